This is an optimization exercise on Yosys and OpenROAD, whose aim is small area, not a production implementation. Where RTL was checked, it was by simulation tests only, not by an equivalence proof against the original. Runs are listed by start time; runs that overlapped did not see each other's results, and the first one shown may already differ from the original design. Some runs may be left out. An edit can pass the tests and still lose a function that they never use. The RTL of runs 5 to 8 was laid out without a check of its function. In runs 10 to 14 the design's own scripts or RTL, not TritonCTS, make the clock network. The clock port is modelled as an ideal driver, which makes a skipped or thinned clock tree look cheaper than it is; a real chip needs a root buffer or a tree. Power and IR drop assume default switching activity.

==> design/flow/design.v <==
`timescale 1 ns / 1 ps
module  MT9V_REG
   (
   pclk,
   data_in,   
   fm_in,
   ln_in,  
   data_out, 
   fm_out,
   ln_out  
   );
	input pclk;
	input [7:0] data_in;	
	input fm_in;
	input ln_in;	
	output [7:0] data_out;	
	output fm_out;
	output ln_out;	
	reg [7:0] data;
	reg fm;
	reg ln;	
	always @(posedge pclk)
	data <= data_in;
	always @(posedge pclk)
	fm	 <= fm_in;
	always @(posedge pclk)
	ln	 <= ln_in;
	assign data_out = data;
	assign fm_out 	= fm;
	assign ln_out 	= ln;
endmodule
`timescale 1 ns / 1 ps
module MT9V_to_AXIS(
	pclk,
	rst,
    data,
    fm,
    ln,
	m_axis_video_tdata,
	m_axis_video_tlast,
	m_axis_video_tuser,
	m_axis_video_tvalid,
	av,
	hs,
	vs
	);
  localparam P1_delay = 71;
  input pclk;
  input rst;
  input [7:0]data;
  input fm;
  input ln;
  output [7:0] m_axis_video_tdata;
  output m_axis_video_tlast;
  output m_axis_video_tuser;
  output m_axis_video_tvalid;
  output av;
  output hs;
  output vs;
  reg fm_reg1;
  reg fm_reg2;
  reg ln_reg1;
  reg ln_reg2;
  reg ln_reg3;
  reg ln_reg4;
  reg [7:0] data_reg1;
  reg [7:0] data_reg2;
  reg flag;
  reg start;
  reg [P1_delay + 1:0] fm_with_P1_delay_reg;
  reg [15:0] pixcnt1;	 
  reg [15:0] pixcnt2;	 
  reg [15:0] pixcnt3;	 
  reg [15:0] pixcnt_max;
  reg [15:0] linecnt;
  reg hs_reg1;	 
  reg hs_reg2;	 
  reg vs_reg;
  always @(posedge pclk)
  data_reg1 <= data;
  always @(posedge pclk)
  data_reg2 <= data_reg1;
  always @(posedge pclk)
  if(rst)
	ln_reg1 <= 1'b0;
  else
	ln_reg1 <= ln;
  always @(posedge pclk)
  if(rst)
	ln_reg2 <= 1'b0;
  else
	ln_reg2 <= ln_reg1 & (!ln);
  always @(posedge pclk)
  if(rst)
	ln_reg3 <= 1'b0;
  else
	ln_reg3 <= (!ln_reg1) & ln;  
  always @(posedge pclk)
	  if(rst)
		ln_reg4 <= 1'b0;
	  else
	  if(ln_reg3)
		ln_reg4 <= 1'b0;
	  else
		if(ln_reg1 & (!ln))
		ln_reg4 <= 1'b1;
		else
		ln_reg4 <= ln_reg4;
  always @(posedge pclk)
	  if(rst)
		flag <= 1'b0;
	  else
	  if(ln_reg3)
		flag <= 1;
	  else
		if(!fm)
			flag <= 0;
		else
			flag <= flag;
  always @(posedge pclk)
  if(rst)
	start <= 1'b0;
  else
	start <= ln_reg3 & (!flag);
  always @(posedge pclk)
  if(rst)
	fm_reg1 <= 1'b0;
  else
	fm_reg1 <= fm;
  always @(posedge pclk)
  if(rst)
	fm_reg2 <= 1'b0;
  else
	fm_reg2 <= fm_reg1 & ln_reg1;
  always @(posedge pclk)
  if(rst)
	fm_with_P1_delay_reg <= 0;
  else
	fm_with_P1_delay_reg <= {fm,fm_with_P1_delay_reg[P1_delay + 1:1]};
  assign m_axis_video_tdata = data_reg2;
  assign m_axis_video_tlast = ln_reg4; 
  assign m_axis_video_tuser = start;
  assign m_axis_video_tvalid = fm_reg2;
  always @(posedge pclk)
	  if(rst)
		  pixcnt1 <= 0;
	  else
	  if((fm_reg2)|(!fm_with_P1_delay_reg[0]))
		  pixcnt1 <= 0;
	  else
		  pixcnt1 <= pixcnt1 + 1;
  always @(posedge pclk)
	  if(rst)
		  hs_reg1 <= 1'b0;
	  else
	  if(pixcnt1 >= 15 & pixcnt1 < 15 + 48)
		  hs_reg1 <= 1'b1;
	  else
		  hs_reg1 <= 1'b0;
  always @(posedge pclk)
	  if(rst)
		  pixcnt2 <= 0;
	  else
	  if(!fm_reg2)
		  pixcnt2 <= 0;
	  else
		  pixcnt2 <= pixcnt2 + 1;
  always @(posedge pclk)
	  if(rst)
		  pixcnt_max <= 0;
	  else
	  if(start) 
		  pixcnt_max <= 0;
	  else
		  if(pixcnt_max <= pixcnt2)
			pixcnt_max <= pixcnt2;
		  else
			pixcnt_max <= pixcnt_max;
  always @(posedge pclk)
	  if(rst)
		  pixcnt3 <= 0;
	  else
	  if(fm_with_P1_delay_reg[0])
		  pixcnt3 <= 0;
	  else
		  if(pixcnt3 == pixcnt_max + 93)
			pixcnt3 <= 0;
		  else
			pixcnt3 <= pixcnt3 + 1;
  always @(posedge pclk)
	  if(rst)
		  hs_reg2 <= 1'b0;
	  else
	  if(pixcnt3 >= pixcnt_max + 15 & pixcnt3 < pixcnt_max + 15 + 48)
		  hs_reg2 <= 1'b1;
	  else
		  hs_reg2 <= 1'b0;			
	always @(posedge pclk)
	  if(rst)
		  linecnt <= 0;
	  else
	  if(fm_with_P1_delay_reg[0]) 
		  linecnt <= 0;
	  else  
		  if(pixcnt3 == pixcnt_max + 92) 
			linecnt <= linecnt + 1;
		  else
			linecnt <= linecnt;  
  always @(posedge pclk)
	  if(rst)
		  vs_reg <= 1'b0;
	  else
	  if(linecnt == 16'h000a | linecnt == 16'h000b)
		  vs_reg <= 1'b1;
	  else
		  vs_reg <= 1'b0;			
  assign hs = hs_reg1 | hs_reg2;
  assign vs = vs_reg;
  assign av = fm_reg2;
endmodule
`timescale 1 ns / 1 ps
module mt9v_frontend (
	input        pclk,
	input        rst,
	input  [7:0] data,
	input        fm,
	input        ln,
	output [7:0] m_axis_video_tdata,
	output       m_axis_video_tlast,
	output       m_axis_video_tuser,
	output       m_axis_video_tvalid,
	output       av,
	output       hs,
	output       vs
);
  wire [7:0] data_r;
  wire       fm_r;
  wire       ln_r;
  MT9V_REG u_reg (
	.pclk(pclk),
	.data_in(data),
	.fm_in(fm),
	.ln_in(ln),
	.data_out(data_r),
	.fm_out(fm_r),
	.ln_out(ln_r)
  );
  MT9V_to_AXIS u_axis (
	.pclk(pclk),
	.rst(rst),
	.data(data_r),
	.fm(fm_r),
	.ln(ln_r),
	.m_axis_video_tdata(m_axis_video_tdata),
	.m_axis_video_tlast(m_axis_video_tlast),
	.m_axis_video_tuser(m_axis_video_tuser),
	.m_axis_video_tvalid(m_axis_video_tvalid),
	.av(av),
	.hs(hs),
	.vs(vs)
  );
endmodule
==> design/flow/run.sh <==
#!/bin/bash
# synth_recipe.tcl (not shown) runs the flow's synth.tcl, then flattens the netlist and writes it again
# the make line also repeats each setting of config.mk as NAME=value (left out here)
make -C /OpenROAD-flow-scripts/flow DESIGN_CONFIG=/design/flow/config.mk WORK_HOME=/design/flow/orfs CLKGATE_MAP_FILE= SYNTH_SCRIPT=/design/flow/synth_recipe.tcl finish
==> design/flow/config.mk <==
export PLATFORM = sky130hd
export DESIGN_NAME = mt9v_frontend
export DESIGN_NICKNAME = mt9v_frontend
export VERILOG_FILES = /design/flow/design.v
export SDC_FILE = /design/flow/constraint.sdc
export NUM_CORES = 4
export LEC_CHECK = 0
export CAP_MARGIN = 20
export CORE_MARGIN = 2
export CORE_UTILIZATION = 40
export PLACE_DENSITY = 0.6
export SLEW_MARGIN = 20
==> design/flow/constraint.sdc <==
create_clock -name core_clock -period 5.0 [get_ports {pclk}]
set_input_delay 1.0000 -clock core_clock [delete_from_list [all_inputs] [get_ports {pclk}]]
set_output_delay 1.0000 -clock core_clock [all_outputs]
set_load 0.01 [all_outputs]
==> flow_summary_export.csv, run 1 <==
group,metric,value,unit
run_status,status,"complete, no violations",
timing,fin_crit_sh,0.769,
global_route,grt_max_degree,76,
worst_hold_path,whs_endpoint,"u_axis.data_reg2[3]",
global_route,antenna_found_initial,0,
synth,syn-cell-area,8600,sq um
place,port_buffers,25,
pwr,p_leak,3.58,nW
place,dpl.hpwl,11300,microns
die,rows,53,
final_layout,area_growth,12.2,%
critical_path,timing.rr.start,"u_axis.pixcnt_max[2]",
critical_path,max_stage_delay,0.58,ns
critical_path,r2r_slack,1.16,ns
critical_path,cp-start-kind,"register",
critical_path,cpLargestDelayFamily,"compound AO/OA/AOI/OAI gates",
final_layout,drive_above_1_share,0.0472,
clocking,post-cts-setup-buffer-count,0,
drt,detail-route-antenna-nets,0,
synth,avgSynthCellArea,9.13,sq um
critical_path,crit_chain,"inv_1 > ha_1 > a21oi_1 > nor4bb_1 > o21ai_0 > a21boi_1 > nand2_1 > xnor2_1 > ha_1 > a21oi_1 > nor2b_1 > o211ai_1 > a31oi_1 > a211o_1 > a221oi_1",
synth,netlist.area_leader.share,0.437,
critical_path,cp_slowest_cell,"dfxtp_1",
clocking,cts_resized,0,
place,place_ws,1.19,ns
synth,yosysWarnings,2,
synth,synthCells,942,
pwr,vdd.ir_drop.worst,280,uV
final_layout,n_antenna_cell,0,
critical_path,r2r_end,"u_axis.hs_reg2",
worst_hold_path,hold_depth,0,
worst_hold_path,min_from,"u_axis.data_reg1[3]",
clocking,clk_pin_slew,0.09,ns
clocking,cts_tree,"done",
drt,drc,0,
drt,routed_via_density,5.01,
drt,dr.pass1.iters,4,
clocking,cts_num_sinks,188,
global_route,grt_usage,0.152,
timing,slew_headroom,0.344,
global_route,grt_pass1_wl,27800,microns
timing,hold_violations,0,
clocking,htreeDepth,4,
die,coreArea,21100,sq um
pwr,powerDensity,315,nW/um^2
critical_path,cp.required,5.35,ns
critical_path,cp_data_arrival_time,4.19,ns
synth,synth_edf_count,0,
final_layout,multi_input_area,4500,sq um
clocking,holdBufCountCts,0,
final_layout,n_fill_cell,2053,
drt,drtIter0Drc,246,
final_layout,final_cell_mix,"188 x dfxtp_1, 83 x nor2b_1, 81 x nand2_1, 73 x nor2_1, 59 x xnor2_1",
synth,syn-num-nets,1008,
clocking,numCtsBuffers,17,
timing,period_minus_slack,3.84,ns
synth,netlist-cell-type-count,64,
die,io-pin-count,26,
clocking,clkLatencyLatePin,0.44,ns
synth,synthTopCellsByArea,"dfxtp_1 44%, ha_1 7.9%, nor2b_1 6.0%",
pwr,power,3.04,mW
final_layout,layout.cells.most_common,"dfxtp_1",
timing,fmax,260,MHz
global_route,gr-total-overflow,0,
final_layout,final_area,9650,sq um
clocking,cts.path.max_buffers,2,
run,cap_violations,0,
final_layout,final_util,0.458,
synth,synthFlopType,"dfxtp_1",
die,start_util,0.408,
timing,skew,0.0190,ns
final_layout,largest_reg_flops,72,
critical_path,crit_path_end_kind,"register",
synth,synth_largest_area_cell,"dfxtp_1",
timing,rsz0062_at_grt,"no",
critical_path,cp_num_buf_inv,1,
place,place.gp.congestion,0.832,
critical_path,reg2reg_depth,15,
die,fp.dieH,151,microns
timing,fin_ws,1.16,ns
synth,ys_ff_latch,188,
timing,setup_violations,0,
place,dpl_cell_area,9000,sq um
critical_path,crit_fanout,12,
clocking,clockRootBuffer,"clkbuf_16",
die,dieArea,22700,sq um
synth,seq_area_frac_synth,0.437,
synth,async_flop_share,0,
timing,tightestPinTransition,0.984,ns
drt,drt_wl_total,16400,microns
global_route,grt_pass1_vias,5650,
worst_hold_path,min_path_type,"register to register",
final_layout,final_nets,1007,
drt,wl_per_cell,13.4,microns
final_layout,register_area,3760,sq um
die,die_w,151,microns
drt,vias,6157,
critical_path,worstSetupPathType,"register to register",
timing,fin_setup_tns,0,ns
timing,report.final.slew_viol_count,0,
-- stage by stage --
step                      std cells  hold slack (ns)
after floorplan                 942            0.310
after global placement         1197            0.309
after detailed placement       1197            0.312
after CTS                      1229            0.326
after global routing           1229            0.331
final                          1229            0.321
-- cell type report --
class | count | share of cell area
Clock buffer | 17 | 0.0441
Sequential cell | 188 | 0.390
Tap cell | 275 | 0.0356
Clock inverter | 15 | 0.0236
Timing Repair Buffer | 28 | 0.0277
Inverter | 33 | 0.0128
Multi-Input combinational cell | 673 | 0.466
-- logic make-up after synthesis --
logic type      share of synthesized area
buf+inv                            0.0397
simple gates                        0.239
flops                               0.437
compound gates                     0.0916
xor+xnor                           0.0906
fa+ha+maj                          0.0797
mux                                0.0224
-- worst max path at each step --
stage / end / cells past startpoint / startpoint
after floorplan: u_axis.hs_reg2 / 17 / u_axis.pixcnt_max[2]
final: u_axis.hs_reg2 / 15 / u_axis.pixcnt_max[2]
after global placement: u_axis.hs_reg2 / 15 / u_axis.pixcnt_max[2]
after CTS: u_axis.hs_reg2 / 15 / u_axis.pixcnt_max[2]
after detailed placement: u_axis.hs_reg2 / 15 / u_axis.pixcnt_max[2]
after global routing: u_axis.hs_reg2 / 15 / u_axis.pixcnt_max[2]
-- cell usage after synthesis, types with 9 or more instances --
| cell | n |
|---|---|
| ha_1 | 54 |
| xnor2_1 | 59 |
| a21oi_1 | 38 |
| and2_1 | 11 |
| buf_2 | 12 |
| nor4_1 | 9 |
| nand3_1 | 30 |
| o21ai_0 | 23 |
| clkbuf_1 | 30 |
| dfxtp_1 | 188 |
| nand2_1 | 81 |
| nor2b_1 | 83 |
| nor3_1 | 14 |
| nor2_1 | 74 |
| o31ai_1 | 11 |
| or4_1 | 12 |
| and3_1 | 17 |
| xor2_1 | 30 |
| mux2i_1 | 17 |
| nand4_1 | 19 |
| inv_1 | 33 |
-- power by group --
group          leakage [nW]  switching [mW]  internal [mW]
clock                 0.316           0.711          0.746
combinational          1.74          0.0336         0.0256
sequential             1.53         0.00856           1.51
-- routing by layer --
metal  vias to the layer above  part of all wire  GRT usage
met5                         -                 0          0
met4                         0             0.015     0.0570
met3                        16             0.028     0.0221
met2                        75              0.43      0.232
met1                      2832              0.52      0.218
li1                       3234                 -          -
==> run 2: changes to the inputs <==
==> design/flow/design.v (replaced) <==
`timescale 1 ns / 1 ps
module MT9V_REG (
	input        pclk,
	input  [7:0] data_in,
	input        fm_in,
	input        ln_in,
	output [7:0] data_out,
	output       fm_out,
	output       ln_out
);
	reg [7:0] data;
	reg       fm;
	reg       ln;
	always @(posedge pclk) begin
		data <= data_in;
		fm   <= fm_in;
		ln   <= ln_in;
	end
	assign data_out = data;
	assign fm_out   = fm;
	assign ln_out   = ln;
endmodule
`timescale 1 ns / 1 ps
module MT9V_to_AXIS (
	input        pclk,
	input        rst,
	input  [7:0] data,
	input        fm,
	input        ln,
	output [7:0] m_axis_video_tdata,
	output       m_axis_video_tlast,
	output       m_axis_video_tuser,
	output       m_axis_video_tvalid,
	output       av,
	output       hs,
	output       vs
);
	reg [7:0]  data_reg1, data_reg2;
	reg        ln_reg1, ln_reg3, ln_reg4;
	reg        flag, start, fm_reg2;
	reg [72:0] fm_dly;
	reg        fmd_ok;
	reg [15:0] pixcnt1, pixcnt2, pixcnt3, pixcnt_max, linecnt;
	reg        hs_reg, vs_reg;
	wire fm_reg1 = fm_dly[72];
	wire fmd     = fm_dly[0] & fmd_ok;
	wire [16:0] diff = {1'b0, pixcnt3} - {1'b0, pixcnt_max};
	wire diff_hi0 = ~|diff[16:7];
	wire d93  = diff_hi0 & (diff[6:0] == 7'd93);
	wire d92  = diff_hi0 & (diff[6:0] == 7'd92);
	wire dhs  = diff_hi0 & (diff[6:0] >= 7'd15) & (diff[6:0] < 7'd63);
	wire p1hs = (pixcnt1[15:6] == 10'd0) & (pixcnt1[5:0] >= 6'd15) & (pixcnt1[5:0] != 6'd63);
	always @(posedge pclk) begin
		data_reg1 <= data;
		data_reg2 <= data_reg1;
		fm_dly    <= {fm, fm_dly[72:1]};
	end
	always @(posedge pclk)
		if (rst) begin
			ln_reg1    <= 1'b0;
			ln_reg3    <= 1'b0;
			ln_reg4    <= 1'b0;
			flag       <= 1'b0;
			start      <= 1'b0;
			fm_reg2    <= 1'b0;
			fmd_ok     <= 1'b0;
			pixcnt1    <= 16'd0;
			pixcnt2    <= 16'd0;
			pixcnt3    <= 16'd0;
			pixcnt_max <= 16'd0;
			linecnt    <= 16'd0;
			hs_reg     <= 1'b0;
			vs_reg     <= 1'b0;
		end else begin
			ln_reg1 <= ln;
			ln_reg3 <= ~ln_reg1 & ln;
			if (ln_reg3)
				ln_reg4 <= 1'b0;
			else if (ln_reg1 & ~ln)
				ln_reg4 <= 1'b1;
			if (ln_reg3)
				flag <= 1'b1;
			else if (~fm)
				flag <= 1'b0;
			start   <= ln_reg3 & ~flag;
			fm_reg2 <= fm_reg1 & ln_reg1;
			if (pixcnt3[6] & pixcnt3[3])
				fmd_ok <= 1'b1;
			pixcnt1 <= (fm_reg2 | ~fmd) ? 16'd0 : pixcnt1 + 16'd1;
			pixcnt2 <= fm_reg2 ? pixcnt2 + 16'd1 : 16'd0;
			if (start)
				pixcnt_max <= 16'd0;
			else if (pixcnt_max <= pixcnt2)
				pixcnt_max <= pixcnt2;
			pixcnt3 <= (fmd | d93) ? 16'd0 : pixcnt3 + 16'd1;
			if (fmd)
				linecnt <= 16'd0;
			else if (d92)
				linecnt <= linecnt + 16'd1;
			hs_reg <= p1hs | dhs;
			vs_reg <= (linecnt[15:1] == 15'd5);
		end
	assign m_axis_video_tdata  = data_reg2;
	assign m_axis_video_tlast  = ln_reg4;
	assign m_axis_video_tuser  = start;
	assign m_axis_video_tvalid = fm_reg2;
	assign av = fm_reg2;
	assign hs = hs_reg;
	assign vs = vs_reg;
endmodule
`timescale 1 ns / 1 ps
module mt9v_frontend (
	input        pclk,
	input        rst,
	input  [7:0] data,
	input        fm,
	input        ln,
	output [7:0] m_axis_video_tdata,
	output       m_axis_video_tlast,
	output       m_axis_video_tuser,
	output       m_axis_video_tvalid,
	output       av,
	output       hs,
	output       vs
);
  wire [7:0] data_r;
  wire       fm_r;
  wire       ln_r;
  MT9V_REG u_reg (
	.pclk(pclk),
	.data_in(data),
	.fm_in(fm),
	.ln_in(ln),
	.data_out(data_r),
	.fm_out(fm_r),
	.ln_out(ln_r)
  );
  MT9V_to_AXIS u_axis (
	.pclk(pclk),
	.rst(rst),
	.data(data_r),
	.fm(fm_r),
	.ln(ln_r),
	.m_axis_video_tdata(m_axis_video_tdata),
	.m_axis_video_tlast(m_axis_video_tlast),
	.m_axis_video_tuser(m_axis_video_tuser),
	.m_axis_video_tvalid(m_axis_video_tvalid),
	.av(av),
	.hs(hs),
	.vs(vs)
  );
endmodule
--- a/design/flow/config.mk
+++ b/design/flow/config.mk
@@ -5,6 +5,7 @@
 export SDC_FILE = /design/flow/constraint.sdc
 export NUM_CORES = 4
 export LEC_CHECK = 0
+export ABC_AREA = 1
 export CAP_MARGIN = 20
 export CORE_MARGIN = 2
 export CORE_UTILIZATION = 40
==> run 2 against run 1 <==
Net effect: clock-buffer cell count unchanged; routed wire length decreased by 16%; clock skew decreased by 0.0023 ns; via count shrank 10%; final cell count is 2.7% lower; global-route usage down 0.11 points; clock power down 5%; sequential power is essentially flat; first-iteration DRC count increased by 20%; utilization grew 1.7 points; worst hold slack improved by 0.0033 ns; synthesized cell count decreased by 2.5%; largest cell class is now registers.
==> flow_summary_export.csv, run 2 <==
group,metric,value,unit
run_status,status,"complete, no violations",
pwr,p_leak,3.66,nW
critical_path,cpLargestDelayFamily,"simple AND/OR/NAND/NOR gates",
timing,period_minus_slack,2.99,ns
timing,rsz0062_at_grt,"no",
drt,routed_via_density,4.63,
run,cap_violations,0,
clocking,cts_tree,"done",
synth,async_flop_share,0,
pwr,p_seq_frac,0.495,
critical_path,cp_data_arrival_time,3.31,ns
pwr,p_comb_frac,0.058,
final_layout,final_cell_mix,"204 x nand2_1, 188 x dfxtp_1, 134 x inv_1, 80 x nor2_1, 67 x a21oi_1",
critical_path,cpMostUsedCell,"nand2_1",
die,coreArea,18100,sq um
die,rows,49,
critical_path,cp-start-kind,"register",
synth,seq_area_frac_synth,0.506,
critical_path,worstSetupPathType,"register to register",
drt,drtIter0Drc,295,
final_layout,layout.cells.most_common,"nand2_1",
clocking,clkLatencyLatePin,0.43,ns
synth,yosysMostFrequentCell,"nand2_1",
timing,tightestPinTransition,0.884,ns
die,start_util,0.412,
critical_path,max_stage_delay,0.70,ns
clocking,post-cts-setup-buffer-count,0,
global_route,grt_pass1_vias,5419,
final_layout,final_util,0.474,
pwr,switching_share,0.253,
synth,ys_ff_latch,188,
timing,fin_crit_sh,0.598,
worst_hold_path,min_from,"u_axis.fm_dly[3]",
synth,yosysWarnings,2,
timing,skew,0.0167,ns
pwr,vdd.ir_drop.worst,385,uV
synth,synth_common_cells,"204 x nand2_1, 188 x dfxtp_1, 134 x inv_1",
final_layout,n_antenna_cell,0,
critical_path,cp-startpoint,"u_axis.pixcnt3[0]",
synth,avgSynthCellArea,8.11,sq um
clocking,holdBufCountCts,0,
clocking,cts_resized,0,
critical_path,crit_fanout,23,
pwr,powerDensity,364,nW/um^2
final_layout,drive_above_1_share,0.0889,
critical_path,cp_num_buf_inv,2,
die,dieArea,19700,sq um
drt,drt_wl_total,13800,microns
pwr,clkPwrFrac,0.447,
synth,syn-cell-area,7440,sq um
clocking,cts_num_sinks,188,
synth,syn-num-nets,967,
final_layout,largest_reg_flops,73,
timing,setup_violations,0,
timing,fin_setup_tns,0,ns
place,port_buffers,25,
drt,dr.pass1.iters,5,
clocking,htreeDepth,4,
synth,synthTopCellsByArea,"dfxtp_1 51%, nand2_1 10%, inv_1 6.8%",
synth,synthCells,918,
timing,report.final.slew_viol_count,0,
die,die_w,140,microns
place,dpl.hpwl,10200,microns
worst_hold_path,min_path_type,"register to register",
place,dpl_cell_area,7930,sq um
critical_path,crit_chain,"inv_1 > ha_1 > fa_1 > inv_1 > nand2_1 > nand2_1 > nand3_1 > nand2_1 > nand2_1 > nand3_2 > nand2_1 > nor2_2 > nand3b_1 > nor2_2 > nand3_1 > nand2_1 > nor2_1",
synth,netlist.area_leader.share,0.506,
final_layout,area_growth,15.2,%
timing,hold_violations,0,
synth,synth_largest_area_cell,"dfxtp_1",
synth,netlist-cell-type-count,38,
drt,detail-route-antenna-nets,0,
final_layout,final_area,8580,sq um
global_route,gr-total-overflow,0,
critical_path,crit_path_end_kind,"register",
timing,fmax,335,MHz
synth,synth_edf_count,0,
pwr,internal_power,2.33,mW
clocking,clk_pin_slew,0.08,ns
drt,wl_per_cell,11.6,microns
drt,drc,0,
timing,slew_headroom,0.410,
final_layout,final_nets,1003,
critical_path,cp.required,5.32,ns
global_route,grt_usage,0.151,
die,io-pin-count,26,
global_route,antenna_found_initial,0,
synth,synthFlopType,"dfxtp_1",
critical_path,cp_slowest_cell,"nor2_2",
clocking,cts.path.max_buffers,2,
drt,vias,5543,
critical_path,timing.rr.start,"u_axis.pixcnt3[0]",
place,place.gp.congestion,0.840,
clocking,clockRootBuffer,"clkbuf_16",
clocking,numCtsBuffers,17,
pwr,p_sw,791,uW
die,fp.dieH,140,microns
global_route,grt_pass1_wl,24400,microns
global_route,grt_max_degree,24,
==> run 2: worst reg2reg max path, stage by stage (launching register included) <==
cell and delay (ns):
dfxtp_1 0.37, inv_1 0.08, ha_1 0.20, fa_1 0.36, inv_1 0.11, nand2_1 0.08
nand2_1 0.06, nand3_1 0.08, nand2_1 0.09, nand2_1 0.10, nand3_2 0.09, nand2_1 0.06
nor2_2 0.09, nand3b_1 0.10, nor2_2 0.70, nand3_1 0.15, nand2_1 0.10, nor2_1 0.04
==> run 2: per-stage QoR <==
stage	cells	power [mW]	hold WS (ns)	setup WS, ns
detailed placement	1164	1.76	0.312	2.02
CTS	1196	3.17	0.327	2.01
global route	1196	3.25	0.324	1.62
floorplan	918	1.72	0.310	2.65
global placement	1164	1.76	0.310	2.10
finish	1196	3.12	0.325	2.01
==> run 2: worst paths after layout <==
kind         depth (start not counted)  slack (ns)                end
min reg2reg                          0        0.32   u_axis.fm_dly[2]
max reg2reg                         17        2.01  u_axis.linecnt[6]
max                                 17        2.01  u_axis.linecnt[6]
min                                  0        0.32   u_axis.fm_dly[2]
==> run 2: logic make-up after synthesis <==
group / synth area share
flops: 0.506
fa+ha+maj: 0.0632
simple gates: 0.266
compound gates: 0.0694
xor+xnor: 0.0176
buf+inv: 0.0780
==> run 2: layer usage <==
metal  vias up  share of wire  routed length (microns)  track usage
met5         -              0                        0            0
met4         0         0.0082                      114       0.0425
met3         8          0.029                      395       0.0427
met2        58           0.47                     6540        0.257
met1      2472           0.49                     6780        0.188
li1       3005              -                        -            -
==> run 2: final cells by class <==
cell class	count	area, sq um
clock buffers	17	425
clock inverters	15	220
fillers	1736	9510
inverters	136	510
multi-input cells	583	3100
flip-flops and latches	188	3760
well taps	229	287
repair buffers	28	273
==> run 2: power groups by stage <==
| stage | Sequential (mW) | Combinational (mW) | Clock [mW] |
|---|---|---|---|
| 6_report | 1.54 | 0.182 | 1.39 |
| 2_1_floorplan | 1.58 | 0.139 | 0 |
| 4_1_cts | 1.55 | 0.185 | 1.44 |
| 3_3_place_gp | 1.58 | 0.182 | 0 |
| 5_1_grt | 1.55 | 0.208 | 1.50 |
| 3_5_place_dp | 1.58 | 0.184 | 0 |
==> run 3: changes to the inputs <==
--- a/design/flow/config.mk
+++ b/design/flow/config.mk
@@ -5,7 +5,6 @@
 export SDC_FILE = /design/flow/constraint.sdc
 export NUM_CORES = 4
 export LEC_CHECK = 0
-export ABC_AREA = 1
 export CAP_MARGIN = 20
 export CORE_MARGIN = 2
 export CORE_UTILIZATION = 40
==> run 3 against run 2 <==
Net effect: clock-buffer cell count stayed put; utilization is 0.44 points lower; clock power hardly changed; still clean on timing, DRC and antenna; first-iteration DRC count is 5.4% higher; fmax is 21% lower; largest power group unchanged.
==> flow_summary_export.csv, run 3 <==
group,metric,value,unit
timing,slew_headroom,0.527,
synth,ys_ff_latch,188,
drt,detail-route-antenna-nets,0,
critical_path,crit_fanout,16,
place,dpl.hpwl,10700,microns
clocking,holdBufCountCts,0,
synth,synth_common_cells,"188 x dfxtp_1, 67 x nor2_1, 50 x nand3_1",
clocking,htreeDepth,4,
run_status,status,"complete, no violations",
place,dpl.cell_count,988,
drt,wl_per_cell,14.9,microns
final_layout,drive_above_1_share,0.0645,
pwr,internal_power,2.29,mW
timing,fin_setup_tns,0,ns
pwr,switching_share,0.256,
synth,synthCells,755,
final_layout,n_fill_cell,1680,
final_layout,final_area,8440,sq um
clocking,cts_resized,0,
drt,routed_via_density,5.38,
final_layout,final_cell_mix,"188 x dfxtp_1, 67 x nor2_1, 50 x nand3_1, 48 x inv_1, 47 x nand2_1",
clocking,cts_tree,"done",
pwr,clkPwrFrac,0.459,
die,fp.dieH,139,microns
global_route,use_met3,0.0392,
global_route,gr-total-overflow,0,
global_route,grt_use_met1,0.197,
pwr,powerDensity,365,nW/um^2
worst_hold_path,min_path_type,"register to register",
pwr,p_sw,788,uW
critical_path,cp-startpoint,"u_axis.pixcnt_max[3]",
synth,netlist-cell-type-count,59,
die,die_w,139,microns
synth,syn-cell-area,7330,sq um
pwr,vdd.ir_drop.worst,301,uV
global_route,grt_pass1_vias,5181,
final_layout,largest_reg_flops,73,
global_route,grt_pass1_wl,25000,microns
critical_path,crit_path_end_kind,"register",
drt,drtIter0Drc,311,
worst_hold_path,min_from,"u_axis.fm_dly[35]",
synth,synthFlopType,"dfxtp_1",
final_layout,area_growth,15.3,%
critical_path,timing.rr.start,"u_axis.pixcnt_max[3]",
global_route,grt_busiest_layer,"met2",
timing,fmax,264,MHz
synth,syn-num-nets,804,
die,coreArea,18000,sq um
final_layout,layout.cells.most_common,"dfxtp_1",
place,dpl_cell_area,7790,sq um
final_layout,n_antenna_cell,0,
synth,synth_edf_count,0,
pwr,p_comb_frac,0.039,
clocking,cts.path.max_buffers,2,
clocking,numCtsBuffers,17,
timing,fin_crit_sh,0.758,
place,place.gp.congestion,0.885,
pwr,p_seq_frac,0.501,
synth,seq_area_frac_synth,0.514,
die,start_util,0.408,
final_layout,final_nets,827,
timing,setup_violations,0,
clocking,post-cts-setup-buffer-count,0,
pwr,p_leak,3.17,nW
timing,skew,0.0137,ns
timing,rsz0062_at_grt,"no",
clocking,clockRootBuffer,"clkbuf_16",
synth,yosysWarnings,2,
run,cap_violations,0,
synth,avgSynthCellArea,9.70,sq um
synth,netlist.area_leader.share,0.514,
synth,synthTopCellsByArea,"dfxtp_1 51%, ha_1 6.1%, nor2_1 3.4%",
die,dieArea,19400,sq um
timing,report.final.slew_viol_count,0,
timing,period_minus_slack,3.79,ns
drt,drt_wl_total,15200,microns
global_route,antenna_found_initial,0,
global_route,grt_max_degree,24,
die,io-pin-count,26,
clocking,cts_num_sinks,188,
synth,async_flop_share,0,
place,port_buffers,25,
drt,drc,0,
drt,vias,5491,
timing,hold_violations,0,
clocking,clk_pin_slew,0.08,ns
critical_path,cp.required,5.30,ns
synth,yosysMostFrequentCell,"dfxtp_1",
critical_path,cp_data_arrival_time,4.09,ns
clocking,clkLatencyLatePin,0.44,ns
die,rows,49,
synth,synth_largest_area_cell,"dfxtp_1",
final_layout,instances_no_fill,1020,
critical_path,cp-start-kind,"register",
timing,tightestPinTransition,0.710,ns
critical_path,worstSetupPathType,"register to register",
global_route,grtUsageMet2,0.261,
global_route,grt_usage,0.160,
drt,dr.pass1.iters,5,
timing,hold_ws,0.330,ns
## run 3: power groups by stage
stage	combinational (mW)	sequential [mW]	clock, mW
after floorplan	0.0792	1.58	0
after global placement	0.119	1.58	0
after detailed placement	0.121	1.58	0
after CTS	0.122	1.55	1.45
after global routing	0.134	1.55	1.51
final	0.122	1.54	1.41
## run 3: kinds of logic (layout without fill, tap and decap cells)
kind of cell	Yosys count	count (layout)	share of synthesized area
AOI/OAI and AO/OA	136	136	0.132
xor gates and xnor gates	46	46	0.0550
adders and majority gates	37	37	0.0642
buffers and inverters	75	111	0.0406
DFF	188	188	0.514
muxes	4	4	0.00547
and+or+nand+nor	269	269	0.189
## run 3: per-stage QoR
| step | power, mW | setup slack [ns] | utilization |
|---|---|---|---|
| detailed placement | 1.70 | 1.21 | 0.434 |
| CTS | 3.12 | 1.21 | 0.470 |
| global placement | 1.70 | 1.35 | 0.434 |
| global route | 3.20 | 0.872 | 0.470 |
| finish | 3.08 | 1.21 | 0.470 |
| floorplan | 1.66 | 1.63 | - |
## run 3: area by class of cell
| type | count | area [sq um] | share of cell area |
|---|---|---|---|
| tap | 229 | 287 | 0.0339 |
| clock buffer | 17 | 425 | 0.0504 |
| clock inverter | 15 | 223 | 0.0264 |
| sequential | 188 | 3760 | 0.446 |
| multi-input combinational | 492 | 3270 | 0.387 |
| inverter | 48 | 180 | 0.0213 |
| timing repair buffer | 31 | 295 | 0.0350 |
## run 3: final timing paths
| check | endpoint | slack, ns | cells after the start |
|---|---|---|---|
| worst max-delay path | u_axis.pixcnt3[5] | 1.21 | 11 |
| worst min-delay path | u_axis.fm_dly[34] | 0.33 | 0 |
| worst max register to register | u_axis.pixcnt3[5] | 1.21 | 11 |
| worst min register to register | u_axis.fm_dly[34] | 0.33 | 0 |
## run 3: per-layer routing
metal | routed length, microns | up-vias
li1 | - | 2732
met1 | 7030 | 2624
met2 | 7240 | 107
met3 | 535 | 28
met4 | 404 | 0
met5 | 0 | -
## run 3: critical path, stage by stage (launching register included)
cell	delay [ns]
dfxtp_1	0.40
inv_1	0.07
ha_1	0.42
a21o_1	0.24
and2_4	0.17
or4_4	0.53
a2111o_1	0.37
and3_1	0.17
nor4_4	0.34
o21ai_1	0.20
o31ai_4	0.62
nor2_1	0.11
==> run 4: changes to the inputs <==
--- a/design/flow/config.mk
+++ b/design/flow/config.mk
@@ -8,5 +8,6 @@
 export CAP_MARGIN = 20
 export CORE_MARGIN = 2
 export CORE_UTILIZATION = 40
+export CTS_BUF_LIST = sky130_fd_sc_hd__clkbuf_2 sky130_fd_sc_hd__clkbuf_4 sky130_fd_sc_hd__clkbuf_8
 export PLACE_DENSITY = 0.6
 export SLEW_MARGIN = 20
==> run 4 against run 3 <==
Net effect: utilization shrank 1.1 points; worst hold slack is essentially flat; sequential share of layout area grew 1.0 points; combinational power is essentially flat; synthesized area is the same; critical path type unchanged; fmax is essentially flat; total power shrank 11%; clock skew grew 0.0017 ns; highest routed layer unchanged; worst setup slack lost 0.0030 ns; still clean; global-route usage shrank 0.16 points.
==> flow_summary_export.csv, run 4 <==
group,metric,value,unit
worst_hold_path,min_path_type,"register to register",
drt,routed_via_density,5.36,
synth,synthFlopType,"dfxtp_1",
pwr,p_sw,742,uW
critical_path,crit_path_end_kind,"register",
timing,tightestPinTransition,0.708,ns
critical_path,cp-start-kind,"register",
worst_hold_path,min_from,"u_axis.fm_dly[13]",
global_route,grt_usage,0.158,
timing,fin_setup_tns,0,ns
timing,fin_crit_sh,0.759,
clocking,cts_resized,0,
die,fp.dieH,139,microns
pwr,internal_power,2.00,mW
final_layout,n_antenna_cell,0,
synth,async_flop_share,0,
critical_path,cp_data_arrival_time,4.13,ns
timing,slew_headroom,0.528,
synth,ys_ff_latch,188,
run,cap_violations,0,
critical_path,crit_chain,"inv_1 > ha_1 > fa_1 > nor2b_1 > o211ai_1 > a211oi_1 > o21ai_0 > a2111o_1 > nor4_4 > o21ai_1 > o31ai_4 > nor2_1",
pwr,p_comb_frac,0.044,
synth,syn-cell-area,7330,sq um
clocking,cts_tree,"done",
drt,wl_per_cell,14.8,microns
clocking,cts.path.max_buffers,2,
pwr,switching_share,0.271,
synth,netlist.area_leader.share,0.514,
clocking,clkLatencyLatePin,0.48,ns
final_layout,final_util,0.459,
place,place.gp.congestion,0.885,
pwr,powerDensity,332,nW/um^2
timing,report.final.slew_viol_count,0,
die,start_util,0.408,
final_layout,n_fill_cell,1700,
pwr,vdd.ir_drop.worst,304,uV
timing,skew,0.0154,ns
drt,dr.pass1.iters,6,
die,dieArea,19400,sq um
final_layout,final_cell_mix,"188 x dfxtp_1, 67 x nor2_1, 50 x nand3_1, 48 x inv_1, 47 x nand2_1",
drt,drt_wl_total,15100,microns
clocking,clockRootBuffer,"clkbuf_8",
synth,seq_area_frac_synth,0.514,
critical_path,cp.required,5.34,ns
synth,synth_largest_area_cell,"dfxtp_1",
synth,synth_common_cells,"188 x dfxtp_1, 67 x nor2_1, 50 x nand3_1",
die,io-pin-count,26,
critical_path,max_stage_delay,0.62,ns
timing,fmax,264,MHz
synth,yosysMostFrequentCell,"dfxtp_1",
final_layout,final_nets,827,
synth,yosysWarnings,2,
global_route,grt_pass1_wl,24700,microns
global_route,grt_pass1_vias,5141,
synth,synth_edf_count,0,
synth,synthCells,755,
synth,netlist-cell-type-count,59,
synth,avgSynthCellArea,9.70,sq um
critical_path,cp_num_buf_inv,1,
worst_hold_path,hold_depth,0,
critical_path,r2r_end,"u_axis.pixcnt3[2]",
timing,hold_violations,0,
global_route,gr-total-overflow,0,
final_layout,final_area,8250,sq um
synth,syn-num-nets,804,
die,die_w,139,microns
pwr,clkPwrFrac,0.392,
place,dpl_cell_area,7790,sq um
final_layout,layout.cells.most_common,"dfxtp_1",
critical_path,reg2reg_depth,12,
clocking,post-cts-setup-buffer-count,0,
critical_path,timing.rr.start,"u_axis.pixcnt3[0]",
final_layout,largest_reg_flops,73,
clocking,cts_num_sinks,188,
global_route,grt_max_degree,24,
clocking,numCtsBuffers,17,
critical_path,crit_fanout,16,
drt,drc,0,
die,coreArea,18000,sq um
worst_hold_path,whs_endpoint,"u_axis.fm_dly[12]",
clocking,htreeDepth,4,
critical_path,cpLargestDelayFamily,"compound AO/OA/AOI/OAI gates",
timing,period_minus_slack,3.79,ns
timing,setup_violations,0,
place,dpl.hpwl,10700,microns
final_layout,drive_above_1_share,0.0645,
drt,detail-route-antenna-nets,0,
pwr,p_leak,3.09,nW
critical_path,r2r_slack,1.21,ns
pwr,p_seq_frac,0.564,
clocking,clk_pin_slew,0.12,ns
critical_path,worstSetupPathType,"register to register",
run_status,status,"complete, no violations",
final_layout,area_growth,12.6,%
die,rows,49,
drt,vias,5466,
critical_path,cp_slowest_cell,"o31ai_4",
synth,synthTopCellsByArea,"dfxtp_1 51%, ha_1 6.1%, nor2_1 3.4%",
timing,rsz0062_at_grt,"no",
drt,drtIter0Drc,302,
clocking,holdBufCountCts,0,
global_route,antenna_found_initial,0,
place,port_buffers,25,
## run 4: cell counts after synthesis
Identical to the previous run, type by type.
## run 4: final cells by class
| cell class | count | area [sq um] | area share |
|---|---|---|---|
| Clock buffer | 17 | 234 | 0.0284 |
| Clock inverter | 15 | 223 | 0.0270 |
| Inverter | 48 | 180 | 0.0218 |
| Multi-Input combinational cell | 492 | 3270 | 0.396 |
| Sequential cell | 188 | 3760 | 0.456 |
| Tap cell | 229 | 287 | 0.0347 |
| Timing Repair Buffer | 31 | 295 | 0.0358 |
## run 4: worst max-delay path by stage
stage          cells after the start            endpoint  slack [ns]                  from
3_5_place_dp                      12   u_axis.pixcnt3[2]        1.21     u_axis.pixcnt3[0]
4_1_cts                           11   u_axis.pixcnt3[2]        1.20  u_axis.pixcnt_max[3]
3_3_place_gp                      11   u_axis.pixcnt3[2]        1.35  u_axis.pixcnt_max[3]
5_1_grt                           12   u_axis.pixcnt3[3]        0.86     u_axis.pixcnt3[0]
2_1_floorplan                     13  u_axis.pixcnt3[12]        1.63  u_axis.pixcnt_max[3]
6_report                          12   u_axis.pixcnt3[2]        1.21     u_axis.pixcnt3[0]
## run 4: layer usage
metal / GRT usage / routed length, microns / up-vias
met2: 0.255 / 7050 / 135
met1: 0.195 / 6930 / 2566
met5: 0 / 0 / -
met3: 0.0403 / 645 / 31
met4: 0.0824 / 430 / 0
li1: - / - / 2734
## run 4: cell families (layout without fill, tap and decap cells)
group / count (synthesis) / in the layout / synth area share
muxes: 4 / 4 / 0.00547
DFF: 188 / 188 / 0.514
adders and majority gates: 37 / 37 / 0.0642
AOI/OAI and AO/OA: 136 / 136 / 0.132
buffers and inverters: 75 / 111 / 0.0406
xor gates and xnor gates: 46 / 46 / 0.0550
and+or+nand+nor: 269 / 269 / 0.189
## run 4: metrics by stage
stage | power, mW | worst slack, ns | cells | hold WS [ns]
2_1_floorplan | 1.66 | 1.63 | 755 | 0.310
3_3_place_gp | 1.70 | 1.35 | 988 | 0.310
3_5_place_dp | 1.70 | 1.21 | 988 | 0.312
4_1_cts | 2.78 | 1.20 | 1020 | 0.334
5_1_grt | 2.86 | 0.858 | 1020 | 0.333
6_report | 2.74 | 1.21 | 1020 | 0.330
## run 4: worst register-to-register path, cell delays in order, from the launching register on
cell and delay [ns]:
dfxtp_1 0.40, inv_1 0.06, ha_1 0.20, fa_1 0.42, nor2b_1 0.19, o211ai_1 0.10, a211oi_1 0.45, o21ai_0 0.17
a2111o_1 0.42, nor4_4 0.31, o21ai_1 0.20, o31ai_4 0.62, nor2_1 0.11
## run 4: power by group through the flow
stage | Clock (mW) | Combinational, mW | Sequential, mW
after detailed placement | 0 | 0.121 | 1.58
after CTS | 1.11 | 0.122 | 1.55
final | 1.07 | 0.121 | 1.55
after global placement | 0 | 0.119 | 1.58
after floorplan | 0 | 0.0792 | 1.58
after global routing | 1.18 | 0.134 | 1.55
==> run 5: changes to the inputs <==
--- a/design/flow/design.v
+++ b/design/flow/design.v
@@ -41,7 +41,7 @@
 	reg [72:0] fm_dly;
 	reg        fmd_ok;
 	reg [15:0] pixcnt1, pixcnt2, pixcnt3, pixcnt_max, linecnt;
-	reg        hs_reg, vs_reg;
+	reg        hs_reg, hs1_reg, vs_reg;
 	wire fm_reg1 = fm_dly[72];
 	wire fmd     = fm_dly[0] & fmd_ok;
 	wire [16:0] diff = {1'b0, pixcnt3} - {1'b0, pixcnt_max};
@@ -49,7 +49,14 @@
 	wire d93  = diff_hi0 & (diff[6:0] == 7'd93);
 	wire d92  = diff_hi0 & (diff[6:0] == 7'd92);
 	wire dhs  = diff_hi0 & (diff[6:0] >= 7'd15) & (diff[6:0] < 7'd63);
-	wire p1hs = (pixcnt1[15:6] == 10'd0) & (pixcnt1[5:0] >= 6'd15) & (pixcnt1[5:0] != 6'd63);
+	localparam [15:0] P1_15 = 16'h400b;
+	localparam [15:0] P1_63 = 16'h44f4;
+	wire p1_low0 = ~|pixcnt1[14:0];
+	wire p1_fb   = pixcnt1[15] ^ pixcnt1[13] ^ pixcnt1[12] ^ pixcnt1[10] ^ p1_low0;
+	wire p1_zero = p1_low0 & ~pixcnt1[15];
+	wire lc_low0 = ~|linecnt[14:0];
+	wire lc_fb   = linecnt[15] ^ linecnt[13] ^ linecnt[12] ^ linecnt[10] ^ lc_low0;
+	wire hs1_next = (pixcnt1 == P1_15) | (hs1_reg & ~p1_zero & (pixcnt1 != P1_63));
 	always @(posedge pclk) begin
 		data_reg1 <= data;
 		data_reg2 <= data_reg1;
@@ -70,6 +77,7 @@
 			pixcnt_max <= 16'd0;
 			linecnt    <= 16'd0;
 			hs_reg     <= 1'b0;
+			hs1_reg    <= 1'b0;
 			vs_reg     <= 1'b0;
 		end else begin
 			ln_reg1 <= ln;
@@ -86,7 +94,7 @@
 			fm_reg2 <= fm_reg1 & ln_reg1;
 			if (pixcnt3[6] & pixcnt3[3])
 				fmd_ok <= 1'b1;
-			pixcnt1 <= (fm_reg2 | ~fmd) ? 16'd0 : pixcnt1 + 16'd1;
+			pixcnt1 <= (fm_reg2 | ~fmd) ? 16'd0 : {pixcnt1[14:0], p1_fb};
 			pixcnt2 <= fm_reg2 ? pixcnt2 + 16'd1 : 16'd0;
 			if (start)
 				pixcnt_max <= 16'd0;
@@ -96,16 +104,17 @@
 			if (fmd)
 				linecnt <= 16'd0;
 			else if (d92)
-				linecnt <= linecnt + 16'd1;
-			hs_reg <= p1hs | dhs;
-			vs_reg <= (linecnt[15:1] == 15'd5);
+				linecnt <= {linecnt[14:0], lc_fb};
+			hs1_reg <= hs1_next;
+			hs_reg  <= dhs;
+			vs_reg <= (linecnt[15:11] == 5'd0) & (linecnt[8:0] == 9'd0) & (linecnt[10] ^ linecnt[9]);
 		end
 	assign m_axis_video_tdata  = data_reg2;
 	assign m_axis_video_tlast  = ln_reg4;
 	assign m_axis_video_tuser  = start;
 	assign m_axis_video_tvalid = fm_reg2;
 	assign av = fm_reg2;
-	assign hs = hs_reg;
+	assign hs = hs_reg | hs1_reg;
 	assign vs = vs_reg;
 endmodule
 `timescale 1 ns / 1 ps
==> design/flow/flow/run.sh (new file) <==
#!/bin/bash
export CTS_ARGS="-sink_clustering_enable -repair_clock_nets -dont_use_dummy_load"
bash standard.sh > standard.log 2>&1
==> design/flow/standard.sh (new file) <==
#!/bin/bash
# synth_recipe.tcl (not shown) runs the flow's synth.tcl, then flattens the netlist and writes it again
# the make line also repeats each setting of config.mk as NAME=value (left out here)
make -C /OpenROAD-flow-scripts/flow DESIGN_CONFIG=/design/flow/config.mk WORK_HOME=/design/flow/orfs CLKGATE_MAP_FILE= SYNTH_SCRIPT=/design/flow/synth_recipe.tcl "${@:-finish}"
--- a/design/flow/config.mk
+++ b/design/flow/config.mk
@@ -8,6 +8,5 @@
 export CAP_MARGIN = 20
 export CORE_MARGIN = 2
 export CORE_UTILIZATION = 40
-export CTS_BUF_LIST = sky130_fd_sc_hd__clkbuf_2 sky130_fd_sc_hd__clkbuf_4 sky130_fd_sc_hd__clkbuf_8
 export PLACE_DENSITY = 0.6
 export SLEW_MARGIN = 20
removed: design/flow/run.sh
==> run 5 against run 4 <==
Net effect: via count shrank 17%; worst hold slack lost 0.0094 ns; still clean; fmax grew 11%.
==> flow_summary_export.csv, run 5 <==
group,metric,value,unit
drt,wl_per_cell,13.4,microns
die,io-pin-count,26,
final_layout,area_growth,13.0,%
place,dpl.cell_count,897,
clocking,holdBufCountCts,0,
drt,vias,4521,
timing,fin_setup_tns,0,ns
timing,skew,0.0164,ns
timing,setup_violations,0,
timing,fin_crit_sh,0.685,
critical_path,worstSetupPathType,"register to register",
drt,dr.pass1.iters,4,
synth,synth_largest_area_cell,"dfxtp_1",
drt,wl_met1,5920,microns
synth,synthTopCellsByArea,"dfxtp_1 55%, ha_1 6.2%, mux2i_1 4.8%",
timing,hold_ws,0.320,ns
critical_path,reg2reg_depth,12,
die,fp.dieH,135,microns
die,die_w,135,microns
drt,met3_length,505,microns
critical_path,cp_data_arrival_time,3.75,ns
global_route,gr-total-overflow,0,
drt,drt_wl_total,12300,microns
clocking,clockRootBuffer,"clkbuf_16",
drt,detail-route-antenna-nets,0,
die,dieArea,18200,sq um
worst_hold_path,min_path_type,"register to register",
final_layout,largest_reg_flops,73,
synth,synth_edf_count,0,
critical_path,crit_path_end_kind,"register",
final_layout,final_cell_mix,"189 x dfxtp_1, 70 x nor2_1, 57 x nand2_1, 40 x inv_1, 34 x ha_1",
global_route,antenna_found_initial,0,
clocking,cts.path.max_buffers,2,
timing,period_minus_slack,3.42,ns
critical_path,crit_fanout,16,
critical_path,cp-startpoint,"u_axis.pixcnt3[0]",
final_layout,drive_above_1_share,0.0548,
die,coreArea,16600,sq um
final_layout,n_fill_cell,1515,
synth,syn-num-nets,715,
synth,synth_common_cells,"189 x dfxtp_1, 70 x nor2_1, 57 x nand2_1",
timing,tightestPinTransition,0.719,ns
synth,avgSynthCellArea,10.3,sq um
global_route,grt_pass1_wl,21300,microns
critical_path,r2r_slack,1.58,ns
place,port_buffers,25,
synth,netlist.area_leader.share,0.552,
critical_path,timing.rr.start,"u_axis.pixcnt3[0]",
synth,yosysMostFrequentCell,"dfxtp_1",
synth,synthCells,668,
drt,routed_via_density,4.95,
timing,report.final.slew_viol_count,0,
drt,dr_wl_met2,5460,microns
global_route,grt_max_degree,34,
synth,synthFlopType,"dfxtp_1",
synth,syn-cell-area,6860,sq um
worst_hold_path,min_from,"u_axis.fm_dly[55]",
clocking,post-cts-setup-buffer-count,0,
global_route,grt_usage,0.147,
place,dpl.hpwl,8660,microns
worst_hold_path,hold_depth,0,
synth,netlist-cell-type-count,61,
final_layout,instances_no_fill,914,
synth,seq_area_frac_synth,0.552,
pwr,p_leak,3.02,nW
clocking,cts_resized,0,
final_layout,layout.cells.most_common,"dfxtp_1",
worst_hold_path,whs_endpoint,"u_axis.fm_dly[54]",
die,start_util,0.412,
pwr,powerDensity,353,nW/um^2
timing,hold_violations,0,
critical_path,cp-start-kind,"register",
timing,fmax,292,MHz
clocking,cts_tree,"done",
timing,rsz0062_at_grt,"no",
pwr,vdd.ir_drop.worst,237,uV
clocking,clkLatencyLatePin,0.43,ns
place,place.gp.congestion,0.878,
synth,ys_ff_latch,189,
synth,async_flop_share,0,
clocking,clk_pin_slew,0.08,ns
drt,top_layer,"met4",
drt,drtIter0Drc,183,
timing,slew_headroom,0.521,
synth,yosysWarnings,2,
run,cap_violations,0,
global_route,grt_pass1_vias,4591,
critical_path,cp.required,5.32,ns
clocking,cts_num_sinks,189,
drt,drc,0,
die,rows,47,
final_layout,final_nets,743,
run_status,status,"complete, no violations",
final_layout,n_antenna_cell,0,
clocking,numCtsBuffers,17,
clocking,htreeDepth,4,
critical_path,r2r_end,"u_axis.linecnt[2]",
run 5: kinds of logic after synthesis:
group                      share of synthesized area
and+or+nand+nor                                0.172
DFF                                            0.552
AOI/OAI and AO/OA                             0.0743
buffers and inverters                         0.0371
xor gates and xnor gates                      0.0511
adders and majority gates                     0.0650
muxes                                         0.0482
run 5: critical path, cell delays in order, from the launching register on:
cell and delay [ns]:
dfxtp_1 0.39, inv_1 0.06, ha_1 0.20, fa_1 0.41, nand2b_1 0.18, a21oi_1 0.31, o21a_2 0.24, o21ai_1 0.06
nor3b_1 0.14, or4_4 0.58, nor4_4 0.22, buf_4 0.31, mux2i_1 0.25
run 5: power by group:
| group | internal (mW) | leakage [nW] | switching [mW] |
|---|---|---|---|
| Combinational | 0.0507 | 1.26 | 0.0579 |
| Clock | 0.591 | 0.209 | 0.477 |
| Sequential | 1.54 | 1.55 | 0.0124 |
| Total | 2.18 | 3.02 | 0.548 |
run 5: layout make-up:
cell class / instances / area (sq um) / share of cell area
well taps: 220 / 275 / 0.0355
inverters: 40 / 150 / 0.0194
clock buffers: 17 / 425 / 0.0549
flip-flops and latches: 189 / 3780 / 0.489
repair buffers: 29 / 280 / 0.0362
multi-input cells: 419 / 2830 / 0.365
run 5: through the flow:
| stage | total power [mW] | setup slack [ns] | util | area (sq um) |
|---|---|---|---|---|
| floorplan | 1.66 | 1.72 | - | 6860 |
| global placement | 1.69 | 1.72 | 0.440 | 7310 |
| detailed placement | 1.70 | 1.60 | 0.440 | 7310 |
| CTS | 2.77 | 1.58 | 0.465 | 7740 |
| global route | 2.84 | 1.35 | 0.465 | 7740 |
| finish | 2.73 | 1.58 | 0.465 | 7740 |
run 5: worst max-delay path by stage:
stage,to,slack (ns),cells past startpoint
after floorplan,u_axis.linecnt[10],1.72,12
after global placement,u_axis.linecnt[10],1.72,12
after detailed placement,u_axis.linecnt[2],1.60,12
after CTS,u_axis.linecnt[2],1.58,12
after global routing,u_axis.linecnt[2],1.35,12
final,u_axis.linecnt[2],1.58,12
run 5: metal layers:
layer / vias to the layer above / GRT usage
met5: - / 0
met4: 0 / 0.0760
met3: 31 / 0.0383
met2: 80 / 0.234
met1: 2100 / 0.185
li1: 2310 / -
==> run 6: changes to the inputs <==
==> design/flow/flow/run.sh (replaced) <==
#!/bin/bash
export CTS_ARGS="-sink_clustering_enable -repair_clock_nets -dont_use_dummy_load -buf_list sky130_fd_sc_hd__clkbuf_8"
export BUFFER_PORTS_ARGS="-buffer_cell sky130_fd_sc_hd__buf_1"
bash standard.sh > standard.log 2>&1
==> run 6 against run 5 <==
Net effect: final cell count is 0.11% lower; worst setup slack improved by 0.026 ns; via count down 0.49%; clock-buffer cell count is the same; sequential power is essentially flat; fmax up 0.75%; clock skew up 0.013 ns.
==> flow_summary_export.csv, run 6 <==
group,metric,value,unit
synth,synthTopCellsByArea,"dfxtp_1 55%, ha_1 6.2%, mux2i_1 4.8%",
synth,muxShareOfSynthArea,0.0482,
drt,detail-route-antenna-nets,0,
clocking,cts_tree,"done",
pwr,vdd.ir_drop.worst,292,uV
place,port_buffers,25,
drt,drtIter0Drc,182,
synth,synth_xor_area_frac,0.0511,
synth,ys_ff_latch,189,
die,coreArea,16600,sq um
critical_path,crit_path_end_kind,"register",
clocking,clk_pin_slew,0.10,ns
timing,fin_setup_tns,0,ns
pwr,power,2.38,mW
synth,yosysMostFrequentCell,"dfxtp_1",
worst_hold_path,min_path_type,"register to register",
drt,routed_via_density,4.93,
synth,synthAdderAreaFrac,0.0650,
synth,syn-num-nets,715,
final_layout,multi_input_area,2840,sq um
timing,hold_violations,0,
timing,period_minus_slack,3.40,ns
synth,netlist.area_leader.share,0.552,
clocking,cts.path.max_buffers,2,
critical_path,worstSetupPathType,"register to register",
drt,wl_per_cell,13.3,microns
pwr,p_sw,498,uW
global_route,grt_pass1_vias,4414,
global_route,grt_usage,0.144,
final_layout,n_fill_cell,1570,
synth,synth_compound_area_frac,0.0743,
pwr,clkPwrFrac,0.306,
timing,fin_crit_sh,0.679,
final_layout,final_cell_mix,"189 x dfxtp_1, 70 x nor2_1, 57 x nand2_1, 40 x inv_1, 34 x ha_1",
synth,synth_common_cells,"189 x dfxtp_1, 70 x nor2_1, 57 x nand2_1",
place,place_ws,1.62,ns
drt,drc,0,
die,start_util,0.412,
synth,yosysWarnings,2,
place,place.gp.congestion,0.850,
synth,synthCells,668,
critical_path,cp_slowest_cell,"or4_4",
pwr,powerDensity,322,nW/um^2
final_layout,area_growth,7.90,%
critical_path,cp-start-kind,"register",
die,io-pin-count,26,
clocking,clockRootBuffer,"clkbuf_8",
drt,drt_wl_total,12200,microns
critical_path,cp_data_arrival_time,3.74,ns
clocking,numCtsBuffers,17,
place,dpl.hpwl,8660,microns
synth,seq_area_frac_synth,0.552,
pwr,switching_share,0.209,
final_layout,largest_reg_flops,73,
global_route,gr-total-overflow,0,
synth,syn-cell-area,6860,sq um
timing,setup_violations,0,
final_layout,layout.cells.most_common,"dfxtp_1",
critical_path,max_stage_delay,0.58,ns
critical_path,cpLargestDelayFamily,"simple AND/OR/NAND/NOR gates",
clocking,holdBufCountCts,0,
synth,synth_top_family_by_area,"simple AND/OR/NAND/NOR gates",
pwr,p_leak,2.86,nW
pwr,internal_power,1.88,mW
pwr,p_seq_frac,0.653,
synth,avgSynthCellArea,10.3,sq um
timing,fmax,294,MHz
clocking,clkLatencyLatePin,0.45,ns
final_layout,drive_above_1_share,0.0534,
final_layout,register_area,3780,sq um
timing,fin_ws,1.60,ns
critical_path,cp_num_buf_inv,2,
run,cap_violations,0,
timing,slew_headroom,0.509,
final_layout,final_nets,742,
timing,tightestPinTransition,0.734,ns
critical_path,crit_fanout,16,
die,fp.dieH,135,microns
run_status,status,"complete, no violations",
drt,dr.pass1.iters,4,
global_route,grt_pass1_wl,20900,microns
clocking,cts_num_sinks,189,
synth,synth_edf_count,0,
die,die_w,135,microns
pwr,p_comb_frac,0.041,
synth,async_flop_share,0,
timing,hold_ws,0.311,ns
timing,report.final.slew_viol_count,0,
drt,vias,4499,
clocking,post-cts-setup-buffer-count,0,
clocking,htreeDepth,4,
clocking,cts_resized,0,
synth,synth_largest_area_cell,"dfxtp_1",
synth,synthFlopType,"dfxtp_1",
global_route,antenna_found_initial,0,
timing,rsz0062_at_grt,"no",
die,dieArea,18200,sq um
critical_path,crit_chain,"inv_1 > ha_1 > fa_1 > nand2b_1 > a21oi_1 > o21a_2 > o21ai_1 > nor3b_1 > or4_4 > nor4_4 > buf_4 > mux2i_1",
critical_path,cp.required,5.34,ns
synth,netlist-cell-type-count,61,
timing,skew,0.0297,ns
synth,synth-simple-area-share,0.172,
die,rows,47,
final_layout,n_antenna_cell,0,
global_route,grt_max_degree,34,
==> run 6: cell types whose count changed in the layout (fill, tap and decap cells not counted), sizes merged <==
cell           change
buf               +24
clkdlybuf4s50     -25
==> run 6: final timing paths <==
path	to	startpoint	cells past startpoint	slack, ns
worst min-delay path	u_axis.fm_dly[13]	u_axis.fm_dly[14]	0	0.31
worst max-delay path	u_axis.linecnt[2]	u_axis.pixcnt3[0]	12	1.60
worst min register to register	u_axis.fm_dly[13]	u_axis.fm_dly[14]	0	0.31
worst max register to register	u_axis.linecnt[2]	u_axis.pixcnt3[0]	12	1.60
==> run 6: logic make-up (layout without fill, tap and decap cells) <==
kind of cell               after synthesis  in the layout
AOI/OAI and AO/OA                       74             74
xor gates and xnor gates                40             40
muxes                                   33             33
DFF                                    189            189
adders and majority gates               35             35
buffers and inverters                   60             85
and+or+nand+nor                        237            237
==> run 6: per-stage QoR <==
stage | area (sq um) | util | cells
global route | 7400 | 0.444 | 913
detailed placement | 7160 | 0.430 | 896
global placement | 7150 | 0.430 | 896
CTS | 7390 | 0.444 | 913
finish | 7400 | 0.444 | 913
floorplan | 6860 | - | 668
==> run 6: power by group through the flow <==
| stage | Sequential (mW) | Clock, mW | Combinational, mW |
|---|---|---|---|
| final | 1.55 | 0.729 | 0.0975 |
| after global routing | 1.56 | 0.823 | 0.108 |
| after CTS | 1.55 | 0.764 | 0.0973 |
| after detailed placement | 1.59 | 0 | 0.0966 |
| after global placement | 1.59 | 0 | 0.0944 |
| after floorplan | 1.59 | 0 | 0.0706 |
==> run 6: routing by layer <==
| metal | up-vias | wire (microns) | GRT usage |
|---|---|---|---|
| met3 | 22 | 470 | 0.0345 |
| met5 | - | 0 | 0 |
| met2 | 85 | 5560 | 0.229 |
| met1 | 2099 | 5850 | 0.188 |
| li1 | 2293 | - | - |
| met4 | 0 | 289 | 0.0579 |
==> run 6: final cells by class <==
class	instances	area share
inverters	40	0.0203
clock buffers	17	0.0316
well taps	220	0.0372
multi-input cells	419	0.384
repair buffers	28	0.0157
flip-flops and latches	189	0.512
==> run 7: changes to the inputs <==
--- a/design/flow/design.v
+++ b/design/flow/design.v
@@ -40,6 +40,7 @@
 	reg        flag, start, fm_reg2;
 	reg [72:0] fm_dly;
 	reg        fmd_ok;
+	reg        track;
 	reg [15:0] pixcnt1, pixcnt2, pixcnt3, pixcnt_max, linecnt;
 	reg        hs_reg, hs1_reg, vs_reg;
 	wire fm_reg1 = fm_dly[72];
@@ -71,6 +72,7 @@
 			start      <= 1'b0;
 			fm_reg2    <= 1'b0;
 			fmd_ok     <= 1'b0;
+			track      <= 1'b0;
 			pixcnt1    <= 16'd0;
 			pixcnt2    <= 16'd0;
 			pixcnt3    <= 16'd0;
@@ -98,8 +100,9 @@
 			pixcnt2 <= fm_reg2 ? pixcnt2 + 16'd1 : 16'd0;
 			if (start)
 				pixcnt_max <= 16'd0;
-			else if (pixcnt_max <= pixcnt2)
+			else if (track)
 				pixcnt_max <= pixcnt2;
+			track <= fm_reg2 & (start | (track ? ~&pixcnt2 : (pixcnt2 == pixcnt_max)));
 			pixcnt3 <= (fmd | d93) ? 16'd0 : pixcnt3 + 16'd1;
 			if (fmd)
 				linecnt <= 16'd0;
--- a/design/flow/config.mk
+++ b/design/flow/config.mk
@@ -7,6 +7,6 @@
 export LEC_CHECK = 0
 export CAP_MARGIN = 20
 export CORE_MARGIN = 2
-export CORE_UTILIZATION = 40
-export PLACE_DENSITY = 0.6
+export CORE_UTILIZATION = 70
+export PLACE_DENSITY = 0.75
 export SLEW_MARGIN = 20
==> run 7 against run 6 <==
Net effect: register-to-register slack got worse by 0.15 ns; design area shrank 5.5%; synthesized area is 3.9% lower; non-clock buffer count shrank 2; sequential power barely moved; via count down 6.3%; critical path type unchanged; critical path depth shrank 2; global-route usage increased by 9.2 points; largest cell class unchanged.
==> flow_summary_export.csv, run 7 <==
group,metric,value,unit
synth,synthFlopType,"dfxtp_1",
final_layout,layout.cells.most_common,"dfxtp_1",
place,place.gp.congestion,0.883,
critical_path,max_stage_delay,0.81,ns
pwr,p_comb_frac,0.038,
timing,report.final.slew_viol_count,0,
clocking,cts_resized,0,
timing,period_minus_slack,3.54,ns
global_route,grt_use_met1,0.297,
timing,slew_headroom,0.376,
clocking,clk_pin_slew,0.08,ns
timing,hold_ws,0.316,ns
final_layout,final_area,6990,sq um
final_layout,largest_reg_flops,73,
die,start_util,0.716,
timing,rsz0062_at_grt,"no",
final_layout,area_growth,6.10,%
timing,setup_violations,0,
synth,synthAdderAreaFrac,0.0372,
drt,dr.pass1.iters,4,
critical_path,reg2reg_depth,10,
synth,synth_largest_area_cell,"dfxtp_1",
critical_path,cp-start-kind,"register",
timing,fin_setup_tns,0,ns
synth,syn-num-nets,651,
pwr,vdd.ir_drop.worst,350,uV
worst_hold_path,whs_endpoint,"u_axis.fm_dly[21]",
timing,fmax,282,MHz
worst_hold_path,min_path_type,"register to register",
drt,drc,0,
pwr,powerDensity,342,nW/um^2
critical_path,cpLargestDelayFamily,"simple AND/OR/NAND/NOR gates",
synth,synthCells,620,
pwr,clkPwrFrac,0.307,
run_status,status,"complete, no violations",
critical_path,cp.required,5.35,ns
worst_hold_path,min_from,"u_axis.fm_dly[22]",
place,dpl_cell_area,6750,sq um
pwr,internal_power,1.89,mW
synth,synth_compound_area_frac,0.0718,
synth,syn-cell-area,6590,sq um
global_route,grt_pass1_wl,18500,microns
pwr,p_leak,2.78,nW
synth,async_flop_share,0,
clocking,cts.path.max_buffers,2,
synth,avgSynthCellArea,10.6,sq um
drt,detail-route-antenna-nets,0,
die,die_w,101,microns
drt,routed_via_density,5.55,
timing,hold_violations,0,
global_route,use_met3,0.0624,
die,dieArea,10200,sq um
pwr,p_seq_frac,0.655,
drt,drtIter0Drc,131,
global_route,grt_busiest_layer,"met2",
global_route,grt_pass1_vias,4059,
synth,ys_ff_latch,190,
synth,synth_common_cells,"190 x dfxtp_1, 71 x nor2_1, 45 x nand2_1",
clocking,cts_num_sinks,190,
critical_path,worstSetupPathType,"register to register",
synth,netlist-cell-type-count,52,
critical_path,r2r_end,"u_axis.linecnt[2]",
global_route,grtUsageMet2,0.391,
final_layout,final_nets,681,
critical_path,cp_slowest_cell,"nor3_4",
worst_hold_path,hold_depth,0,
run,cap_violations,0,
clocking,clkLatencyLatePin,0.45,ns
drt,drt_wl_total,11200,microns
die,rows,35,
clocking,post-cts-setup-buffer-count,0,
drt,wl_per_cell,14.7,microns
critical_path,r2r_slack,1.46,ns
critical_path,timing.rr.start,"u_axis.pixcnt_max[1]",
place,port_buffers,25,
synth,synthTopCellsByArea,"dfxtp_1 58%, mux2i_1 4.9%, xor2_1 4.3%",
timing,skew,0.0334,ns
clocking,cts_tree,"done",
synth,synth_xor_area_frac,0.0718,
die,coreArea,9200,sq um
global_route,gr-total-overflow,0,
global_route,grt_max_degree,22,
critical_path,crit_path_end_kind,"register",
critical_path,cp_data_arrival_time,3.89,ns
synth,synth-simple-area-share,0.167,
final_layout,n_antenna_cell,0,
synth,seq_area_frac_synth,0.577,
place,dpl.hpwl,7980,microns
die,io-pin-count,26,
synth,muxShareOfSynthArea,0.0503,
die,fp.dieH,101,microns
timing,fin_crit_sh,0.709,
synth,synth_edf_count,0,
clocking,holdBufCountCts,0,
final_layout,final_cell_mix,"190 x dfxtp_1, 71 x nor2_1, 45 x nand2_1, 32 x mux2i_1, 32 x xor2_1",
critical_path,cp_num_buf_inv,1,
drt,vias,4216,
global_route,antenna_found_initial,0,
pwr,switching_share,0.210,
synth,yosysMostFrequentCell,"dfxtp_1",
synth,yosysWarnings,2,
clocking,htreeDepth,4,
clocking,numCtsBuffers,17,
timing,tightestPinTransition,0.932,ns
final_layout,drive_above_1_share,0.0556,
synth,synth_top_family_by_area,"simple AND/OR/NAND/NOR gates",
pwr,p_sw,501,uW
synth,netlist.area_leader.share,0.577,
critical_path,crit_fanout,16,
critical_path,crit_chain,"inv_1 > ha_1 > nor2b_4 > o31ai_2 > a21oi_2 > or3_4 > a2111oi_4 > nand4_4 > nor3_4 > mux2i_1",
global_route,grt_usage,0.235,
clocking,clockRootBuffer,"clkbuf_8",
[run 7: cell types whose count changed in the layout (fill, tap and decap cells not counted), sizes merged, moves of 5 or more]
cell,change
xnor2,-11
nand2,-12
nor3,-6
ha,-16
xor2,+25
inv,-17
or3,+5
or4,-5
[run 7: per-stage QoR]
stage                     utilization  total power [mW]  setup slack [ns]  instances
after floorplan                     -              1.67              2.01        620
after global placement          0.734              1.68              1.66        742
after detailed placement        0.734              1.69              1.47        742
after CTS                       0.759              2.41              1.45        759
after global routing            0.760              2.48              1.25        759
final                           0.760              2.39              1.46        759
[run 7: worst max-delay path by stage]
| stage | start | to | slack [ns] | depth (start not counted) |
|---|---|---|---|---|
| final | u_axis.pixcnt_max[1] | u_axis.linecnt[2] | 1.46 | 10 |
| after global routing | u_axis.pixcnt3[0] | u_axis.linecnt[12] | 1.25 | 11 |
| after CTS | u_axis.pixcnt_max[1] | u_axis.linecnt[2] | 1.45 | 10 |
| after detailed placement | u_axis.pixcnt_max[1] | u_axis.linecnt[2] | 1.47 | 10 |
| after global placement | u_axis.pixcnt_max[1] | u_axis.linecnt[0] | 1.66 | 10 |
| after floorplan | u_axis.pixcnt_max[1] | u_axis.linecnt[6] | 2.01 | 11 |
[run 7: logic make-up after synthesis]
family	after synthesis
fa+ha+maj	19
buf+inv	38
compound gates	68
simple gates	218
xor+xnor	54
flops	190
mux	33
[run 7: power groups by stage]
stage	Clock [mW]	Combinational (mW)	Sequential, mW
CTS	0.752	0.0917	1.57
finish	0.734	0.0911	1.56
floorplan	0	0.0707	1.59
global placement	0	0.0873	1.60
global route	0.811	0.100	1.57
detailed placement	0	0.0908	1.60
[run 7: routing by layer]
layer / share of wire / wire [microns] / up-vias
li1: - / - / 2137
met1: 0.46 / 5120 / 1989
met2: 0.49 / 5490 / 68
met3: 0.033 / 366 / 22
met4: 0.016 / 184 / 0
met5: 0 / 0 / -
[run 7: cell type report]
cell class | count | area (sq um)
Sequential cell | 190 | 3800
Multi-Input combinational cell | 392 | 2630
Inverter | 23 | 86.3
Fill cell | 635 | 2210
Tap cell | 111 | 139
Timing Repair Buffer | 26 | 101
Clock buffer | 17 | 234
==> run 8: changes to the inputs <==
--- a/design/flow/design.v
+++ b/design/flow/design.v
@@ -51,13 +51,12 @@
 	wire d92  = diff_hi0 & (diff[6:0] == 7'd92);
 	wire dhs  = diff_hi0 & (diff[6:0] >= 7'd15) & (diff[6:0] < 7'd63);
 	localparam [15:0] P1_15 = 16'h400b;
-	localparam [15:0] P1_63 = 16'h44f4;
 	wire p1_low0 = ~|pixcnt1[14:0];
 	wire p1_fb   = pixcnt1[15] ^ pixcnt1[13] ^ pixcnt1[12] ^ pixcnt1[10] ^ p1_low0;
 	wire p1_zero = p1_low0 & ~pixcnt1[15];
 	wire lc_low0 = ~|linecnt[14:0];
 	wire lc_fb   = linecnt[15] ^ linecnt[13] ^ linecnt[12] ^ linecnt[10] ^ lc_low0;
-	wire hs1_next = (pixcnt1 == P1_15) | (hs1_reg & ~p1_zero & (pixcnt1 != P1_63));
+	wire hs1_next = (pixcnt1 == P1_15) | (hs1_reg & ~p1_zero & ~(~pixcnt1[0] & pixcnt1[4] & ~pixcnt1[9] & pixcnt1[10]));
 	always @(posedge pclk) begin
 		data_reg1 <= data;
 		data_reg2 <= data_reg1;
==> design/flow/flow/run.sh (replaced) <==
#!/bin/bash
# The standard layout (standard.sh), changed only in:
# - synthesis: ABC maps the logic for area (flow/abc_area.script, run in
#   place of ORFS's abc_speed.script), and adders are left to ABC instead of
#   being mapped to half/full-adder cells first (ADDER_MAP_FILE empty);
#   registers are untouched, so they keep the standard synthesis's names and
#   cell types;
# - CTS: no dummy clock loads, clkbuf_8 clock buffers;
# - port buffers: buf_1.
set -e
here=$(pwd)
rm -rf "$here/scripts_area"
cp -r "$FLOW_HOME/scripts" "$here/scripts_area"
cp "$here/flow/abc_area.script" "$here/scripts_area/abc_speed.script"
export CTS_ARGS="-sink_clustering_enable -repair_clock_nets -dont_use_dummy_load -buf_list sky130_fd_sc_hd__clkbuf_8"
export BUFFER_PORTS_ARGS="-buffer_cell sky130_fd_sc_hd__buf_1"
bash standard.sh SCRIPTS_DIR="$here/scripts_area" ADDER_MAP_FILE= synth > synth.log 2>&1
bash standard.sh > standard.log 2>&1
==> design/flow/flow/abc_area.script (new file) <==
strash
dch -f
amap
strash
dch -f
amap
strash
dch -f
amap
strash
dch -f
amap
==> run 8 against run 7 <==
Net effect: critical endpoint is now u_axis.linecnt[13]; utilization is 1.9 points higher; critical path depth grew 16; clock power decreased by 1%; largest power group unchanged; still clean on timing, DRC and antenna; synthesized cell count decreased by 11%; total power rose by 0.36%; die area shrank 12%.
==> flow_summary_export.csv, run 8 <==
group,metric,value,unit
run_status,status,"complete, no violations",
synth,syn-cell-area,5750,sq um
clocking,clockRootBuffer,"clkbuf_8",
final_layout,final_util,0.779,
clocking,clk_pin_slew,0.09,ns
clocking,cts.path.max_buffers,2,
timing,slew_headroom,0.358,
pwr,vdd.ir_drop.worst,297,uV
critical_path,cp.required,5.32,ns
place,port_buffers,25,
critical_path,reg2reg_depth,26,
pwr,clkPwrFrac,0.303,
clocking,cts_num_sinks,190,
critical_path,worstSetupPathType,"register to register",
drt,drtIter0Drc,200,
critical_path,max_stage_delay,0.36,ns
final_layout,n_antenna_cell,0,
drt,wl_per_cell,14.7,microns
pwr,p_sw,504,uW
timing,fin_setup_tns,0,ns
timing,fmax,224,MHz
clocking,clkLatencyLatePin,0.46,ns
synth,yosysWarnings,2,
drt,routed_via_density,5.75,
final_layout,layout.cells.most_common,"dfxtp_1",
place,place.gp.congestion,0.925,
global_route,grt_pass1_vias,3771,
synth,synthTopCellsByArea,"dfxtp_1 66%, nor2_1 5.4%, clkinv_1 3.7%",
global_route,gr-total-overflow,0,
final_layout,n_fill_cell,538,
die,fp.dieH,94.6,microns
drt,drt_wl_total,10500,microns
timing,period_minus_slack,4.47,ns
synth,async_flop_share,0,
synth,netlist-cell-type-count,38,
synth,synthCells,554,
final_layout,area_growth,9.65,%
pwr,p_seq_frac,0.653,
final_layout,multi_input_area,1750,sq um
final_layout,final_cell_mix,"189 x dfxtp_1, 83 x nor2_1, 55 x clkinv_1, 36 x nand2_1, 25 x buf_1",
synth,syn-num-nets,566,
place,dpl.hpwl,7120,microns
die,die_w,94.6,microns
global_route,grt_pass1_wl,16800,microns
final_layout,largest_reg_flops,73,
synth,seq_area_frac_synth,0.662,
synth,synth_edf_count,0,
die,dieArea,8950,sq um
run,cap_violations,0,
worst_hold_path,hold_depth,0,
die,start_util,0.710,
clocking,cts_tree,"done",
timing,setup_violations,0,
synth,synth_common_cells,"190 x dfxtp_1, 83 x nor2_1, 56 x clkinv_1",
critical_path,cp-start-kind,"register",
worst_hold_path,min_path_type,"register to register",
die,io-pin-count,26,
final_layout,final_nets,619,
pwr,powerDensity,381,nW/um^2
synth,avgSynthCellArea,10.4,sq um
worst_hold_path,min_from,"u_axis.data_reg1[7]",
die,coreArea,8090,sq um
timing,skew,0.0392,ns
critical_path,cp_data_arrival_time,4.79,ns
final_layout,drive_above_1_share,0.0562,
timing,report.final.slew_viol_count,0,
critical_path,timing.rr.start,"u_axis.pixcnt3[1]",
timing,hold_violations,0,
pwr,power,2.40,mW
clocking,holdBufCountCts,0,
synth,netlist.area_leader.share,0.662,
final_layout,register_area,3800,sq um
pwr,internal_power,1.89,mW
global_route,grt_max_degree,22,
pwr,p_comb_frac,0.044,
pwr,switching_share,0.210,
critical_path,cpMostUsedCell,"nand2_1",
clocking,numCtsBuffers,17,
critical_path,crit_path_end_kind,"register",
clocking,htreeDepth,4,
timing,rsz0062_at_grt,"no",
synth,ys_ff_latch,190,
pwr,p_leak,2.29,nW
drt,dr.pass1.iters,5,
timing,fin_crit_sh,0.894,
synth,synth_largest_area_cell,"dfxtp_1",
drt,drc,0,
die,rows,33,
synth,yosysMostFrequentCell,"dfxtp_1",
worst_hold_path,whs_endpoint,"u_axis.data_reg2[7]",
critical_path,crit_fanout,13,
drt,detail-route-antenna-nets,0,
global_route,grt_usage,0.246,
critical_path,r2r_slack,0.53,ns
synth,synthFlopType,"dfxtp_1",
critical_path,r2r_end,"u_axis.linecnt[13]",
timing,tightestPinTransition,0.963,ns
drt,vias,4079,
critical_path,cp_slowest_cell,"dfxtp_1",
global_route,antenna_found_initial,0,
-- run 8: cell count changes after synthesis, moves of 18 or more --
cell and delta:
clkinv_1 +56, mux2i_1 -32, xor2_1 -30, a211oi_1 +24
inv_1 -23, xnor2_1 -22, and2_1 -19, ha_1 -18
-- run 8: per-stage QoR --
step	cell area, sq um	setup WS [ns]	std cells	hold WS [ns]
after floorplan	5750	0.616	554	0.310
after global placement	5980	0.498	685	0.310
after detailed placement	5980	0.237	685	0.312
after CTS	6210	0.209	702	0.311
after global routing	6300	0.0435	710	0.315
final	6300	0.529	710	0.309
-- run 8: what timing repair did --
action                                  CTS  global route
setup buffers                             0             7
endpoints found under the setup margin    0            32
resized for setup                         0             9
-- run 8: cell families (layout without fill, tap and decap cells) --
logic type,after synthesis,after routing,share of synthesized area
buf+inv,57,108,0.0379
xor+xnor,2,2,0.00305
flops,190,190,0.662
compound gates,134,134,0.165
simple gates,171,171,0.133
-- run 8: power by group through the flow --
stage	clock network, mW	logic, mW	registers (mW)
after floorplan	0	0.0748	1.60
after global placement	0	0.0975	1.60
after detailed placement	0	0.0999	1.60
after CTS	0.739	0.100	1.57
after global routing	0.801	0.118	1.57
final	0.726	0.105	1.57
-- run 8: cell type report --
type / instances / share of cell area
Multi-Input combinational cell: 307 / 0.278
Sequential cell: 190 / 0.604
Timing Repair Buffer: 34 / 0.0256
Tap cell: 105 / 0.0208
Inverter: 56 / 0.0340
Clock buffer: 17 / 0.0371
Timing Repair inverter: 1 / 0.000794
-- run 8: routing by layer --
metal,vias to the layer above,track usage,routed length [microns]
met4,0,0.107,218
met1,1897,0.305,4790
met3,23,0.0638,380
met2,111,0.407,5080
li1,2048,-,-
met5,-,0,0
-- run 8: how the worst max path moves through the flow --
stage | endpoint | slack [ns] | startpoint
after floorplan | u_axis.linecnt[12] | 0.62 | u_axis.pixcnt_max[1]
after global placement | u_axis.linecnt[0] | 0.50 | u_axis.pixcnt_max[1]
after detailed placement | u_axis.linecnt[13] | 0.24 | u_axis.pixcnt_max[1]
after CTS | u_axis.linecnt[13] | 0.21 | u_axis.pixcnt_max[1]
after global routing | u_axis.linecnt[13] | 0.04 | u_axis.pixcnt3[1]
final | u_axis.linecnt[13] | 0.53 | u_axis.pixcnt3[1]
-- run 8: worst max-delay path, delay by kind of cell, from the launching register on --
kind                      cells  cell delay (ns)
and+or+nand+nor              13             1.54
buffers and inverters         2             0.37
xor gates and xnor gates      1             0.13
AOI/OAI and AO/OA            10             1.96
DFF                           1             0.36
==> run 9: changes to the inputs <==
--- a/design/flow/design.v
+++ b/design/flow/design.v
@@ -101,7 +101,7 @@
 				pixcnt_max <= 16'd0;
 			else if (track)
 				pixcnt_max <= pixcnt2;
-			track <= fm_reg2 & (start | (track ? ~&pixcnt2 : (pixcnt2 == pixcnt_max)));
+			track <= fm_reg2 & (start | (~&pixcnt2 & (track | (pixcnt2 == pixcnt_max))));
 			pixcnt3 <= (fmd | d93) ? 16'd0 : pixcnt3 + 16'd1;
 			if (fmd)
 				linecnt <= 16'd0;
==> design/flow/flow/abc_area.script (replaced) <==

strash
dc2
dch -f
amap
strash
dc2
dch -f
amap
strash
dc2
dch -f
amap
strash
dc2
dch -f
amap
strash
dc2
dch -f
amap
strash
dc2
dch -f
amap
==> run 9 against run 8 <==
Net effect: sequential share of layout area grew 1.9 points; final cell count shrank 3.1%; sequential power is essentially flat; design area shrank 3.1%; clock-buffer cell count is the same; global-route usage grew 0.19 points; critical path depth shrank 4; routed wire length shrank 5.4%; clock power shrank 0.6%; combinational power shrank 19%; largest power group unchanged.
==> flow_summary_export.csv, run 9 <==
group,metric,value,unit
run_status,status,"complete, no violations",
critical_path,reg2reg_depth,22,
timing,fin_ws,0.933,ns
clocking,clk_pin_slew,0.09,ns
synth,synthFlopType,"dfxtp_1",
global_route,grt_pass1_vias,3621,
timing,period_minus_slack,4.07,ns
pwr,vdd.ir_drop.worst,357,uV
timing,fin_setup_tns,0,ns
place,dpl.cell_count,671,
synth,netlist-cell-type-count,32,
place,dpl.hpwl,6910,microns
pwr,p_leak,2.23,nW
synth,yosysWarnings,2,
clocking,numCtsBuffers,17,
critical_path,crit_fanout,18,
worst_hold_path,min_from,"u_axis.data_reg1[1]",
final_layout,layout.cells.most_common,"dfxtp_1",
timing,tightestPinTransition,0.827,ns
final_layout,n_antenna_cell,0,
pwr,powerDensity,389,nW/um^2
clocking,cts.path.max_buffers,2,
place,place_ws,0.795,ns
synth,synthTopCellsByArea,"dfxtp_1 67%, nor2_1 5.4%, a21oi_1 3.5%",
drt,dr.pass1.iters,6,
die,io-pin-count,26,
drt,vias,3884,
synth,seq_area_frac_synth,0.673,
pwr,power,2.38,mW
clocking,cts_num_sinks,190,
die,rows,32,
drt,drtIter0Drc,385,
final_layout,drive_above_1_share,0.0307,
synth,avgSynthCellArea,10.4,sq um
die,die_w,93.9,microns
timing,report.final.slew_viol_count,0,
final_layout,final_area,6110,sq um
final_layout,largest_reg_flops,73,
synth,netlist.area_leader.share,0.673,
drt,drc,0,
die,dieArea,8810,sq um
place,place.gp.congestion,0.939,
die,fp.dieH,93.9,microns
clocking,cts_tree,"done",
clocking,htreeDepth,4,
final_layout,final_cell_mix,"190 x dfxtp_1, 81 x nor2_1, 51 x clkinv_1, 39 x a21oi_1, 38 x o21ai_0",
synth,synth_largest_area_cell,"dfxtp_1",
synth,async_flop_share,0,
timing,setup_violations,0,
critical_path,cp_data_arrival_time,4.40,ns
clocking,post-cts-setup-buffer-count,0,
critical_path,timing.rr.start,"u_axis.pixcnt_max[1]",
worst_hold_path,whs_endpoint,"u_axis.data_reg2[1]",
synth,syn-cell-area,5650,sq um
place,dpl_cell_area,5870,sq um
global_route,grt_usage,0.248,
timing,fmax,246,MHz
global_route,antenna_found_initial,0,
clocking,clkLatencyLatePin,0.45,ns
critical_path,worstSetupPathType,"register to register",
synth,yosysMostFrequentCell,"dfxtp_1",
timing,fin_crit_sh,0.813,
critical_path,cp-start-kind,"register",
timing,rsz0062_at_grt,"no",
final_layout,area_growth,8.01,%
synth,ys_ff_latch,190,
final_layout,final_nets,600,
timing,hold_ws,0.309,ns
critical_path,cp.required,5.34,ns
worst_hold_path,min_path_type,"register to register",
drt,wl_per_cell,14.4,microns
drt,routed_via_density,5.65,
critical_path,r2r_end,"u_axis.linecnt[0]",
drt,drt_wl_total,9900,microns
synth,synth_common_cells,"190 x dfxtp_1, 81 x nor2_1, 51 x clkinv_1",
synth,synth_edf_count,0,
run,cap_violations,0,
clocking,clockRootBuffer,"clkbuf_8",
clocking,holdBufCountCts,0,
global_route,grt_pass1_wl,16800,microns
place,port_buffers,25,
timing,slew_headroom,0.447,
global_route,grt_max_degree,33,
drt,detail-route-antenna-nets,0,
global_route,gr-total-overflow,0,
final_layout,final_util,0.786,
synth,syn-num-nets,557,
critical_path,crit_path_end_kind,"register",
critical_path,r2r_slack,0.93,ns
final_layout,instances_no_fill,688,
timing,skew,0.0394,ns
worst_hold_path,hold_depth,0,
die,coreArea,7770,sq um
die,start_util,0.728,
timing,hold_violations,0,
synth,synthCells,545,
-- run 9: final cells by class --
cell class | count | area [sq um]
Multi-Input combinational cell | 303 | 1660
Timing Repair Buffer | 25 | 93.8
Inverter | 51 | 191
Fill cell | 463 | 1660
Sequential cell | 190 | 3800
Tap cell | 102 | 128
Clock buffer | 17 | 234
-- run 9: what timing repair did --
item | CTS | global route
resized for setup | 0 | 1
endpoints found under the setup margin | 0 | 14
endpoints found under the hold margin | 0 | 0
-- run 9: per-layer routing --
layer	vias to the layer above	wire length [microns]	global-route usage
met5	-	0	0
li1	1981	-	-
met3	18	455	0.0803
met4	0	141	0.0930
met1	1786	4570	0.324
met2	99	4730	0.388
-- run 9: worst max-delay path by stage --
stage                                    start           endpoint  cells past startpoint
after detailed placement  u_axis.pixcnt_max[1]  u_axis.linecnt[0]                     22
after global routing      u_axis.pixcnt_max[1]  u_axis.linecnt[0]                     22
after CTS                 u_axis.pixcnt_max[1]  u_axis.linecnt[0]                     22
after floorplan           u_axis.pixcnt_max[1]  u_axis.linecnt[0]                     22
final                     u_axis.pixcnt_max[1]  u_axis.linecnt[0]                     22
after global placement    u_axis.pixcnt_max[1]  u_axis.linecnt[0]                     22
-- run 9: cells by family after synthesis --
logic type | synth area share
AOI/OAI and AO/OA | 0.157
buffers and inverters | 0.0352
DFF | 0.673
and+or+nand+nor | 0.135
-- run 9: worst max-delay path, cell delays in order, from the launching register on --
cell and delay, ns:
dfxtp_1 0.34, clkinv_1 0.08, a22oi_1 0.11, nand2_1 0.10
o21ai_0 0.10, and2_0 0.18, o21ai_0 0.19, o21ai_0 0.14
nand2_1 0.10, o21ai_0 0.09, nand2_1 0.09, o21ai_0 0.13
o22ai_1 0.20, o21ai_0 0.16, a21oi_1 0.20, a21oi_1 0.10
a2111oi_0 0.32, o21ai_0 0.21, nor2_1 0.21, nand3_2 0.31
clkinv_1 0.35, nor2_1 0.08, a211oi_1 0.20
-- run 9: power by group --
group	internal [mW]	switching, mW	total [mW]
combinational	0.0300	0.0552	0.0853
sequential	1.55	0.0142	1.57
clock	0.301	0.421	0.722
==> run 10: changes to the inputs <==
==> design/flow/flow/run.sh (replaced) <==
#!/bin/bash
# The standard layout (standard.sh), changed only in:
# - synthesis: ABC maps the logic for area (flow/abc_area.script, run in
#   place of ORFS's abc_speed.script), and adders are left to ABC instead of
#   being mapped to half/full-adder cells first (ADDER_MAP_FILE empty);
#   registers are untouched, so they keep the standard synthesis's names and
#   cell types;
# - CTS: a two-level inverter clock tree built by flow/manual_cts.tcl in
#   place of TritonCTS: the clock port drives one inv_6, which drives 9 inv_8,
#   each driving one balanced cluster of flip-flop clock pins (positive clock
#   at every flip-flop, no deliberate skew);
# - port buffers: buf_1.
set -e
here=$(pwd)
rm -rf "$here/scripts_area"
cp -r "$FLOW_HOME/scripts" "$here/scripts_area"
cp "$here/flow/abc_area.script" "$here/scripts_area/abc_speed.script"
python3 - "$here" <<'PY'
import sys
here = sys.argv[1]
p = here + "/scripts_area/cts.tcl"
s = open(p).read()
old = "log_cmd clock_tree_synthesis {*}$cts_args"
assert old in s
s = s.replace(old, "source " + here + "/flow/manual_cts.tcl\n"
    "manual_cts pclk 9 sky130_fd_sc_hd__inv_8 sky130_fd_sc_hd__inv_6")
open(p, "w").write(s)
PY
export BUFFER_PORTS_ARGS="-buffer_cell sky130_fd_sc_hd__buf_1"
bash standard.sh SCRIPTS_DIR="$here/scripts_area" ADDER_MAP_FILE= > standard.log 2>&1
==> design/flow/flow/manual_cts.tcl (new file) <==
proc cts_connect { inst in_net out_net } {
  foreach it [$inst getITerms] {
    if {[$it isInputSignal]} { $it connect $in_net }
    if {[$it isOutputSignal]} { $it connect $out_net }
  }
}
# Manual clock tree: the clock port drives NLEAF clock buffers, each of which
# drives the flip-flop clock pins of one cluster (k-means on pin location).
proc manual_cts { clk_port nleaf bufname {rootname ""} } {
  set db [ord::get_db]
  set block [ord::get_db_block]
  set clk_net [$block findNet $clk_port]
  set master [$db findMaster $bufname]
  set sinks {}
  foreach it [$clk_net getITerms] {
    set bb [[$it getInst] getBBox]
    lappend sinks [list $it [expr {([$bb xMin] + [$bb xMax]) / 2.0}] [expr {([$bb yMin] + [$bb yMax]) / 2.0}]]
  }
  set n [llength $sinks]
  # initial centers: sinks sorted by angle around the centroid
  set cx 0; set cy 0
  foreach s $sinks { set cx [expr {$cx + [lindex $s 1]}]; set cy [expr {$cy + [lindex $s 2]}] }
  set cx [expr {$cx / $n}]; set cy [expr {$cy / $n}]
  set byang {}
  foreach s $sinks { lappend byang [list [expr {atan2([lindex $s 2] - $cy, [lindex $s 1] - $cx)}] [lindex $s 1] [lindex $s 2]] }
  set byang [lsort -real -index 0 $byang]
  set centers {}
  for {set k 0} {$k < $nleaf} {incr k} {
    set e [lindex $byang [expr {int(($k + 0.5) * $n / $nleaf)}]]
    lappend centers [list [lindex $e 1] [lindex $e 2]]
  }
  # balanced k-means: each cluster holds at most ceil(n/nleaf) sinks
  set cap [expr {int(ceil(double($n) / $nleaf))}]
  for {set iter 0} {$iter < 30} {incr iter} {
    set pairs {}
    set i 0
    foreach s $sinks {
      for {set k 0} {$k < $nleaf} {incr k} {
        set c [lindex $centers $k]
        set d [expr {abs([lindex $s 1] - [lindex $c 0]) + abs([lindex $s 2] - [lindex $c 1])}]
        lappend pairs [list $d $i $k]
      }
      incr i
    }
    set pairs [lsort -real -index 0 $pairs]
    array unset asg; array unset cnt
    for {set k 0} {$k < $nleaf} {incr k} { set cnt($k) 0 }
    foreach p $pairs {
      lassign $p d i k
      if {[info exists asg($i)] || $cnt($k) >= $cap} continue
      set asg($i) $k; incr cnt($k)
    }
    set newc {}
    for {set k 0} {$k < $nleaf} {incr k} { set sx($k) 0; set sy($k) 0 }
    set i 0
    foreach s $sinks { set k $asg($i); set sx($k) [expr {$sx($k) + [lindex $s 1]}]; set sy($k) [expr {$sy($k) + [lindex $s 2]}]; incr i }
    for {set k 0} {$k < $nleaf} {incr k} { lappend newc [list [expr {$sx($k) / max(1,$cnt($k))}] [expr {$sy($k) / max(1,$cnt($k))}]] }
    set centers $newc
  }
  set drv_net $clk_net
  if {$rootname ne ""} {
    set rinst [odb::dbInst_create $block [$db findMaster $rootname] "clkbuf_root"]
    set drv_net [odb::dbNet_create $block "clknet_root"]
    $drv_net setSigType CLOCK
    cts_connect $rinst $clk_net $drv_net
    set rx 0; set ry 0
    foreach c $centers { set rx [expr {$rx + [lindex $c 0]}]; set ry [expr {$ry + [lindex $c 1]}] }
    $rinst setLocation [expr {int($rx / $nleaf)}] [expr {int($ry / $nleaf)}]
    $rinst setPlacementStatus PLACED
  }
  for {set k 0} {$k < $nleaf} {incr k} {
    set inst [odb::dbInst_create $block $master "clkbuf_leaf_$k"]
    set net [odb::dbNet_create $block "clknet_leaf_$k"]
    $net setSigType CLOCK
    cts_connect $inst $drv_net $net
    set c [lindex $centers $k]
    $inst setLocation [expr {int([lindex $c 0])}] [expr {int([lindex $c 1])}]
    $inst setPlacementStatus PLACED
    set leafnet($k) $net
  }
  set i 0
  foreach s $sinks {
    set it [lindex $s 0]
    $it disconnect
    $it connect $leafnet($asg($i))
    incr i
  }
  global_connect
  puts "manual_cts: $n sinks, $nleaf leaf buffers $bufname, at most $cap sinks each"
}
==> run 10 against run 9 <==
Net effect: clock power fell by 25%; via count fell by 1.4%; still clean; design area fell by 2.0%; worst setup slack improved by 0.022 ns; sequential cell count did not move; fmax rose by 0.53%; synthesized cell count did not move.
==> flow_summary_export.csv, run 10 <==
group,metric,value,unit
pwr,internal_power,1.65,mW
pwr,p_leak,2.17,nW
drt,drc,0,
timing,rsz0062_at_grt,"no",
final_layout,final_util,0.770,
synth,yosysWarnings,2,
pwr,switching_share,0.248,
die,coreArea,7770,sq um
final_layout,layout.cells.most_common,"dfxtp_1",
timing,fin_crit_sh,0.809,
timing,slew_headroom,0.486,
drt,drt_wl_total,9700,microns
critical_path,endpoint,"u_axis.linecnt[0]",
die,start_util,0.728,
place,port_buffers,25,
pwr,vdd.ir_drop.worst,315,uV
final_layout,final_area,5980,sq um
timing,setup_violations,0,
timing,fin_setup_tns,0,ns
synth,netlist-cell-type-count,32,
final_layout,n_fill_cell,496,
critical_path,timing.rr.start,"u_axis.pixcnt_max[1]",
global_route,grt_usage,0.228,
pwr,powerDensity,367,nW/um^2
clocking,cts_resized,0,
clocking,clkLatencyLatePin,0.28,ns
clocking,post-cts-setup-buffer-count,0,
final_layout,final_cell_mix,"190 x dfxtp_1, 81 x nor2_1, 51 x clkinv_1, 39 x a21oi_1, 38 x o21ai_0",
timing,report.final.slew_viol_count,0,
die,dieArea,8810,sq um
synth,yosysMostFrequentCell,"dfxtp_1",
critical_path,crit_fanout,18,
critical_path,reg2reg_depth,22,
timing,skew,0.0135,ns
drt,wl_per_cell,14.2,microns
synth,netlist.area_leader.share,0.673,
worst_hold_path,min_from,"u_axis.data_reg1[5]",
critical_path,worstSetupPathType,"register to register",
global_route,antenna_found_initial,0,
critical_path,r2r_end,"u_axis.linecnt[0]",
drt,detail-route-antenna-nets,0,
clocking,holdBufCountCts,0,
final_layout,largest_reg_flops,73,
global_route,grt_pass1_wl,16500,microns
global_route,grt_max_degree,33,
pwr,p_sw,545,uW
critical_path,cp.required,5.20,ns
worst_hold_path,min_path_type,"register to register",
timing,hold_violations,0,
synth,syn-num-nets,557,
synth,synth_largest_area_cell,"dfxtp_1",
synth,synthTopCellsByArea,"dfxtp_1 67%, nor2_1 5.4%, a21oi_1 3.5%",
critical_path,cp-startpoint,"u_axis.pixcnt_max[1]",
drt,vias,3829,
final_layout,area_growth,5.82,%
synth,ys_ff_latch,190,
drt,dr.pass1.iters,5,
timing,fmax,247,MHz
pwr,clkPwrFrac,0.248,
synth,synthCells,545,
synth,avgSynthCellArea,10.4,sq um
worst_hold_path,hold_depth,0,
pwr,p_comb_frac,0.039,
drt,routed_via_density,5.62,
synth,seq_area_frac_synth,0.673,
synth,async_flop_share,0,
critical_path,crit_path_end_kind,"register",
timing,period_minus_slack,4.04,ns
die,die_w,93.9,microns
drt,drtIter0Drc,324,
run_status,status,"complete, no violations",
synth,synth_common_cells,"190 x dfxtp_1, 81 x nor2_1, 51 x clkinv_1",
die,fp.dieH,93.9,microns
global_route,grt_pass1_vias,3573,
critical_path,cp-start-kind,"register",
synth,synthFlopType,"dfxtp_1",
final_layout,multi_input_area,1660,sq um
timing,tightestPinTransition,0.767,ns
clocking,clk_pin_slew,0.11,ns
place,dpl.hpwl,6910,microns
critical_path,cp_data_arrival_time,4.25,ns
critical_path,r2r_slack,0.96,ns
place,dpl_cell_area,5870,sq um
run,cap_violations,0,
die,rows,32,
global_route,gr-total-overflow,0,
pwr,p_seq_frac,0.714,
die,io-pin-count,26,
final_layout,drive_above_1_share,0.0190,
timing,fin_ws,0.955,ns
final_layout,register_area,3800,sq um
synth,syn-cell-area,5650,sq um
synth,synth_edf_count,0,
final_layout,final_nets,593,
place,place.gp.congestion,0.939,
final_layout,n_antenna_cell,0,
place,place_ws,0.795,ns
-- run 10: logic make-up after synthesis --
| kind of cell | count (synthesis) | synth area share |
|---|---|---|
| AO/OA/AOI/OAI | 135 | 0.157 |
| buffers and inverters | 52 | 0.0352 |
| flip-flops | 190 | 0.673 |
| AND/OR/NAND/NOR | 168 | 0.135 |
-- run 10: final cells by class --
type,instances,area share
flip-flops and latches,190,0.636
inverters,61,0.0504
repair buffers,25,0.0157
multi-input cells,303,0.277
well taps,102,0.0213
-- run 10: how the worst min path moves through the flow --
stage / end / slack (ns)
floorplan: u_axis.data_reg1[0] / 0.31
global placement: u_axis.data_reg2[7] / 0.31
detailed placement: u_axis.fm_dly[22] / 0.31
CTS: u_axis.data_reg2[5] / 0.31
global route: u_axis.fm_dly[62] / 0.33
finish: u_axis.data_reg2[5] / 0.32
-- run 10: per-layer routing --
layer / share of wire / global-route usage / up-vias
li1: - / - / 1966
met1: 0.46 / 0.321 / 1742
met5: 0 / 0 / -
met3: 0.046 / 0.0233 / 19
met4: 0.018 / 0.0447 / 0
met2: 0.47 / 0.388 / 102
-- run 10: critical path, cell delays in order, from the launching register on --
cell and delay [ns]:
dfxtp_1 0.35, clkinv_1 0.08, a22oi_1 0.11, nand2_1 0.10, o21ai_0 0.09, and2_0 0.18, o21ai_0 0.19, o21ai_0 0.14
nand2_1 0.10, o21ai_0 0.09, nand2_1 0.09, o21ai_0 0.13, o22ai_1 0.19, o21ai_0 0.15, a21oi_1 0.20, a21oi_1 0.10
a2111oi_0 0.32, o21ai_0 0.21, nor2_1 0.21, nand3_2 0.31, clkinv_1 0.37, nor2_1 0.08, a211oi_1 0.20
-- run 10: power by group through the flow --
| stage | combinational (mW) | clock [mW] | sequential [mW] |
|---|---|---|---|
| after floorplan | 0.0587 | 0 | 1.60 |
| after global placement | 0.0787 | 0 | 1.60 |
| after detailed placement | 0.0834 | 0 | 1.60 |
| after CTS | 0.0838 | 0.427 | 1.60 |
| after global routing | 0.0976 | 0.608 | 1.57 |
| final | 0.0848 | 0.545 | 1.57 |
-- run 10: per-stage QoR --
step / hold WS, ns / cells / total power [mW]
after floorplan: 0.310 / 545 / 1.66
after global placement: 0.310 / 671 / 1.68
after detailed placement: 0.312 / 671 / 1.69
after CTS: 0.313 / 681 / 2.11
after global routing: 0.334 / 681 / 2.28
final: 0.325 / 681 / 2.20
==> run 11: changes to the inputs <==
--- a/design/flow/flow/abc_area.script
+++ b/design/flow/flow/abc_area.script
@@ -1,4 +1,7 @@
-
+strash
+&get -n
+&deepsyn -I 20 -J 5
+&put
 strash
 dc2
 dch -f
==> run 11 against run 10 <==
Net effect: fmax up 13%; still clean; worst hold slack better by 0.0061 ns; highest routed layer unchanged; synthesized cell count down 2.9%; register-to-register slack better by 0.48 ns; synthesized area down 2.2%; largest cell class unchanged; worst setup slack better by 0.48 ns.
==> flow_summary_export.csv, run 11 <==
group,metric,value,unit
synth,synth_compound_area_frac,0.140,
synth,seq_area_frac_synth,0.688,
place,dpl.hpwl,6920,microns
drt,detail-route-antenna-nets,0,
final_layout,layout.cells.most_common,"dfxtp_1",
critical_path,cp-start-kind,"register",
global_route,use_met3,0.0195,
synth,syn-num-nets,541,
synth,synthCells,529,
synth,synth-simple-area-share,0.122,
synth,yosysMostFrequentCell,"dfxtp_1",
final_layout,final_cell_mix,"190 x dfxtp_1, 71 x clkinv_1, 67 x nor2_1, 46 x o22ai_1, 28 x nand2_1",
pwr,powerDensity,366,nW/um^2
synth,synth_top_family_by_area,"compound AO/OA/AOI/OAI gates",
place,port_buffers,25,
synth,synth_largest_area_cell,"dfxtp_1",
die,die_w,92.9,microns
synth,netlist.area_leader.share,0.688,
critical_path,worstSetupPathType,"register to register",
synth,synthAdderAreaFrac,0,
synth,muxShareOfSynthArea,0,
final_layout,n_antenna_cell,0,
clocking,clk_pin_slew,0.11,ns
synth,avgSynthCellArea,10.4,sq um
place,dpl.cell_count,655,
timing,fin_setup_tns,0,ns
die,dieArea,8620,sq um
run,cap_violations,0,
clocking,post-cts-setup-buffer-count,0,
die,start_util,0.719,
clocking,cts_resized,0,
synth,synth_common_cells,"190 x dfxtp_1, 71 x clkinv_1, 67 x nor2_1",
synth,synthTopCellsByArea,"dfxtp_1 69%, o22ai_1 5.2%, clkinv_1 4.8%",
die,fp.dieH,92.9,microns
final_layout,area_growth,5.86,%
critical_path,r2r_end,"u_axis.linecnt[3]",
pwr,power,2.14,mW
critical_path,r2r_slack,1.43,ns
global_route,grt_pass1_wl,15800,microns
global_route,grt_usage,0.225,
drt,drt_wl_total,9610,microns
timing,period_minus_slack,3.57,ns
timing,hold_ws,0.331,ns
synth,synth_xor_area_frac,0,
synth,async_flop_share,0,
die,io-pin-count,26,
synth,syn-cell-area,5530,sq um
timing,fmax,280,MHz
drt,drc,0,
timing,rsz0062_at_grt,"no",
timing,hold_violations,0,
synth,synth_edf_count,0,
timing,tightestPinTransition,0.671,ns
global_route,grt_busiest_layer,"met2",
die,coreArea,7690,sq um
clocking,holdBufCountCts,0,
final_layout,drive_above_1_share,0.0178,
die,rows,32,
critical_path,cp.required,5.17,ns
critical_path,timing.rr.start,"u_axis.pixcnt_max[12]",
timing,report.final.slew_viol_count,0,
run_status,status,"complete, no violations",
timing,slew_headroom,0.552,
final_layout,final_nets,577,
worst_hold_path,min_path_type,"register to register",
global_route,antenna_found_initial,0,
clocking,clkLatencyLatePin,0.28,ns
critical_path,crit_fanout,16,
global_route,grt_max_degree,23,
timing,fin_crit_sh,0.713,
critical_path,reg2reg_depth,12,
global_route,grt_pass1_vias,3440,
drt,wl_per_cell,14.5,microns
worst_hold_path,hold_depth,0,
synth,ys_ff_latch,190,
final_layout,n_fill_cell,531,
timing,setup_violations,0,
worst_hold_path,min_from,"u_axis.fm_dly[60]",
critical_path,crit_path_end_kind,"register",
final_layout,largest_reg_flops,73,
critical_path,cp_data_arrival_time,3.74,ns
worst_hold_path,whs_endpoint,"u_axis.fm_dly[59]",
synth,yosysWarnings,2,
pwr,p_leak,2.08,nW
drt,routed_via_density,5.54,
global_route,grt_use_met1,0.310,
final_layout,instances_no_fill,665,
synth,netlist-cell-type-count,32,
global_route,gr-total-overflow,0,
drt,vias,3684,
drt,drtIter0Drc,171,
synth,synthFlopType,"dfxtp_1",
timing,skew,0.0169,ns
place,place.gp.congestion,0.926,
drt,dr.pass1.iters,5,
pwr,vdd.ir_drop.worst,349,uV
global_route,grtUsageMet2,0.394,
-- run 11: cell type report --
cell class | instances | area (sq um) | share of cell area
multi-input cells | 267 | 1450 | 0.248
inverters | 81 | 377 | 0.0644
well taps | 102 | 128 | 0.0218
repair buffers | 25 | 93.8 | 0.0160
flip-flops and latches | 190 | 3800 | 0.650
-- run 11: kinds of logic after synthesis --
kind of cell	count (synthesis)
compound gates	119
simple gates	148
flops	190
buf+inv	72
-- run 11: through the flow --
step,utilization,setup slack (ns),cell area (sq um)
CTS,0.761,1.63,5850
floorplan,-,2.47,5530
finish,0.761,1.43,5850
detailed placement,0.747,1.64,5740
global placement,0.747,1.96,5740
global route,0.761,1.05,5850
-- run 11: worst max path at each step --
stage	startpoint	to	slack, ns	depth (start not counted)
after floorplan	u_axis.pixcnt_max[12]	u_axis.linecnt[10]	2.47	12
after global placement	u_axis.pixcnt_max[12]	u_axis.linecnt[3]	1.96	12
after detailed placement	u_axis.pixcnt_max[12]	u_axis.linecnt[3]	1.64	12
after CTS	u_axis.pixcnt_max[12]	u_axis.linecnt[3]	1.63	12
after global routing	u_axis.pixcnt_max[12]	u_axis.linecnt[3]	1.05	12
final	u_axis.pixcnt_max[12]	u_axis.linecnt[3]	1.43	12
-- run 11: power by group --
part,switching [mW],leakage (nW),total (mW),internal [mW]
Clock,0.480,0.0590,0.549,0.0687
Sequential,0.0122,1.56,1.56,1.55
Combinational,0.0211,0.458,0.0299,0.00884
-- run 11: worst max-delay path, stage by stage, from the launching register on --
cell and delay [ns]:
dfxtp_1 0.36, clkinv_1 0.15, nor2_1 0.20, nor2_1 0.09
nor2_1 0.12, nor2_1 0.05, a21oi_1 0.11, o221ai_1 0.12
a2111oi_0 0.42, o311ai_0 0.32, nor4_1 0.53, nand4_1 0.65
o22ai_1 0.35
-- run 11: layer usage --
metal	part of all wire	wire length [microns]
met1	0.46	4450
met2	0.48	4640
met3	0.036	345
met4	0.018	175
met5	0	0
==> run 12: changes to the inputs <==
--- a/design/flow/flow/run.sh
+++ b/design/flow/flow/run.sh
@@ -1,12 +1,12 @@
 #!/bin/bash
 # The standard layout (standard.sh), changed only in:
-# - synthesis: ABC maps the logic for area (flow/abc_area.script, run in
+# - synthesis: ABC restructures (deepsyn) and maps the logic for area (flow/abc_area.script, run in
 #   place of ORFS's abc_speed.script), and adders are left to ABC instead of
 #   being mapped to half/full-adder cells first (ADDER_MAP_FILE empty);
 #   registers are untouched, so they keep the standard synthesis's names and
 #   cell types;
 # - CTS: a two-level inverter clock tree built by flow/manual_cts.tcl in
-#   place of TritonCTS: the clock port drives one inv_6, which drives 9 inv_8,
+#   place of TritonCTS: the clock port drives one inv_8, which drives 10 inv_8,
 #   each driving one balanced cluster of flip-flop clock pins (positive clock
 #   at every flip-flop, no deliberate skew);
 # - port buffers: buf_1.
@@ -23,7 +23,7 @@
 old = "log_cmd clock_tree_synthesis {*}$cts_args"
 assert old in s
 s = s.replace(old, "source " + here + "/flow/manual_cts.tcl\n"
-    "manual_cts pclk 9 sky130_fd_sc_hd__inv_8 sky130_fd_sc_hd__inv_6")
+    "manual_cts pclk 10 sky130_fd_sc_hd__inv_8 sky130_fd_sc_hd__inv_8")
 open(p, "w").write(s)
 PY
 export BUFFER_PORTS_ARGS="-buffer_cell sky130_fd_sc_hd__buf_1"
==> run 12 against run 11 <==
Net effect: worst setup slack better by 0.13 ns; die area stayed put; register-to-register slack better by 0.13 ns; design area is 0.24% higher; combinational power hardly changed; via count is 0.41% higher; worst hold slack worse by 0.0039 ns; first-iteration DRC count is 7.6% higher; final cell count is 0.15% higher; global-route usage hardly changed.
==> flow_summary_export.csv, run 12 <==
group,metric,value,unit
timing,slew_headroom,0.548,
run,cap_violations,0,
die,rows,32,
worst_hold_path,whs_endpoint,"u_axis.fm_dly[22]",
final_layout,n_fill_cell,537,
critical_path,timing.rr.start,"u_axis.pixcnt_max[12]",
final_layout,n_antenna_cell,0,
global_route,antenna_found_initial,0,
pwr,p_leak,2.09,nW
synth,async_flop_share,0,
timing,fin_crit_sh,0.688,
critical_path,cp_data_arrival_time,3.58,ns
clocking,holdBufCountCts,0,
critical_path,worstSetupPathType,"register to register",
timing,rsz0062_at_grt,"no",
worst_hold_path,min_path_type,"register to register",
clocking,clk_pin_slew,0.10,ns
final_layout,layout.cells.most_common,"dfxtp_1",
drt,drc,0,
global_route,grt_usage,0.224,
drt,drtIter0Drc,184,
synth,yosysWarnings,2,
timing,fmax,291,MHz
synth,netlist-cell-type-count,32,
synth,synthCells,529,
drt,detail-route-antenna-nets,0,
synth,synth_largest_area_cell,"dfxtp_1",
die,start_util,0.719,
timing,setup_violations,0,
global_route,grt_pass1_wl,15900,microns
synth,yosysMostFrequentCell,"dfxtp_1",
worst_hold_path,hold_depth,0,
final_layout,final_nets,578,
synth,synth_edf_count,0,
drt,routed_via_density,5.55,
final_layout,final_cell_mix,"190 x dfxtp_1, 71 x clkinv_1, 67 x nor2_1, 46 x o22ai_1, 28 x nand2_1",
synth,syn-cell-area,5530,sq um
critical_path,cp.required,5.14,ns
clocking,post-cts-setup-buffer-count,0,
global_route,grt_pass1_vias,3456,
global_route,gr-total-overflow,0,
critical_path,crit_fanout,16,
die,dieArea,8620,sq um
synth,synthFlopType,"dfxtp_1",
synth,avgSynthCellArea,10.4,sq um
place,dpl_cell_area,5740,sq um
die,coreArea,7690,sq um
timing,report.final.slew_viol_count,0,
place,place.gp.congestion,0.926,
timing,skew,0.0175,ns
die,fp.dieH,92.9,microns
critical_path,cp-start-kind,"register",
drt,drt_wl_total,9590,microns
clocking,cts_resized,0,
global_route,grt_max_degree,20,
drt,vias,3699,
critical_path,crit_path_end_kind,"register",
place,dpl.hpwl,6920,microns
die,io-pin-count,26,
timing,period_minus_slack,3.44,ns
final_layout,drive_above_1_share,0.0195,
timing,tightestPinTransition,0.676,ns
synth,syn-num-nets,541,
drt,dr.pass1.iters,5,
timing,fin_setup_tns,0,ns
final_layout,area_growth,6.11,%
timing,hold_violations,0,
final_layout,final_area,5870,sq um
synth,synth_common_cells,"190 x dfxtp_1, 71 x clkinv_1, 67 x nor2_1",
die,die_w,92.9,microns
worst_hold_path,min_from,"u_axis.fm_dly[23]",
synth,netlist.area_leader.share,0.688,
pwr,powerDensity,368,nW/um^2
run_status,status,"complete, no violations",
final_layout,largest_reg_flops,73,
synth,synthTopCellsByArea,"dfxtp_1 69%, o22ai_1 5.2%, clkinv_1 4.8%",
critical_path,reg2reg_depth,12,
critical_path,r2r_end,"u_axis.linecnt[3]",
drt,wl_per_cell,14.4,microns
clocking,clkLatencyLatePin,0.24,ns
place,port_buffers,25,
synth,seq_area_frac_synth,0.688,
pwr,vdd.ir_drop.worst,286,uV
synth,ys_ff_latch,190,
critical_path,r2r_slack,1.56,ns
-- run 12: changes by cell type in the layout (fill, tap and decap cells not counted) --
| cell | delta |
|---|---|
| inv_8 | +2 |
| inv_6 | -1 |
-- run 12: worst max path at each step --
stage	end	from
6_report	u_axis.linecnt[3]	u_axis.pixcnt_max[12]
4_1_cts	u_axis.linecnt[3]	u_axis.pixcnt_max[12]
2_1_floorplan	u_axis.linecnt[10]	u_axis.pixcnt_max[12]
3_5_place_dp	u_axis.linecnt[3]	u_axis.pixcnt_max[12]
3_3_place_gp	u_axis.linecnt[3]	u_axis.pixcnt_max[12]
5_1_grt	u_axis.linecnt[3]	u_axis.pixcnt_max[12]
-- run 12: metal layers --
metal	part of all wire	track usage	vias to the layer above
met4	0.011	0.0343	0
li1	-	-	1889
met2	0.49	0.394	88
met3	0.048	0.0252	11
met1	0.45	0.308	1711
met5	0	0	-
-- run 12: critical path: stages (launching register included) --
cell,delay (ns)
dfxtp_1,0.35
clkinv_1,0.14
nor2_1,0.17
nor2_1,0.07
nor2_1,0.11
nor2_1,0.05
a21oi_1,0.12
o221ai_1,0.12
a2111oi_0,0.38
o311ai_0,0.30
nor4_1,0.51
nand4_1,0.65
o22ai_1,0.35
-- run 12: area by class of cell --
type                            count  area, sq um  share of cell area
Inverter                           82          390              0.0666
Multi-Input combinational cell    267         1450               0.247
Sequential cell                   190         3800               0.648
Tap cell                          102          128              0.0218
Timing Repair Buffer               25         93.8              0.0160
-- run 12: cell families (layout without fill, tap and decap cells) --
family / Yosys count / count (layout) / share of synthesized area
flops: 190 / 190 / 0.688
simple gates: 148 / 148 / 0.122
compound gates: 119 / 119 / 0.140
buf+inv: 72 / 107 / 0.0496
-- run 12: power by group --
group | total (mW) | leakage [nW] | switching (mW) | internal (mW)
logic | 0.0300 | 0.458 | 0.0212 | 0.00885
clock network | 0.567 | 0.0666 | 0.490 | 0.0773
registers | 1.56 | 1.56 | 0.0123 | 1.55
-- run 12: per-stage QoR --
| step | utilization | worst slack (ns) | total power, mW | hold WS [ns] | cells |
|---|---|---|---|---|---|
| finish | 0.763 | 1.56 | 2.16 | 0.327 | 666 |
| global route | 0.763 | 1.06 | 2.24 | 0.336 | 666 |
| CTS | 0.763 | 1.66 | 2.08 | 0.312 | 666 |
| detailed placement | 0.747 | 1.64 | 1.63 | 0.312 | 655 |
| global placement | 0.747 | 1.96 | 1.62 | 0.310 | 655 |
| floorplan | - | 2.47 | 1.61 | 0.310 | 529 |
==> run 13: changes to the inputs <==
--- a/design/flow/flow/run.sh
+++ b/design/flow/flow/run.sh
@@ -6,7 +6,7 @@
 #   registers are untouched, so they keep the standard synthesis's names and
 #   cell types;
 # - CTS: a two-level inverter clock tree built by flow/manual_cts.tcl in
-#   place of TritonCTS: the clock port drives one inv_8, which drives 10 inv_8,
+#   place of TritonCTS: the clock port drives one inv_8, which drives 9 inv_8,
 #   each driving one balanced cluster of flip-flop clock pins (positive clock
 #   at every flip-flop, no deliberate skew);
 # - port buffers: buf_1.
@@ -23,7 +23,7 @@
 old = "log_cmd clock_tree_synthesis {*}$cts_args"
 assert old in s
 s = s.replace(old, "source " + here + "/flow/manual_cts.tcl\n"
-    "manual_cts pclk 10 sky130_fd_sc_hd__inv_8 sky130_fd_sc_hd__inv_8")
+    "manual_cts pclk 9 sky130_fd_sc_hd__inv_8 sky130_fd_sc_hd__inv_8")
 open(p, "w").write(s)
 PY
 export BUFFER_PORTS_ARGS="-buffer_cell sky130_fd_sc_hd__buf_1"
--- a/design/flow/config.mk
+++ b/design/flow/config.mk
@@ -8,5 +8,5 @@
 export CAP_MARGIN = 20
 export CORE_MARGIN = 2
 export CORE_UTILIZATION = 70
-export PLACE_DENSITY = 0.75
+export PLACE_DENSITY = 0.85
 export SLEW_MARGIN = 20
==> run 13 against run 12 <==
Net effect: highest routed layer unchanged; largest power group unchanged; clock skew decreased by 0.0067 ns; fmax decreased by 0.12%; still clean on timing, DRC and antenna; sequential power hardly changed; combinational power up 3%; synthesized cell count is the same; global-route usage grew 1.6 points; via count is 2.7% higher; critical path depth is the same.
==> flow_summary_export.csv, run 13 <==
group,metric,value,unit
final_layout,n_fill_cell,544,
timing,rsz0062_at_grt,"no",
pwr,vdd.ir_drop.worst,286,uV
global_route,grt_usage,0.240,
critical_path,cp.required,5.14,ns
place,dpl.hpwl,7500,microns
clocking,clk_pin_slew,0.10,ns
synth,synth_largest_area_cell,"dfxtp_1",
synth,synth_edf_count,0,
worst_hold_path,whs_endpoint,"u_axis.fm_dly[25]",
die,dieArea,8620,sq um
drt,dr.pass1.iters,5,
drt,drt_wl_total,10300,microns
die,start_util,0.719,
worst_hold_path,hold_depth,0,
critical_path,timing.rr.start,"u_axis.pixcnt_max[12]",
clocking,post-cts-setup-buffer-count,0,
place,place_ws,1.69,ns
die,die_w,92.9,microns
critical_path,cpLargestDelayFamily,"simple AND/OR/NAND/NOR gates",
critical_path,crit_chain,"clkinv_1 > nor2_1 > nor2_1 > nor2_1 > nor2_1 > a21oi_1 > o221ai_1 > a2111oi_0 > o311ai_0 > nor4_1 > nand4_1 > o22ai_1",
final_layout,instances_no_fill,665,
synth,yosysWarnings,2,
critical_path,max_stage_delay,0.65,ns
synth,netlist-cell-type-count,32,
worst_hold_path,min_from,"u_axis.fm_dly[26]",
run,cap_violations,0,
timing,fin_crit_sh,0.689,
critical_path,crit_path_end_kind,"register",
critical_path,cp_slowest_cell,"nand4_1",
timing,report.final.slew_viol_count,0,
final_layout,final_util,0.762,
clocking,clkLatencyLatePin,0.23,ns
critical_path,r2r_end,"u_axis.linecnt[8]",
timing,slew_headroom,0.543,
timing,setup_violations,0,
clocking,holdBufCountCts,0,
run_status,status,"complete, no violations",
global_route,grt_pass1_vias,3653,
final_layout,final_nets,577,
critical_path,crit_fanout,16,
global_route,grt_max_degree,23,
final_layout,area_growth,5.91,%
global_route,gr-total-overflow,0,
place,place.gp.congestion,0.956,
synth,avgSynthCellArea,10.4,sq um
critical_path,r2r_slack,1.56,ns
synth,synthCells,529,
global_route,antenna_found_initial,0,
synth,synthTopCellsByArea,"dfxtp_1 69%, o22ai_1 5.2%, clkinv_1 4.8%",
final_layout,final_cell_mix,"190 x dfxtp_1, 71 x clkinv_1, 67 x nor2_1, 46 x o22ai_1, 28 x nand2_1",
drt,routed_via_density,5.71,
timing,fin_ws,1.56,ns
final_layout,drive_above_1_share,0.0178,
pwr,powerDensity,366,nW/um^2
synth,yosysMostFrequentCell,"dfxtp_1",
synth,netlist.area_leader.share,0.688,
global_route,grt_pass1_wl,17000,microns
die,rows,32,
drt,drc,0,
synth,syn-cell-area,5530,sq um
critical_path,cp-start-kind,"register",
timing,fin_setup_tns,0,ns
drt,vias,3799,
drt,drtIter0Drc,205,
timing,skew,0.0107,ns
critical_path,cp-startpoint,"u_axis.pixcnt_max[12]",
final_layout,largest_reg_flops,73,
place,dpl.cell_count,655,
critical_path,reg2reg_depth,12,
synth,synth_common_cells,"190 x dfxtp_1, 71 x clkinv_1, 67 x nor2_1",
critical_path,cp_num_buf_inv,1,
clocking,cts_resized,0,
die,io-pin-count,26,
die,coreArea,7690,sq um
final_layout,layout.cells.most_common,"dfxtp_1",
drt,detail-route-antenna-nets,0,
synth,async_flop_share,0,
synth,seq_area_frac_synth,0.688,
worst_hold_path,min_path_type,"register to register",
synth,syn-num-nets,541,
drt,wl_per_cell,15.5,microns
synth,synthFlopType,"dfxtp_1",
final_layout,n_antenna_cell,0,
timing,hold_violations,0,
place,port_buffers,25,
pwr,p_leak,2.08,nW
timing,period_minus_slack,3.44,ns
timing,tightestPinTransition,0.684,ns
timing,fmax,290,MHz
critical_path,cpMostUsedCell,"nor2_1",
synth,ys_ff_latch,190,
critical_path,worstSetupPathType,"register to register",
die,fp.dieH,92.9,microns
critical_path,cp_data_arrival_time,3.58,ns
run 13: cell counts after synthesis:
Identical to the previous run, type by type.
run 13: cells by family (layout without fill, tap and decap cells):
family / Yosys count / in the layout / synth area share
AO/OA/AOI/OAI: 119 / 119 / 0.140
buffers and inverters: 72 / 106 / 0.0496
flip-flops: 190 / 190 / 0.688
AND/OR/NAND/NOR: 148 / 148 / 0.122
run 13: worst max path at each step:
stage                     slack, ns  cells after the start                 end
after detailed placement       1.69                     12   u_axis.linecnt[8]
final                          1.56                     12   u_axis.linecnt[8]
after global routing           1.28                     12  u_axis.linecnt[14]
after CTS                      1.70                     12   u_axis.linecnt[8]
after floorplan                2.47                     12  u_axis.linecnt[10]
after global placement         2.03                     12   u_axis.linecnt[5]
run 13: per-stage QoR:
stage,power (mW),hold WS (ns),instance area (sq um)
final,2.15,0.335,5850
after global routing,2.22,0.341,5850
after CTS,2.06,0.312,5850
after detailed placement,1.63,0.312,5740
after global placement,1.62,0.310,5740
after floorplan,1.61,0.310,5530
run 13: area by class of cell:
type	count	area, sq um	area share
Sequential cell	190	3800	0.650
Inverter	81	379	0.0648
Tap cell	102	128	0.0218
Timing Repair Buffer	25	93.8	0.0160
Multi-Input combinational cell	267	1450	0.248
run 13: metal layers:
metal | vias to the layer above | GRT usage | wire (microns)
met2 | 127 | 0.421 | 5200
met4 | 0 | 0.0625 | 258
li1 | 1893 | - | -
met5 | - | 0 | 0
met1 | 1753 | 0.322 | 4310
met3 | 26 | 0.0203 | 542
run 13: report_power, final:
group          total [mW]  switching [mW]  internal (mW)
registers            1.56          0.0121           1.55
logic              0.0309          0.0221        0.00886
clock network       0.553           0.482         0.0707
==> run 14: changes to the inputs <==
--- a/design/flow/design.v
+++ b/design/flow/design.v
@@ -54,9 +54,9 @@
 	wire p1_low0 = ~|pixcnt1[14:0];
 	wire p1_fb   = pixcnt1[15] ^ pixcnt1[13] ^ pixcnt1[12] ^ pixcnt1[10] ^ p1_low0;
 	wire p1_zero = p1_low0 & ~pixcnt1[15];
+	wire hs1_next = (pixcnt1 == P1_15) | (hs1_reg & ~p1_zero & ~(~pixcnt1[0] & pixcnt1[4] & ~pixcnt1[9] & pixcnt1[10]));
 	wire lc_low0 = ~|linecnt[14:0];
 	wire lc_fb   = linecnt[15] ^ linecnt[13] ^ linecnt[12] ^ linecnt[10] ^ lc_low0;
-	wire hs1_next = (pixcnt1 == P1_15) | (hs1_reg & ~p1_zero & ~(~pixcnt1[0] & pixcnt1[4] & ~pixcnt1[9] & pixcnt1[10]));
 	always @(posedge pclk) begin
 		data_reg1 <= data;
 		data_reg2 <= data_reg1;
@@ -109,7 +109,7 @@
 				linecnt <= {linecnt[14:0], lc_fb};
 			hs1_reg <= hs1_next;
 			hs_reg  <= dhs;
-			vs_reg <= (linecnt[15:11] == 5'd0) & (linecnt[8:0] == 9'd0) & (linecnt[10] ^ linecnt[9]);
+			vs_reg  <= (linecnt[15:11] == 5'd0) & (linecnt[8:0] == 9'd0) & (linecnt[10] ^ linecnt[9]);
 		end
 	assign m_axis_video_tdata  = data_reg2;
 	assign m_axis_video_tlast  = ln_reg4;
==> run 14 against run 13 <==
Net effect: fmax did not move; final cell count did not move; synthesized area did not move; still clean; worst setup slack did not move; routed wire length did not move; die area did not move; sequential share of layout area did not move; global-route usage did not move; largest cell class unchanged; sequential power barely moved; combinational power barely moved.
==> flow_summary_export.csv, run 14 <==
group,metric,value,unit
run_status,status,"complete, no violations",
worst_hold_path,min_path_type,"register to register",
final_layout,drive_above_1_share,0.0178,
timing,setup_violations,0,
final_layout,largest_reg_flops,73,
final_layout,n_antenna_cell,0,
die,die_w,92.9,microns
run,cap_violations,0,
critical_path,reg2reg_depth,12,
global_route,grt_max_degree,23,
die,start_util,0.719,
critical_path,crit_fanout,16,
timing,fin_crit_sh,0.689,
synth,netlist.area_leader.share,0.688,
drt,drt_wl_total,10300,microns
drt,drc,0,
timing,fin_setup_tns,0,ns
critical_path,worstSetupPathType,"register to register",
final_layout,register_area,3800,sq um
die,rows,32,
pwr,vdd.ir_drop.worst,286,uV
place,dpl.hpwl,7500,microns
global_route,grt_usage,0.240,
synth,synthTopCellsByArea,"dfxtp_1 69%, o22ai_1 5.2%, clkinv_1 4.8%",
clocking,post-cts-setup-buffer-count,0,
clocking,clkLatencyLatePin,0.23,ns
die,coreArea,7690,sq um
global_route,grt_pass1_wl,17000,microns
critical_path,cp.required,5.14,ns
critical_path,timing.rr.start,"u_axis.pixcnt_max[12]",
timing,tightestPinTransition,0.684,ns
die,dieArea,8620,sq um
synth,netlist-cell-type-count,32,
synth,ys_ff_latch,190,
critical_path,endpoint,"u_axis.linecnt[8]",
final_layout,final_nets,577,
final_layout,layout.cells.most_common,"dfxtp_1",
global_route,antenna_found_initial,0,
synth,synth_largest_area_cell,"dfxtp_1",
clocking,cts_resized,0,
drt,routed_via_density,5.71,
synth,seq_area_frac_synth,0.688,
final_layout,area_growth,5.91,%
synth,synth_edf_count,0,
place,port_buffers,25,
drt,detail-route-antenna-nets,0,
critical_path,cp_data_arrival_time,3.58,ns
synth,async_flop_share,0,
clocking,clk_pin_slew,0.10,ns
critical_path,cp-start-kind,"register",
die,fp.dieH,92.9,microns
synth,synth_common_cells,"190 x dfxtp_1, 71 x clkinv_1, 67 x nor2_1",
place,place.gp.congestion,0.956,
clocking,holdBufCountCts,0,
final_layout,multi_input_area,1450,sq um
critical_path,crit_path_end_kind,"register",
timing,report.final.slew_viol_count,0,
timing,fmax,290,MHz
drt,dr.pass1.iters,5,
drt,vias,3799,
synth,avgSynthCellArea,10.4,sq um
pwr,p_leak,2.08,nW
synth,yosysWarnings,2,
synth,syn-num-nets,541,
synth,yosysMostFrequentCell,"dfxtp_1",
timing,slew_headroom,0.543,
synth,syn-cell-area,5530,sq um
timing,period_minus_slack,3.44,ns
critical_path,cp-startpoint,"u_axis.pixcnt_max[12]",
critical_path,r2r_slack,1.56,ns
synth,synthFlopType,"dfxtp_1",
timing,skew,0.0107,ns
drt,wl_per_cell,15.5,microns
critical_path,r2r_end,"u_axis.linecnt[8]",
timing,rsz0062_at_grt,"no",
final_layout,final_cell_mix,"190 x dfxtp_1, 71 x clkinv_1, 67 x nor2_1, 46 x o22ai_1, 28 x nand2_1",
synth,synthCells,529,
pwr,powerDensity,366,nW/um^2
pwr,power,2.15,mW
die,io-pin-count,26,
final_layout,final_util,0.762,
drt,drtIter0Drc,205,
timing,hold_violations,0,
global_route,gr-total-overflow,0,
final_layout,n_fill_cell,544,
global_route,grt_pass1_vias,3653,
==> run 14: how the worst min path moves through the flow <==
stage	cells past startpoint	endpoint	slack [ns]	startpoint
2_1_floorplan	0	u_axis.data_reg1[0]	0.31	u_reg.data[0]
3_3_place_gp	0	u_axis.data_reg1[3]	0.31	u_reg.data[3]
3_5_place_dp	0	u_axis.fm_dly[28]	0.31	u_axis.fm_dly[29]
4_1_cts	0	u_axis.fm_dly[25]	0.31	u_axis.fm_dly[26]
5_1_grt	0	u_axis.fm_dly[39]	0.34	u_axis.fm_dly[40]
6_report	0	u_axis.fm_dly[25]	0.33	u_axis.fm_dly[26]
==> run 14: metal layers <==
| metal | track usage | vias to the layer above | share of wire |
|---|---|---|---|
| li1 | - | 1893 | - |
| met1 | 0.322 | 1753 | 0.42 |
| met2 | 0.421 | 127 | 0.50 |
| met3 | 0.0203 | 26 | 0.053 |
| met4 | 0.0625 | 0 | 0.025 |
| met5 | 0 | - | 0 |
==> run 14: cell families (layout without fill, tap and decap cells) <==
| family | Yosys count | after routing | synth area share |
|---|---|---|---|
| flip-flops | 190 | 190 | 0.688 |
| AND/OR/NAND/NOR | 148 | 148 | 0.122 |
| AO/OA/AOI/OAI | 119 | 119 | 0.140 |
| buffers and inverters | 72 | 106 | 0.0496 |
==> run 14: final cells by class <==
type,count,area share
sequential,190,0.650
multi-input combinational,267,0.248
tap,102,0.0218
timing repair buffer,25,0.0160
inverter,81,0.0648
==> run 14: per-stage QoR <==
step	std cells	hold slack (ns)	setup WS (ns)	instance area (sq um)
3_5_place_dp	655	0.312	1.69	5740
5_1_grt	665	0.341	1.28	5850
3_3_place_gp	655	0.310	2.03	5740
2_1_floorplan	529	0.310	2.47	5530
4_1_cts	665	0.312	1.70	5850
6_report	665	0.335	1.56	5850
==> run 14: power breakdown <==
part / internal, mW / switching (mW) / leakage, nW
Clock: 0.0707 / 0.482 / 0.0605
Combinational: 0.00886 / 0.0221 / 0.458
Sequential: 1.55 / 0.0121 / 1.56
==> run 14: critical path: stages (launching register included) <==
cell	delay, ns
dfxtp_1	0.35
clkinv_1	0.16
nor2_1	0.20
nor2_1	0.09
nor2_1	0.12
nor2_1	0.07
a21oi_1	0.14
o221ai_1	0.13
a2111oi_0	0.30
o311ai_0	0.29
nor4_1	0.48
nand4_1	0.65
o22ai_1	0.38

[port drivers added, routing unchanged]
In the flow no input, the clock included, has a driving cell. The finished layouts below were timed again as built, in two steps.
Step 1: set_driving_cell puts a clkbuf_16 on pclk and a buf_2 on each other input, an assumption about the parent block.
Step 2 adds t to the input delays and takes it off the output delays; t is the mean of the earliest and latest rising clock arrival at the registers after step 1. Input paths then give back, and output paths get back, about the clock's delay inside the block.
Three values: ideal ports, drivers, drivers and shift; two values: the first two.
| run | t (ns) | slack for setup (ns) | worst data-port slew with drivers (ns) |
|---|---|---|---|
| run 1 | 0.472 | 1.156 / 1.156 / 1.156 | 0.03 |
| run 2 | 0.471 | 2.012 / 2.012 / 2.012 | 0.05 |
| run 3 | 0.475 | 1.209 / 1.209 / 1.209 | 0.03 |
| run 4 | 0.509 | 1.206 / 1.206 / 1.206 | 0.03 |
| run 5 | 0.459 | 1.577 / 1.577 / 1.577 | 0.04 |
| run 6 | 0.466 | 1.603 / 1.603 / 1.603 | 0.03 |
| run 7 | 0.462 | 1.455 / 1.455 / 1.455 | 0.03 |
| run 8 | 0.468 | 0.529 / 0.529 / 0.529 | 0.04 |
| run 9 | 0.465 | 0.933 / 0.933 / 0.933 | 0.03 |
| run 10 | 0.308 | 0.955 / 0.955 / 0.955 | 0.03 |
| run 11 | 0.310 | 1.434 / 1.434 / 1.434 | 0.03 |
| run 12 | 0.281 | 1.560 / 1.560 / 1.560 | 0.03 |
| run 13 | 0.276 | 1.556 / 1.556 / 1.556 | 0.04 |
| run 14 | 0.276 | 1.556 / 1.556 / 1.556 | 0.04 |
After both steps every run listed still meets setup and hold.
